This design comes from an exercise in tuning for small area and a short achievable clock period on the open sky130 flow, not from production work.
Only simulation tests tie the RTL to the original design; equivalence was not proved.
Runs are listed by start time; runs that overlapped did not see each other's results, and the first one shown may already differ from the original design.
The series may have gaps, and a smaller design here may also do less where the tests do not look.
Power is estimated from default activity; no workload was simulated.

File: flow/config.mk
export PLATFORM = sky130hd
export DESIGN_NAME = arm_core
export DESIGN_NICKNAME = arm_core
export VERILOG_FILES = /design/flow/design.v
export SDC_FILE = /design/flow/constraint.sdc
export NUM_CORES = 4
export LEC_CHECK = 0
export CAP_MARGIN = 20
export CORE_MARGIN = 2
export CORE_UTILIZATION = 40
export SLEW_MARGIN = 20
File: flow/constraint.sdc
create_clock -name core_clock -period 10.0 [get_ports {CLOCK_50}]
set_input_delay 2.0000 -clock core_clock [delete_from_list [all_inputs] [get_ports {CLOCK_50}]]
set_output_delay 2.0000 -clock core_clock [all_outputs]
set_load 0.01 [all_outputs]
File: flow/design.v
module flopr #(parameter N=64)
				  (input logic clk, reset,
				   input logic [N-1:0] d,
					output logic [N-1:0] q);
	always_ff @(posedge clk, posedge reset)
		if (reset) q <= 'b0;
		else q <= d;
endmodule
module mux2 #(parameter N = 64)
				(input logic [N-1:0] d0, d1,
				input logic s,
				output logic [N-1:0] y);
	assign y = s ? d1 : d0;
endmodule
module adder #(parameter N = 64)
					(input logic [N-1:0] a, b,
					output logic [N-1:0] y);
	assign y = a + b;
endmodule
module sl2 #(parameter N = 64)
				(input logic [N-1:0] a,					
				output logic [N-1:0] y);
	assign y[0] = 1'b0;
	assign y[1] = 1'b0;
	assign y[63:2] = a[61:0];
endmodule
module alu(input logic [63:0] a,b,
           input logic [3:0] ALUControl,
			  output logic [63:0] result,
			  output logic zero);
	always_comb
		casez(ALUControl)
			4'b0000: result = a & b;
			4'b0001: result = a | b;
			4'b0010: result = a + b;
			4'b0110: result = a-b;
			4'b0111: result = b;
			default: result = 64'b1;
		endcase
	always_comb
		casez(result)
			64'b0: zero = 'b1;
			default: zero = 'b0;
		endcase
endmodule
module aludec (input  logic [10:0] funct,  
					input  logic [1:0]  aluop,  
					output logic [3:0] alucontrol);  				
	always_comb
		if (aluop == 2'b00) alucontrol = 4'b0010;			 
		else if (aluop == 2'b01) alucontrol = 4'b0111; 	 
		else if((aluop == 2'b10)  & (funct == 11'b10001011000)) alucontrol = 4'b0010;	 
		else if((aluop == 2'b10)  & (funct == 11'b11001011000)) alucontrol = 4'b0110;	 
		else if((aluop == 2'b10)  & (funct == 11'b10001010000)) alucontrol = 4'b0000;	 
		else if((aluop == 2'b10)  & (funct == 11'b10101010000)) alucontrol = 4'b0001;	 
		else alucontrol = 4'b0000;
endmodule
module maindec(input logic [10:0] Op,
               output logic Reg2Loc, ALUSrc, MemtoReg, RegWrite, MemRead, MemWrite, Branch,
					output logic [1:0] ALUOp);
	always_comb
		casez(Op)
			11'b111_1100_0010: {Reg2Loc, ALUSrc, MemtoReg, RegWrite, MemRead, MemWrite, Branch, ALUOp} = 9'b011110000;
			11'b111_1100_0000: {Reg2Loc, ALUSrc, MemtoReg, RegWrite, MemRead, MemWrite, Branch, ALUOp} = 9'b110001000;
		   11'b101_1010_0???: {Reg2Loc, ALUSrc, MemtoReg, RegWrite, MemRead, MemWrite, Branch, ALUOp} = 9'b100000101;
		   11'b100_0101_1000: {Reg2Loc, ALUSrc, MemtoReg, RegWrite, MemRead, MemWrite, Branch, ALUOp} = 9'b000100010;
		   11'b110_0101_1000: {Reg2Loc, ALUSrc, MemtoReg, RegWrite, MemRead, MemWrite, Branch, ALUOp} = 9'b000100010;
		   11'b100_0101_0000: {Reg2Loc, ALUSrc, MemtoReg, RegWrite, MemRead, MemWrite, Branch, ALUOp} = 9'b000100010;
			11'b101_0101_0000: {Reg2Loc, ALUSrc, MemtoReg, RegWrite, MemRead, MemWrite, Branch, ALUOp} = 9'b000100010;
			default: {Reg2Loc, ALUSrc, MemtoReg, RegWrite, MemRead, MemWrite, Branch, ALUOp} = 9'b0;
		endcase
endmodule
module controller(input logic [10:0] instr,
						output logic [3:0] AluControl,						
						output logic reg2loc, regWrite, AluSrc, Branch,
											memtoReg, memRead, memWrite);
	logic [1:0] AluOp_s;
	maindec 	decPpal 	(.Op(instr), 
							.Reg2Loc(reg2loc), 
							.ALUSrc(AluSrc), 
							.MemtoReg(memtoReg), 
							.RegWrite(regWrite), 
							.MemRead(memRead), 
							.MemWrite(memWrite), 
							.Branch(Branch), 
							.ALUOp(AluOp_s));	
	aludec 	decAlu 	(.funct(instr), 
							.aluop(AluOp_s), 
							.alucontrol(AluControl));
endmodule
module signext(input logic [31:0] a,
               output logic [63:0] y);
	always_comb
		casez(a[31:21])
			11'b111_1100_0010: y = {{55{a[20]}}, a[20:12]};
			11'b111_1100_0000: y = {{55{a[20]}}, a[20:12]};
			11'b101_1010_0???: y = {{45{a[23]}}, a[23:5]};
			default: y = 64'b0;
		endcase
endmodule
module regfile(input logic clk, reset, we3,
               input logic [4:0] ra1, ra2, wa3,
					input logic [63:0] wd3,
					output logic [63:0] rd1, rd2);
	logic [31:0][63:0] regs;
	assign regs[31] = 64'd0;
	genvar g;
	generate
		for (g = 0; g < 31; g = g + 1) begin : r
			always_ff @(posedge clk, posedge reset)
				if (reset) regs[g] <= 64'(g);
				else if ((we3) & (wa3 == 5'(g))) regs[g] <= wd3;
		end
	endgenerate
	always_comb
		begin
			if ((we3) & (wa3 != 5'b11111) & (wa3 == ra1)) rd1 = wd3;
			else rd1 = regs[ra1];
			if ((we3) & (wa3 != 5'b11111) & (wa3 == ra2)) rd2 = wd3;
			else rd2 = regs[ra2];
		end
endmodule
module fetch(input logic PCSrc_F, clk, reset,
             input logic [63:0] PCBranch_F,
				 output logic [63:0] imem_addr_F);
	logic [63:0] adder_result, mux_result;
	mux2 #(64) mux(adder_result, PCBranch_F, PCSrc_F, mux_result);
	flopr #(64) PC(clk, reset, mux_result, imem_addr_F);
	adder #(64) add(imem_addr_F, 64'd4, adder_result);
endmodule
module decode #(parameter N = 64)
					(input logic regWrite_D, reg2loc_D, clk, reset,
					input logic [N-1:0] writeData3_D,
					input logic [31:0] instr_D,
					output logic [N-1:0] signImm_D, readData1_D, readData2_D, 
					input logic [4:0] wa3_D);  
	logic [4:0] ra2;			
	mux2 	#(5) 	ra2mux	(.d0(instr_D[20:16]), .d1(instr_D[4:0]), .s(reg2loc_D), .y(ra2));
	regfile 		registers(.clk(clk), .reset(reset), .we3(regWrite_D), .ra1(instr_D[9:5]), .ra2(ra2), .wa3(wa3_D), 
								 .wd3(writeData3_D), .rd1(readData1_D), .rd2(readData2_D));
	signext 		ext		(.a(instr_D), .y(signImm_D));	
endmodule
module execute #(parameter N = 64)
					(input logic AluSrc,
                input logic [3:0] AluControl,
					 input logic [N-1:0] PC_E,signImm_E, readData1_E, readData2_E,
					 output logic zero_E,
					 output logic [N-1:0] PCBranch_E, aluResult_E, writeData_E);
	logic [N-1:0] shift_result, mux_result;
	sl2 shift(signImm_E, shift_result);
	mux2 mux(readData2_E, signImm_E, AluSrc, mux_result);
	adder add(PC_E, shift_result, PCBranch_E);
	alu ALU(readData1_E, mux_result, AluControl, aluResult_E, zero_E);
	assign writeData_E = readData2_E;
endmodule
module memory 	(input logic Branch_M, zero_M,					
					output logic PCSrc_M);
	assign PCSrc_M = Branch_M & zero_M;
endmodule
module writeback #(parameter N = 64)
					(input logic [N-1:0] aluResult_W, DM_readData_W,
					input logic memtoReg,
					output logic [N-1:0] writeData3_W);					
	mux2 #(64) MtoRmux (.d0(aluResult_W), .d1(DM_readData_W), .s(memtoReg), .y(writeData3_W));
endmodule
module datapath #(parameter N = 64)
					(input logic reset, clk,
					input logic reg2loc,									
					input logic AluSrc,
					input logic [3:0] AluControl,
					input logic	Branch,
					input logic memRead,
					input logic memWrite,
					input logic regWrite,	
					input logic memtoReg,									
					input logic [31:0] IM_readData,
					input logic [N-1:0] DM_readData,
					output logic [N-1:0] IM_addr, DM_addr, DM_writeData,
					output logic DM_writeEnable, DM_readEnable );					
	logic PCSrc;
	logic [N-1:0] PCBranch_E, aluResult_E, writeData_E, writeData3; 
	logic [N-1:0] signImm_D, readData1_D, readData2_D;
	logic zero_E;
	logic [95:0] qIF_ID;
	logic [270:0] qID_EX;
	logic [202:0] qEX_MEM;
	logic [134:0] qMEM_WB;
	fetch					FETCH 	(.PCSrc_F(PCSrc),
										.clk(clk),
										.reset(reset),
										.PCBranch_F(qEX_MEM[197:134]),
										.imem_addr_F(IM_addr));								
	flopr 	#(96)		IF_ID 	(.clk(clk),
										.reset(reset), 
										.d({IM_addr, IM_readData}),
										.q(qIF_ID));
	decode 	#(64) 	DECODE 	(.regWrite_D(qMEM_WB[134]),
										.reg2loc_D(reg2loc), 
										.clk(clk),
										.reset(reset),
										.writeData3_D(writeData3),
										.instr_D(qIF_ID[31:0]), 
										.signImm_D(signImm_D), 
										.readData1_D(readData1_D),
										.readData2_D(readData2_D),
										.wa3_D(qMEM_WB[4:0]));				
	flopr 	#(271)	ID_EX 	(.clk(clk),
										.reset(reset), 
										.d({AluSrc, AluControl, Branch, memRead, memWrite, regWrite, memtoReg,	
											qIF_ID[95:32], signImm_D, readData1_D, readData2_D, qIF_ID[4:0]}),
										.q(qID_EX));	
	execute 	#(64) 	EXECUTE 	(.AluSrc(qID_EX[270]),
										.AluControl(qID_EX[269:266]),
										.PC_E(qID_EX[260:197]), 
										.signImm_E(qID_EX[196:133]), 
										.readData1_E(qID_EX[132:69]), 
										.readData2_E(qID_EX[68:5]), 
										.PCBranch_E(PCBranch_E), 
										.aluResult_E(aluResult_E), 
										.writeData_E(writeData_E), 
										.zero_E(zero_E));											
	flopr 	#(203)	EX_MEM 	(.clk(clk),
										.reset(reset), 
										.d({qID_EX[265:261], PCBranch_E, zero_E, aluResult_E, writeData_E, qID_EX[4:0]}),
										.q(qEX_MEM));	
	memory				MEMORY	(.Branch_M(qEX_MEM[202]), 
										.zero_M(qEX_MEM[133]), 
										.PCSrc_M(PCSrc));
	assign DM_writeData = qEX_MEM[68:5];
	assign DM_addr = qEX_MEM[132:69];
	assign DM_writeEnable = qEX_MEM[200];
	assign DM_readEnable = qEX_MEM[201];
	flopr 	#(135)	MEM_WB 	(.clk(clk),
										.reset(reset), 
										.d({qEX_MEM[199:198], qEX_MEM[132:69],	DM_readData, qEX_MEM[4:0]}),
										.q(qMEM_WB));
	writeback #(64) 	WRITEBACK (.aluResult_W(qMEM_WB[132:69]), 
										.DM_readData_W(qMEM_WB[68:5]), 
										.memtoReg(qMEM_WB[133]), 
										.writeData3_W(writeData3));		
endmodule
module arm_core #(parameter N = 64)
							(input logic CLOCK_50, reset,
							output logic [N-1:0] IM_addr,
							input logic [31:0] IM_readData,
							output logic [N-1:0] DM_writeData, DM_addr,
							output logic DM_writeEnable, DM_readEnable,
							input logic [N-1:0] DM_readData);
	logic [3:0] AluControl;
	logic reg2loc, regWrite, AluSrc, Branch, memtoReg, memRead, memWrite;
	logic [10:0] instr;
	controller 		c 			(.instr(instr),
									.AluControl(AluControl),
									.reg2loc(reg2loc),
									.regWrite(regWrite),
									.AluSrc(AluSrc),
									.Branch(Branch),
									.memtoReg(memtoReg),
									.memRead(memRead),
									.memWrite(memWrite));
	datapath #(64) dp 		(.reset(reset),
									.clk(CLOCK_50),
									.reg2loc(reg2loc),
									.AluSrc(AluSrc),
									.AluControl(AluControl),
									.Branch(Branch),
									.memRead(memRead),
									.memWrite(memWrite),
									.regWrite(regWrite),
									.memtoReg(memtoReg),
									.IM_readData(IM_readData),
									.DM_readData(DM_readData),
									.IM_addr(IM_addr),
									.DM_addr(DM_addr),
									.DM_writeData(DM_writeData),
									.DM_writeEnable(DM_writeEnable),
									.DM_readEnable(DM_readEnable));
	flopr #(11)		IF_ID_TOP(.clk(CLOCK_50),
									.reset(reset),
									.d(IM_readData[31:21]),
									.q(instr));
endmodule
File: flow/run.sh
#!/bin/bash
# synth_recipe.tcl (not shown) runs the flow's synth.tcl, then flattens the netlist and writes it again
# the make line also repeats each setting of config.mk as NAME=value (left out here)
make -C /OpenROAD-flow-scripts/flow DESIGN_CONFIG=/design/flow/config.mk WORK_HOME=/design/flow/orfs CLKGATE_MAP_FILE= SYNTH_SCRIPT=/design/flow/synth_recipe.tcl finish
==> results of run 1 <==
metrics by stage:
stage	setup WS (ns)	power (mW)	hold WS, ns	util, %	instance area (um^2)
3_5_place_dp	2.25	14.0	0.335	42.0	144000
3_3_place_gp	2.16	14.0	0.333	42.0	144000
2_1_floorplan	-29.56	13.0	0.331	-	138000
4_1_cts	2.23	25.4	0.341	44.9	154000
6_report	2.11	25.3	0.338	45.0	155000
5_1_grt	1.81	26.0	0.347	45.0	154000
cell usage after synthesis (16+ instances only):
library cell,number
dfstp_2,75
xnor2_1,151
mux2_2,17
o21ai_1,16
nand2b_1,25
buf_1,140
mux2i_1,144
o21ai_0,1419
nor2b_1,91
nand4_1,50
a21o_1,83
ha_1,128
o211ai_1,84
o31ai_1,24
o221ai_1,16
a22oi_1,34
buf_4,128
and3_1,285
xor2_1,90
inv_1,72
nor3_1,55
o21a_1,29
maj3_1,56
or3_1,18
nor2_1,1204
a211o_1,69
dfrtp_1,2630
o21bai_1,22
a31oi_1,80
nand3_1,445
a311oi_1,387
mux4_2,576
buf_2,81
a21oi_1,1397
nand2_1,3223
a211oi_1,79
nor4_1,22
clkbuf_1,1158
layer usage:
layer / global-route usage (%) / wire (um)
met2: 43.9 / 226000
met3: 5.89 / 50300
met4: 12.4 / 24100
met5: 0 / 209
met1: 40.2 / 213000
layout make-up:
| class | instances | area, um^2 | area share (%) |
|---|---|---|---|
| diodes | 17 | 42.5 | 0.0275 |
| clock buffers | 432 | 8950 | 5.79 |
| clock inverters | 82 | 971 | 0.628 |
| inverters | 73 | 278 | 0.180 |
| multi-input cells | 10476 | 64900 | 42.0 |
| flip-flops and latches | 2705 | 67800 | 43.9 |
| well taps | 4557 | 5700 | 3.69 |
| repair buffers | 594 | 5840 | 3.78 |
cell families after synthesis:
group | Yosys count
buffers and inverters | 1582
AOI/OAI and AO/OA | 3837
xor gates and xnor gates | 241
muxes | 737
DFF | 2705
and+or+nand+nor | 5475
adders and majority gates | 186
worst paths after layout:
kind / from / to / slack [ns] / cells past startpoint
min: dp.IF_ID.q[45] / dp.ID_EX.q[210] / 0.34 / 0
max: dp.ID_EX.q[270] / dp.EX_MEM.q[133] / 2.11 / 24
max in group asynchronous: reset / dp.FETCH.PC.q[26] / 6.18 / 4
max reg2reg: dp.ID_EX.q[270] / dp.EX_MEM.q[133] / 2.11 / 24
min in group asynchronous: reset / dp.ID_EX.q[61] / 1.61 / 2
min reg2reg: dp.IF_ID.q[45] / dp.ID_EX.q[210] / 0.34 / 0
power groups by stage:
stage / combinational (mW) / clock, mW / sequential (mW)
2_1_floorplan: 1.50 / 0 / 11.5
3_3_place_gp: 2.37 / 0 / 11.6
3_5_place_dp: 2.37 / 0 / 11.6
4_1_cts: 2.37 / 11.5 / 11.4
5_1_grt: 2.56 / 12.0 / 11.4
6_report: 2.41 / 11.4 / 11.5
flip-flops by register name, summed over array words and instances (netlist names):
register and flops:
IF_ID_TOP.q 10, dp.DECODE.registers.regs 1984, dp.EX_MEM.q 202, dp.FETCH.PC.q 64, dp.ID_EX.q 224, dp.IF_ID.q 86
dp.MEM_WB.q 135
==> impl_metrics.py, run 1 <==
metrics = {
    "outcome": {
        "status": "no timing/DRC/antenna violations",
    },
    "power_and_ir_drop": {
        "seqPwrFrac_pct": 45.4,
        "power_density_nw_per_um2": 163,
        "p_int_mw": 18.5,
        "p_leak_nw": 64.9,
        "power.switching_mw": 6.75,
        "ir_drop_uv": 132,
        "p_comb_share_pct": 9.5,
        "p_sw_share_pct": 26.7,
        "clkPwrFrac_pct": 45.1,
    },
    "clocking": {
        "cts_buffers": 298,
        "cts.clk_slew.worst_paths_ns": 0.07,
        "clock_sinks": 2705,
        "postCtsHoldBufs": 0,
        "cts_resized": 0,
        "post-cts-setup-buffers": 0,
        "htreeDepth": 5,
        "cts_tree": "built",
        "insertion_delay_ns": 0.94,
        "clockBufferDepth": 4,
        "root_buffer": "clkbuf_16",
    },
    "floorplanning": {
        "core_area_um2": 344000,
        "dieHeight_um": 592,
        "ios": 292,
        "fp.dieArea_um2": 351000,
        "die_width_um": 592,
        "rows": 215,
        "start_util_pct": 40.3,
    },
    "worst_hold_path": {
        "min_path_type": "reg2reg",
    },
    "yosys": {
        "synth-warning-count": 11,
        "synth-xor-area-share_pct": 1.53,
        "ys_types": 98,
        "synth_top_area_share_pct": 47.6,
        "yosys.area.top_type": "dfrtp_1",
        "synthFlopType": "dfrtp_1",
        "synthAdderAreaFrac_pct": 1.59,
        "synth-compound-area-share_pct": 16.2,
        "syn_inst": 14763,
        "synth_top_family_by_area": "simple AND/OR/NAND/NOR gates",
        "mappedNetlistArea_um2": 138000,
        "synth-edff-count": 0,
        "synthTopCellsByArea": "dfrtp_1, mux4_2, nand2_1",
        "seq_area_frac_synth_pct": 49.0,
        "avgSynthCellArea_um2": 9.37,
        "synthArstFlopShare_pct": 100,
        "ys_ff_latch": 2705,
        "synth-simple-area-share_pct": 16.4,
        "synth.area.mux_share_pct": 10.6,
    },
    "final_layout": {
        "finalNetCount": 14376,
        "drive_gt1_share_pct": 11.1,
        "fill_cells": 32632,
        "syn_to_final_growth_pct": 11.7,
        "final_cell_mix": "nand2_1, dfrtp_1, o21ai_0",
        "finalNonFillerCells": 18936,
        "final_common_cell": "nand2_1",
    },
    "routing": {
        "routed_wl_mm": 514,
        "wire_per_inst_um": 27.1,
        "ant_nets": 0,
        "via_count": 113784,
        "drt_iter0_drc": 13100,
        "drcViolationCount": 0,
        "firstDrtPassIters": 6,
        "avgViaCountPerCell": 6.01,
    },
    "sta": {
        "hold_viol": 0,
        "slew_headroom_pct": 17.0,
        "rsz0062_at_grt": "no",
        "final_max_slew_viol_count": 0,
        "fin_crit_ns": 7.89,
        "tightest_slew_ns": 1.23,
        "max_freq_mhz": 127,
        "fin_tns_setup_ns": 0,
        "setup_viol": 0,
        "skew_ns": 0.0709,
        "fin_crit_sh_pct": 78.9,
    },
    "worst_setup_path": {
        "crit_path_top_delay_cell": "dfrtp_4",
        "path_common_cell": "nor4_1",
        "path_max_fanout": 52,
        "crit_path_cell_trace": "buf_4 > mux2_2 > nor3_1 > nand2_1 > nor2_4 > o2111ai_1 > and4bb_2 > o2111ai_4 > nand2_1 > o211ai_1 > o21ai_0 > ha_1 > nand4_1 > nor4_1 > inv_1 > a211oi_1 > nor3_1 > o31ai_1 > xnor2_1 > o221ai_1 > nor4_1 > nand3_1 > nor4_1 > and4b_1",
        "start_kind": "flip-flop",
        "crit_family": "simple AND/OR/NAND/NOR gates",
        "cp-end-kind": "flip-flop",
        "cp.buffers_inverters": 2,
        "cpPeakStageDelay_ns": 0.70,
        "path_class": "reg2reg",
        "cp.required_ns": 10.86,
        "critPathArrivalTime_ns": 8.75,
    },
    "placement": {
        "gp_congestion": 0.944,
        "place_inst": 18400,
        "portBuffers": 291,
        "hpwl_mm": 311,
    },
    "global_routing": {
        "first_global_vias": 108747,
        "grt_overflow": 0,
        "antenna_found_initial": 41,
        "grt_pass1_wl_mm": 756,
        "grt_max_degree": 190,
        "grt_util_all_layers_pct": 28.9,
    },
    "run": {
        "max_cap_violations": 0,
    },
}
==> run 2: changes to the inputs <==
==> flow/design.v (replaced) <==
module arm_core #(parameter N = 64)
	(input  logic CLOCK_50, reset,
	 output logic [N-1:0] IM_addr,
	 input  logic [31:0] IM_readData,
	 output logic [N-1:0] DM_writeData, DM_addr,
	 output logic DM_writeEnable, DM_readEnable,
	 input  logic [N-1:0] DM_readData);
	function automatic logic [63:0] ks_add64(input logic [63:0] a, b, input logic ci);
		logic [63:0] p, g, pp, gg, c;
		p = a ^ b;
		g = a & b;
		pp = p; gg = g;
		for (int d = 1; d < 64; d = d * 2) begin
			for (int i = 63; i >= d; i--) begin
				gg[i] = gg[i] | (pp[i] & gg[i-d]);
				pp[i] = pp[i] & pp[i-d];
			end
		end
		c = {gg[62:0] | (pp[62:0] & {63{ci}}), ci};
		ks_add64 = p ^ c;
	endfunction
	function automatic logic [19:0] ks_add19(input logic [18:0] a, b);
		logic [18:0] p, g, pp, gg;
		p = a ^ b;
		g = a & b;
		pp = p; gg = g;
		for (int d = 1; d < 19; d = d * 2) begin
			for (int i = 18; i >= d; i--) begin
				gg[i] = gg[i] | (pp[i] & gg[i-d]);
				pp[i] = pp[i] & pp[i-d];
			end
		end
		ks_add19 = {gg[18], p ^ {gg[17:0], 1'b0}};
	endfunction
	logic [63:0] pc_q;
	logic        m_taken;
	logic [63:0] m_res;
	assign IM_addr = pc_q;
	always_ff @(posedge CLOCK_50, posedge reset)
		if (reset) pc_q[63:2] <= 62'd0;
		else       pc_q[63:2] <= m_taken ? m_res[63:2] : pc_q[63:2] + 62'd1;
	assign pc_q[1:0] = 2'b00;
	logic [31:0] ins;
	assign ins = IM_readData;
	logic f_add, f_sub, f_and, f_orr, f_ld, f_st, f_cbz;
	assign f_add = ins[31:21] == 11'b10001011000;
	assign f_sub = ins[31:21] == 11'b11001011000;
	assign f_and = ins[31:21] == 11'b10001010000;
	assign f_orr = ins[31:21] == 11'b10101010000;
	assign f_ld  = ins[31:21] == 11'b11111000010;
	assign f_st  = ins[31:21] == 11'b11111000000;
	assign f_cbz = ins[31:24] == 8'b10110100;
	logic [63:0] regs [0:30];
	logic [30:0] written;
	logic        m_we;
	logic [4:0]  m_rd;
	logic        m_ld;
	logic [63:0] wdata;
	assign wdata = m_ld ? DM_readData : m_res;
	genvar g;
	generate
		for (g = 0; g < 31; g = g + 1) begin : r
			always_ff @(posedge CLOCK_50)
				if (m_we && m_rd == 5'(g)) regs[g] <= wdata;
			always_ff @(posedge CLOCK_50, posedge reset)
				if (reset) written[g] <= 1'b0;
				else written[g] <= written_n[g];
			assign written_n[g] = written[g] | (m_we && m_rd == 5'(g));
		end
	endgenerate
	logic d_add, d_sub, d_and, d_orr, d_ld, d_st, d_cbz;
	logic [23:0] d_ins;
	logic [63:0] d_pc;
	logic [18:0] d_tlo;
	logic        d_tinc, d_tdec;
	logic [18:0] f_tlo;
	logic        f_tco;
	assign {f_tco, f_tlo} = ks_add19(pc_q[20:2], ins[23:5]);
	logic [30:0] d_s1, d_s2;
	logic [4:0]  d_ra2;
	logic [30:0] written_n;
	logic [4:0]  f_ra1, f_ra2;
	assign f_ra1 = ins[9:5];
	assign f_ra2 = (f_st | f_cbz) ? ins[4:0] : ins[20:16];
	always_ff @(posedge CLOCK_50, posedge reset)
		if (reset) {d_add, d_sub, d_and, d_orr, d_ld, d_st, d_cbz} <= 7'd0;
		else       {d_add, d_sub, d_and, d_orr, d_ld, d_st, d_cbz} <=
		           {f_add, f_sub, f_and, f_orr, f_ld, f_st, f_cbz};
	always_ff @(posedge CLOCK_50) begin
		d_ins <= ins[23:0];
		d_pc  <= pc_q;
		d_tlo <= f_tlo;
		d_tinc <= f_tco & ~ins[23];    
		d_tdec <= ~f_tco & ins[23];    
		for (int i = 0; i < 31; i++) begin
			d_s1[i] <= !f_cbz && f_ra1 == 5'(i) && written_n[i];
			d_s2[i] <= f_ra2 == 5'(i) && written_n[i];
		end
		d_ra2 <= f_ra2;
	end
	logic [63:0] target;
	logic [18:0] tlo;
	assign tlo = d_tlo;
	logic [42:0] all1, all0;
	always_comb begin
		all1[0] = 1'b1;
		all0[0] = 1'b1;
		for (int i = 1; i < 43; i++) begin
			all1[i] = all1[i-1] & d_pc[20+i];
			all0[i] = all0[i-1] & ~d_pc[20+i];
		end
	end
	assign target[1:0]   = d_pc[1:0];
	assign target[20:2]  = tlo;
	assign target[63:21] = d_pc[63:21] ^ (({43{d_tinc}} & all1) | ({43{d_tdec}} & all0));
	logic [4:0] d_i1, d_i2;
	logic [31:0] wr32;
	assign wr32 = {1'b1, written};
	assign d_i1 = (!d_cbz && !wr32[d_ins[9:5]]) ? d_ins[9:5] : 5'd0;
	assign d_i2 = !wr32[d_ra2] ? d_ra2 : 5'd0;
	logic [63:0] rd1, rd2;
	always_comb begin
		rd1 = (d_cbz ? target : 64'd0) | {59'd0, d_i1};
		rd2 = {59'd0, d_i2};
		for (int i = 0; i < 31; i++) begin
			rd1 = rd1 | (d_s1[i] ? regs[i] : 64'd0);
			rd2 = rd2 | (d_s2[i] ? regs[i] : 64'd0);
		end
	end
	logic [63:0] e_a, e_b;
	logic [8:0]  e_imm;
	logic [4:0]  e_rd;
	logic e_sub, e_and, e_orr, e_ldst, e_ld, e_st, e_cbz, e_we;
	always_ff @(posedge CLOCK_50, posedge reset)
		if (reset) {e_sub, e_and, e_orr, e_ldst, e_ld, e_st, e_cbz, e_we} <= 8'd0;
		else       {e_sub, e_and, e_orr, e_ldst, e_ld, e_st, e_cbz, e_we} <=
		           {d_sub, d_and, d_orr, d_ld | d_st, d_ld, d_st, d_cbz,
		            d_add | d_sub | d_and | d_orr | d_ld};
	always_ff @(posedge CLOCK_50) begin
		e_a   <= rd1;
		e_b   <= d_sub ? ~rd2 : rd2;
		e_imm <= d_ins[20:12];
		e_rd  <= d_ins[4:0];
	end
	logic [63:0] bop, sum, res;
	assign bop = e_ldst ? {{55{e_imm[8]}}, e_imm} : e_b;
	assign sum = ks_add64(e_a, bop, e_sub);
	always_comb
		if (e_and)      res = e_a & e_b;
		else if (e_orr) res = e_a | e_b;
		else if (e_cbz) res = e_a;
		else            res = sum;
	logic [63:0] m_wd;
	logic m_st;
	always_ff @(posedge CLOCK_50, posedge reset)
		if (reset) {m_we, m_ld, m_st, m_taken} <= 4'd0;
		else       {m_we, m_ld, m_st, m_taken} <=
		           {e_we, e_ld, e_st, e_cbz && e_b == 64'd0};
	always_ff @(posedge CLOCK_50) begin
		m_res <= res;
		m_wd  <= e_b;
		m_rd  <= e_rd;
	end
	assign DM_addr        = m_res;
	assign DM_writeData   = m_wd;
	assign DM_writeEnable = m_st;
	assign DM_readEnable  = m_ld;
endmodule
--- a/flow/config.mk
+++ b/flow/config.mk
@@ -8,4 +8,7 @@
 export CAP_MARGIN = 20
 export CORE_MARGIN = 2
 export CORE_UTILIZATION = 40
+export PLACE_DENSITY = 0.55
+export SETUP_SLACK_MARGIN = 5
 export SLEW_MARGIN = 20
+export TNS_END_PERCENT = 20
==> run 2 against run 1 <==
Cell count shrank 41%. Sequential power is essentially flat. Clock skew down 0.018 ns. Via count fell by 24%. Fmax increased by 64%. Sequential share of layout area grew 15 points. Worst hold slack lost 0.029 ns. Critical path type unchanged. Highest routed layer unchanged.
==> impl_metrics.py, run 2 <==
metrics = {
    "outcome": {
        "status": "no timing/DRC/antenna violations",
    },
    "floorplanning": {
        "rows": 187,
        "fp.dieArea_um2": 264000,
        "core_area_um2": 259000,
        "start_util_pct": 40.2,
        "ios": 292,
        "dieHeight_um": 514,
        "die_width_um": 514,
    },
    "clocking": {
        "insertion_delay_ns": 0.98,
        "cts_buffers": 278,
        "root_buffer": "clkbuf_16",
        "postCtsHoldBufs": 0,
        "cts_tree": "built",
        "clock_sinks": 2521,
        "htreeDepth": 5,
        "clockBufferDepth": 4,
        "cts.clk_slew.worst_paths_ns": 0.06,
    },
    "global_routing": {
        "grt_pass1_wl_mm": 711,
        "grt_util_all_layers_pct": 39.8,
        "grt_max_degree": 84,
        "first_global_vias": 79212,
        "grt_overflow": 0,
        "antenna_found_initial": 51,
    },
    "routing": {
        "via_count": 86513,
        "drt_iter0_drc": 20869,
        "ant_nets": 0,
        "drcViolationCount": 0,
        "wire_per_inst_um": 48.7,
        "firstDrtPassIters": 10,
        "routed_wl_mm": 546,
        "avgViaCountPerCell": 7.72,
    },
    "yosys": {
        "avgSynthCellArea_um2": 14.2,
        "seq_area_frac_synth_pct": 68.2,
        "yosys.area.top_type": "edfxtp_1",
        "yosys-top-cells-count": "edfxtp_1, a22oi_1, a221oi_1",
        "ys_types": 80,
        "ys_ff_latch": 2521,
        "synthTopCellsByArea": "edfxtp_1, dfxtp_1, a221oi_1",
        "synth_top_area_share_pct": 57.3,
        "mappedNetlistArea_um2": 104000,
        "synthFlopType": "edfxtp_1",
        "synth-edff-count": 1984,
        "synth-warning-count": 3,
        "syn_inst": 7311,
        "synthArstFlopShare_pct": 4.44,
        "yosysMostFrequentCell": "edfxtp_1",
    },
    "sta": {
        "fin_tns_setup_ns": 0,
        "max_freq_mhz": 208,
        "rsz0062_at_grt": "yes",
        "hold_viol": 0,
        "tightest_slew_ns": 1.31,
        "slew_headroom_pct": 12.6,
        "skew_ns": 0.0531,
        "fin_crit_sh_pct": 48.1,
        "setup_viol": 0,
        "fin_crit_ns": 4.81,
        "final_max_slew_viol_count": 0,
    },
    "power_and_ir_drop": {
        "p_comb_share_pct": 2.2,
        "p_int_mw": 17.3,
        "power_density_nw_per_um2": 183,
        "clkPwrFrac_pct": 46.1,
        "power.switching_mw": 4.79,
        "power.total_mw": 22.1,
        "p_sw_share_pct": 21.6,
        "p_leak_nw": 40.6,
        "seqPwrFrac_pct": 51.7,
        "ir_drop_uv": 125,
    },
    "final_layout": {
        "fill_cells": 22380,
        "final_cell_mix": "edfxtp_1, a22oi_1, a221oi_1",
        "drive_gt1_share_pct": 11.0,
        "multiInputGateArea_um2": 31100,
        "top_register": "regs",
        "final_common_cell": "edfxtp_1",
        "syn_to_final_growth_pct": 16.0,
        "largest_register_ffs": 1984,
        "seq_area_um2": 71100,
        "finalNetCount": 7744,
        "design_area_um2": 121000,
    },
    "placement": {
        "portBuffers": 289,
        "gp_congestion": 0.959,
        "placement.cell_area_um2": 112000,
        "hpwl_mm": 303,
    },
    "worst_setup_path": {
        "cp-end-kind": "flip-flop",
        "path_max_fanout": 66,
        "start_kind": "flip-flop",
        "path_class": "reg2reg",
        "critPathArrivalTime_ns": 5.61,
        "cp.required_ns": 10.79,
    },
    "run": {
        "max_cap_violations": 0,
    },
    "worst_hold_path": {
        "min_path_type": "reg2reg",
    },
}
## run 2: kinds of logic (layout without fill, tap and decap cells)
kind of cell / count (synthesis) / in the layout / share of synthesized area [%]
adder cells (fa/ha/maj): 85 / 85 / 1.04
buffers and inverters: 676 / 1121 / 2.45
XOR/XNOR: 231 / 231 / 1.95
other: 1 / 51 / 0.00361
flip-flops: 2521 / 2521 / 68.2
AO/OA/AOI/OAI: 2546 / 2546 / 19.3
multiplexers: 106 / 106 / 1.31
AND/OR/NAND/NOR: 1145 / 1145 / 5.78
## run 2: worst paths after layout
path	start	endpoint	slack, ns	cells after the start
max	e_ldst	m_res[63]	5.19	16
min	d_ins[4]	e_rd[4]	0.31	0
max reg2reg	e_ldst	m_res[63]	5.19	16
min reg2reg	d_ins[4]	e_rd[4]	0.31	0
max in group asynchronous	reset	m_taken	7.16	3
min in group asynchronous	reset	pc_q[5]	1.47	2
## run 2: metrics by stage
step / hold WS, ns / utilization, % / std cells / worst slack (ns)
finish: 0.309 / 46.6 / 11208 / 5.19
detailed placement: 0.312 / 43.1 / 10681 / 3.90
floorplan: 0.310 / - / 7312 / 5.04
CTS: 0.300 / 46.5 / 11158 / 4.89
global placement: 0.310 / 43.1 / 10680 / 3.81
global route: 0.299 / 46.5 / 11164 / 4.93
## run 2: repair_timing
item	CTS	global route
setup endpoints to repair	31	19
gates resized for setup	6	10
setup buffers	1	0
pin swaps	1	1
## run 2: power groups by stage
stage	Combinational (mW)	Clock [mW]	Sequential (mW)
floorplan	0.228	0	11.6
global placement	0.467	0	11.6
detailed placement	0.464	0	11.6
CTS	0.467	10.1	11.4
global route	0.512	10.5	11.4
finish	0.486	10.2	11.4
## run 2: cell type report
class | count | area share, %
antenna | 49 | 0.102
clock buffer | 349 | 6.24
clock inverter | 127 | 0.965
inverter | 136 | 0.431
multi-input combinational | 4115 | 25.7
sequential | 2521 | 59.0
tap | 3402 | 3.53
timing repair buffer | 509 | 4.01
## run 2: per-layer routing
layer | GRT usage [%] | vias up | routed length [um]
met4 | 24.1 | 46 | 42600
met1 | 49.1 | 42559 | 183000
met3 | 19.9 | 2752 | 101000
met5 | 0.0731 | - | 512
met2 | 55.4 | 10114 | 219000
li1 | - | 31042 | -
## run 2: worst max-delay path, stage by stage (launching register included)
cell	delay, ns
dfrtp_2	0.38
buf_12	0.28
mux2_2	0.38
ha_1	0.33
a2111oi_1	0.38
o21ai_1	0.20
a211oi_2	0.33
nand3b_1	0.32
a311oi_4	0.23
o31ai_2	0.35
o21a_1	0.21
o211ai_1	0.11
buf_4	0.19
and3_1	0.18
a2111oi_1	0.42
mux2i_1	0.23
a21oi_1	0.09
==> run 3: changes to the inputs <==
==> flow/flow/run.sh (new file) <==
#!/bin/bash
# Own layout flow: the standard ORFS flow (standard.sh, standard synthesis
# unchanged), with plain buffers (not delay cells) on the ports and a tighter
# setup repair target. Each tool's output goes to a log file in this folder.
set -euo pipefail
export BUFFER_PORTS_ARGS="-buffer_cell sky130_fd_sc_hd__buf_2"
bash standard.sh SETUP_SLACK_MARGIN=6.5 finish > run_make.log 2>&1
==> flow/standard.sh (new file) <==
#!/bin/bash
# synth_recipe.tcl (not shown) runs the flow's synth.tcl, then flattens the netlist and writes it again
# the make line also repeats each setting of config.mk as NAME=value (left out here)
make -C /OpenROAD-flow-scripts/flow DESIGN_CONFIG=/design/flow/config.mk WORK_HOME=/design/flow/orfs CLKGATE_MAP_FILE= SYNTH_SCRIPT=/design/flow/synth_recipe.tcl "${@:-finish}"
--- a/flow/config.mk
+++ b/flow/config.mk
@@ -8,7 +8,8 @@
 export CAP_MARGIN = 20
 export CORE_MARGIN = 2
 export CORE_UTILIZATION = 40
+export CTS_CLUSTER_DIAMETER = 80
+export CTS_CLUSTER_SIZE = 24
 export PLACE_DENSITY = 0.55
-export SETUP_SLACK_MARGIN = 5
 export SLEW_MARGIN = 20
 export TNS_END_PERCENT = 20
removed: flow/run.sh
==> run 3 against run 2 <==
Still clean. Fmax rose by 15%. Sequential share of layout area rose by 2.1 points. Combinational power rose by 1%. Utilization fell by 1.6 points. Critical path depth rose by 3. Register-to-register slack improved by 0.61 ns. Worst hold slack improved by 0.020 ns. Sequential cell count did not move. Clock skew fell by 0.011 ns.
==> impl_metrics.py, run 3 <==
metrics = {
    "floorplanning": {
        "die_width_um": 514,
        "dieHeight_um": 514,
        "fp.dieArea_um2": 264000,
        "ios": 292,
        "core_area_um2": 259000,
        "start_util_pct": 40.2,
        "rows": 187,
    },
    "clocking": {
        "cts_tree": "built",
        "clock_sinks": 2521,
        "cts.clk_slew.worst_paths_ns": 0.10,
        "cts_buffers": 133,
        "insertion_delay_ns": 0.88,
        "root_buffer": "clkbuf_16",
        "htreeDepth": 4,
        "clockBufferDepth": 3,
    },
    "outcome": {
        "status": "no timing/DRC/antenna violations",
    },
    "yosys": {
        "seq_area_frac_synth_pct": 68.2,
        "synthFlopType": "edfxtp_1",
        "syn_inst": 7311,
        "avgSynthCellArea_um2": 14.2,
        "synth-warning-count": 3,
        "synthArstFlopShare_pct": 4.44,
        "mappedNetlistArea_um2": 104000,
        "synth-edff-count": 1984,
        "yosys-top-cells-count": "edfxtp_1, a22oi_1, a221oi_1",
        "yosys.area.top_type": "edfxtp_1",
        "ys_ff_latch": 2521,
        "yosysMostFrequentCell": "edfxtp_1",
        "synth_top_area_share_pct": 57.3,
        "synthTopCellsByArea": "edfxtp_1, dfxtp_1, a221oi_1",
        "ys_types": 80,
    },
    "power_and_ir_drop": {
        "seqPwrFrac_pct": 62.6,
        "clkPwrFrac_pct": 34.7,
        "power.switching_mw": 4.09,
        "p_sw_share_pct": 22.4,
        "p_leak_nw": 39.6,
        "power_density_nw_per_um2": 156,
        "p_int_mw": 14.1,
        "ir_drop_uv": 149,
        "p_comb_share_pct": 2.7,
        "power.total_mw": 18.2,
    },
    "final_layout": {
        "drive_gt1_share_pct": 15.6,
        "finalNonFillerCells": 11042,
        "largest_register_ffs": 1984,
        "utilization_pct": 45.0,
        "fill_cells": 22681,
        "syn_to_final_growth_pct": 12.0,
        "design_area_um2": 117000,
        "final_common_cell": "edfxtp_1",
        "top_register": "regs",
        "finalNetCount": 7695,
        "final_cell_mix": "edfxtp_1, a22oi_1, a221oi_1",
    },
    "routing": {
        "wire_per_inst_um": 49.7,
        "routed_wl_mm": 549,
        "firstDrtPassIters": 13,
        "drt_iter0_drc": 21427,
        "ant_nets": 0,
        "via_count": 86462,
        "drcViolationCount": 0,
        "avgViaCountPerCell": 7.83,
    },
    "global_routing": {
        "grt_overflow": 0,
        "grt_pass1_wl_mm": 713,
        "antenna_found_initial": 58,
        "grt_util_all_layers_pct": 39.9,
        "first_global_vias": 78361,
        "grt_max_degree": 90,
    },
    "run": {
        "max_cap_violations": 0,
    },
    "worst_setup_path": {
        "cp.required_ns": 10.75,
        "critPathArrivalTime_ns": 4.95,
        "ff2ff_path_depth": 19,
        "cp-end-kind": "flip-flop",
        "start_kind": "flip-flop",
        "path_class": "reg2reg",
        "path_max_fanout": 5,
    },
    "placement": {
        "portBuffers": 289,
        "placement.cell_area_um2": 111000,
        "gp_congestion": 0.950,
        "post-place-ws_ns": 4.37,
        "place_inst": 10677,
        "hpwl_mm": 302,
    },
    "sta": {
        "fin_tns_setup_ns": 0,
        "max_freq_mhz": 238,
        "setup_viol": 0,
        "whs_ns": 0.330,
        "hold_viol": 0,
        "tightest_slew_ns": 1.32,
        "fin_crit_sh_pct": 42.0,
        "slew_headroom_pct": 11.3,
        "fin_crit_ns": 4.20,
        "skew_ns": 0.0420,
        "rsz0062_at_grt": "yes",
        "final_max_slew_viol_count": 0,
        "fin_ws_ns": 5.80,
    },
    "worst_hold_path": {
        "min_path_type": "reg2reg",
        "hold_depth": 0,
    },
}
==> run 3: power by group through the flow <==
stage	Clock, mW	Sequential [mW]	Combinational (mW)
final	6.32	11.4	0.492
after global routing	6.61	11.4	0.518
after CTS	6.26	11.4	0.441
after detailed placement	0	11.6	0.433
after global placement	0	11.6	0.431
after floorplan	0	11.6	0.246
==> run 3: worst max-delay path, stage by stage (launching register included) <==
cell and delay (ns):
dfrtp_2 0.47, buf_12 0.15, buf_4 0.14, mux2_4 0.32, ha_4 0.29, nand4_1 0.12
a21oi_2 0.14, a211oi_2 0.10, nand3b_1 0.32, a311oi_4 0.37, buf_12 0.18, o31ai_4 0.07
o21a_1 0.22, o211ai_1 0.18, buf_4 0.19, buf_4 0.17, nand2_2 0.07, xnor2_1 0.15
o22ai_1 0.10, a221oi_1 0.35
==> run 3: logic make-up (layout without fill, tap and decap cells) <==
kind of cell               count (synthesis)  count (layout)  share of synthesized area [%]
buffers and inverters                    676             957                           2.45
adders and majority gates                 85              85                           1.04
xor gates and xnor gates                 231             231                           1.95
muxes                                    106             106                           1.31
AOI/OAI and AO/OA                       2546            2546                           19.3
other                                      1              49                        0.00361
and+or+nand+nor                         1145            1145                           5.78
DFF                                     2521            2521                           68.2
==> run 3: final timing paths <==
path / start / endpoint / slack, ns
max: e_ldst / m_res[57] / 5.80
min in group asynchronous: reset / pc_q[5] / 1.41
max in group asynchronous: reset / m_taken / 7.23
min reg2reg: d_ins[2] / e_rd[2] / 0.33
min: d_ins[2] / e_rd[2] / 0.33
max reg2reg: e_ldst / m_res[57] / 5.80
==> run 3: what timing repair did <==
action,CTS,global route
hold buffers,0,0
gates resized for setup,72,106
pin swaps,43,77
setup buffers,43,51
endpoints found under the setup margin,294,364
gates cloned,5,1
==> run 3: layout make-up <==
type | instances | area (um^2) | share of cell area, %
clock buffers | 168 | 3630 | 3.11
well taps | 3402 | 4260 | 3.65
diodes | 47 | 118 | 0.101
flip-flops and latches | 2521 | 71200 | 61.1
inverters | 136 | 517 | 0.443
multi-input cells | 4115 | 31900 | 27.4
clock inverters | 48 | 475 | 0.408
repair buffers | 605 | 4450 | 3.82
==> run 3: routing by layer <==
metal	wire length [um]	GRT usage, %
met5	687	0.566
met4	43700	24.1
met2	218000	55.4
met3	103000	20.7
met1	183000	48.8
==> run 4: changes to the inputs <==
==> flow/design.v (replaced) <==
module arm_core #(parameter N = 64)
	(input  logic CLOCK_50, reset,
	 output logic [N-1:0] IM_addr,
	 input  logic [31:0] IM_readData,
	 output logic [N-1:0] DM_writeData, DM_addr,
	 output logic DM_writeEnable, DM_readEnable,
	 input  logic [N-1:0] DM_readData);
	function automatic logic [63:0] ks_add64(input logic [63:0] a, b, input logic ci);
		logic [63:0] p, g, pp, gg, c;
		p = a ^ b;
		g = a & b;
		pp = p; gg = g;
		for (int d = 1; d < 64; d = d * 2) begin
			for (int i = 63; i >= d; i--) begin
				gg[i] = gg[i] | (pp[i] & gg[i-d]);
				pp[i] = pp[i] & pp[i-d];
			end
		end
		c = {gg[62:0] | (pp[62:0] & {63{ci}}), ci};
		ks_add64 = p ^ c;
	endfunction
	logic [63:0] pc_q;
	logic        m_taken;
	logic [63:0] m_res;
	assign IM_addr = pc_q;
	always_ff @(posedge CLOCK_50, posedge reset)
		if (reset) pc_q[63:2] <= 62'd0;
		else       pc_q[63:2] <= m_taken ? m_res[63:2] : pc_q[63:2] + 62'd1;
	assign pc_q[1:0] = 2'b00;
	logic [31:0] ins;
	assign ins = IM_readData;
	logic f_add, f_sub, f_and, f_orr, f_ld, f_st, f_cbz;
	assign f_add = ins[31:21] == 11'b10001011000;
	assign f_sub = ins[31:21] == 11'b11001011000;
	assign f_and = ins[31:21] == 11'b10001010000;
	assign f_orr = ins[31:21] == 11'b10101010000;
	assign f_ld  = ins[31:21] == 11'b11111000010;
	assign f_st  = ins[31:21] == 11'b11111000000;
	assign f_cbz = ins[31:24] == 8'b10110100;
	logic [63:0] regs [0:30];
	logic [30:0] written;
	logic [30:0] m_wen;    
	logic        m_ld;
	logic [63:0] wdata;
	assign wdata = m_ld ? DM_readData : m_res;
	genvar g;
	generate
		for (g = 0; g < 31; g = g + 1) begin : r
			always_ff @(posedge CLOCK_50)
				if (m_wen[g]) regs[g] <= wdata;
			always_ff @(posedge CLOCK_50, posedge reset)
				if (reset) written[g] <= 1'b0;
				else if (m_wen[g]) written[g] <= 1'b1;
		end
	endgenerate
	logic d_add, d_sub, d_and, d_orr, d_ld, d_st, d_cbz;
	logic [23:0] d_ins;
	logic [63:0] d_pc;
	logic [30:0] d_s1, d_s2;
	logic [4:0]  d_ra2;
	logic [4:0]  f_ra1, f_ra2;
	assign f_ra1 = ins[9:5];
	assign f_ra2 = (f_st | f_cbz) ? ins[4:0] : ins[20:16];
	always_ff @(posedge CLOCK_50, posedge reset)
		if (reset) {d_add, d_sub, d_and, d_orr, d_ld, d_st, d_cbz} <= 7'd0;
		else       {d_add, d_sub, d_and, d_orr, d_ld, d_st, d_cbz} <=
		           {f_add, f_sub, f_and, f_orr, f_ld, f_st, f_cbz};
	always_ff @(posedge CLOCK_50) begin
		d_ins <= ins[23:0];
		d_pc  <= pc_q;
		for (int i = 0; i < 31; i++) begin
			d_s1[i] <= !f_cbz && f_ra1 == 5'(i);
			d_s2[i] <= f_ra2 == 5'(i);
		end
		d_ra2 <= f_ra2;
	end
	logic [4:0] d_i1, d_i2;
	logic [31:0] wr32;
	assign wr32 = {1'b1, written};
	assign d_i1 = (!d_cbz && !wr32[d_ins[9:5]]) ? d_ins[9:5] : 5'd0;
	assign d_i2 = !wr32[d_ra2] ? d_ra2 : 5'd0;
	logic [63:0] rd1, rd2;
	always_comb begin
		rd1 = (d_cbz ? d_pc : 64'd0) | {59'd0, d_i1};
		rd2 = {59'd0, d_i2};
		for (int i = 0; i < 31; i++) begin
			rd1 = rd1 | ((d_s1[i] & written[i]) ? regs[i] : 64'd0);
			rd2 = rd2 | ((d_s2[i] & written[i]) ? regs[i] : 64'd0);
		end
	end
	logic [63:0] e_a, e_b;
	logic [63:0] e_sd;
	logic [4:0]  e_rd;
	logic e_sub, e_and, e_orr, e_ld, e_st, e_cbz, e_we;
	always_ff @(posedge CLOCK_50, posedge reset)
		if (reset) {e_sub, e_and, e_orr, e_ld, e_st, e_cbz, e_we} <= 7'd0;
		else       {e_sub, e_and, e_orr, e_ld, e_st, e_cbz, e_we} <=
		           {d_sub, d_and, d_orr, d_ld, d_st, d_cbz,
		            d_add | d_sub | d_and | d_orr | d_ld};
	always_ff @(posedge CLOCK_50) begin
		e_a   <= rd1;
		e_b   <= (d_ld | d_st) ? {{55{d_ins[20]}}, d_ins[20:12]} :
		         d_cbz         ? {{43{d_ins[23]}}, d_ins[23:5], 2'b00} :
		                         (d_sub ? ~rd2 : rd2);
		e_sd  <= rd2;    
		e_rd  <= d_ins[4:0];
	end
	logic [63:0] bop, sum, res;
	assign bop = e_b;
	assign sum = ks_add64(e_a, bop, e_sub);
	always_comb
		if (e_and)      res = e_a & e_b;
		else if (e_orr) res = e_a | e_b;
		else            res = sum;
	logic [63:0] m_wd;
	logic m_st;
	always_ff @(posedge CLOCK_50, posedge reset)
		if (reset) {m_wen, m_ld, m_st, m_taken} <= 34'd0;
		else begin
			for (int i = 0; i < 31; i++) m_wen[i] <= e_we && e_rd == 5'(i);
			{m_ld, m_st, m_taken} <= {e_ld, e_st, e_cbz && e_sd == 64'd0};
		end
	always_ff @(posedge CLOCK_50) begin
		m_res <= res;
		m_wd  <= e_sd;
	end
	assign DM_addr        = m_res;
	assign DM_writeData   = m_wd;
	assign DM_writeEnable = m_st;
	assign DM_readEnable  = m_ld;
endmodule
==> run 4 against run 3 <==
Still clean. Power rose by 2.5%. Combinational power is 34% lower. Sequential power about the same. Utilization fell by 0.64 points. Sequential share of layout area increased by 1.4 points. Global-route usage is 1.1 points lower. First-iteration DRC count fell by 4.4%. Cell area hardly changed. Clock power is 5.2% higher. Clock skew up 0.016 ns. Non-clock buffer count is 101 lower. Largest power group unchanged.
==> impl_metrics.py, run 4 <==
metrics = {
    "final_layout": {
        "syn_to_final_growth_pct": 10.1,
        "utilization_pct": 44.3,
        "fill_cells": 23435,
        "top_register": "regs",
        "largest_register_ffs": 1984,
        "drive_gt1_share_pct": 13.0,
        "final_cell_mix": "edfxtp_1, a22oi_1, a221oi_1",
        "finalNetCount": 7816,
        "final_common_cell": "edfxtp_1",
    },
    "global_routing": {
        "antenna_found_initial": 64,
        "grt_overflow": 0,
        "grt_pass1_wl_mm": 709,
        "grt_max_degree": 75,
        "first_global_vias": 78674,
        "grt_util_all_layers_pct": 38.8,
    },
    "yosys": {
        "synth-edff-count": 1984,
        "synth-warning-count": 3,
        "synthFlopType": "edfxtp_1",
        "syn_inst": 7493,
        "ys_types": 90,
        "yosysMostFrequentCell": "edfxtp_1",
        "mappedNetlistArea_um2": 106000,
        "synthTopCellsByArea": "edfxtp_1, dfxtp_1, a22oi_1",
        "avgSynthCellArea_um2": 14.1,
        "yosys.area.top_type": "edfxtp_1",
        "yosys-top-cells-count": "edfxtp_1, a22oi_1, a221oi_1",
        "ys_ff_latch": 2603,
        "seq_area_frac_synth_pct": 68.6,
        "synthArstFlopShare_pct": 5.42,
        "synth_top_area_share_pct": 56.2,
    },
    "routing": {
        "highest_layer": "met5",
        "avgViaCountPerCell": 7.62,
        "drt_iter0_drc": 20490,
        "wl_met1_mm": 185,
        "firstDrtPassIters": 16,
        "ant_nets": 0,
        "wire_per_inst_um": 48.4,
        "wl_met3_mm": 100,
        "via_count": 85778,
        "route.met2.wl_mm": 218,
        "routed_wl_mm": 545,
        "drcViolationCount": 0,
    },
    "floorplanning": {
        "start_util_pct": 40.3,
        "fp.dieArea_um2": 269000,
        "rows": 188,
        "dieHeight_um": 519,
        "ios": 292,
        "die_width_um": 519,
        "core_area_um2": 263000,
    },
    "sta": {
        "fin_crit_sh_pct": 40.1,
        "tightest_slew_ns": 1.43,
        "hold_viol": 0,
        "setup_viol": 0,
        "slew_headroom_pct": 4.71,
        "rsz0062_at_grt": "yes",
        "max_freq_mhz": 249,
        "skew_ns": 0.0576,
        "fin_crit_ns": 4.01,
        "final_max_slew_viol_count": 0,
        "fin_tns_setup_ns": 0,
    },
    "worst_hold_path": {
        "min_path_type": "reg2reg",
    },
    "run": {
        "max_cap_violations": 0,
    },
    "worst_setup_path": {
        "cp.required_ns": 10.68,
        "path_class": "reg2reg",
        "path_max_fanout": 22,
        "cp-end-kind": "flip-flop",
        "critPathArrivalTime_ns": 4.69,
        "start_kind": "flip-flop",
    },
    "clocking": {
        "cts.clk_slew.worst_paths_ns": 0.10,
        "htreeDepth": 4,
        "postCtsHoldBufs": 0,
        "root_buffer": "clkbuf_16",
        "cts_buffers": 135,
        "clock_sinks": 2603,
        "cts_tree": "built",
        "insertion_delay_ns": 0.90,
        "clockBufferDepth": 3,
    },
    "power_and_ir_drop": {
        "p_leak_nw": 37.7,
        "ir_drop_uv": 137,
        "power_density_nw_per_um2": 160,
    },
    "placement": {
        "portBuffers": 289,
        "hpwl_mm": 313,
        "gp_congestion": 0.985,
    },
    "outcome": {
        "status": "no timing/DRC/antenna violations",
    },
}
## run 4: changes by cell type in the layout (fill, tap and decap cells not counted), sizes merged, moves of 53 or more
cell / previous run / this run
nand4: 275 / 152
and2: 10 / 73
or4: 17 / 84
nand3: 177 / 390
a22oi: 660 / 955
dfxtp: 425 / 478
a22o: 592 / 482
nor3: 174 / 26
a221oi: 610 / 483
buf: 600 / 504
## run 4: worst paths after layout
path	startpoint	endpoint	slack, ns	cells past startpoint
min in group asynchronous	reset	d_orr	1.21	2
min	d_ins[4]	e_rd[4]	0.33	0
max in group asynchronous	reset	m_wen[17]	7.39	3
min reg2reg	d_ins[4]	e_rd[4]	0.33	0
max reg2reg	written[1]	e_a[46]	5.99	7
max	written[1]	e_a[46]	5.99	7
## run 4: worst max-delay path: stages, from the launching register on
cell and delay [ns]:
dfrtp_1 0.61, and2_4 0.75, buf_4 0.71, buf_4 0.65, a22o_1 0.26, a221oi_1 0.06, nand3_1 0.11, or4_1 0.50
## run 4: cells by family (layout without fill, tap and decap cells)
logic type               count (synthesis)  count (layout)  synth area share, %
other                                    1              63              0.00354
multiplexers                            98              98                 1.22
flip-flops                            2603            2603                 68.6
buffers and inverters                  715             903                 2.63
AND/OR/NAND/NOR                       1307            1309                 6.49
XOR/XNOR                               178             178                 1.47
adder cells (fa/ha/maj)                130             130                 1.54
AO/OA/AOI/OAI                         2461            2461                 18.0
## run 4: timing repair
item | 4_1_cts | 5_1_grt
resized for setup | 65 | 37
setup buffers | 13 | 11
setup endpoints to repair | 158 | 186
gates cloned | 1 | 1
pin swaps | 2 | 11
## run 4: area by class of cell
type	count	area, um^2	share of cell area [%]
flip-flops and latches	2603	72900	62.5
multi-input cells	4178	30900	26.5
well taps	3515	4400	3.77
clock buffers	188	3810	3.27
repair buffers	504	3320	2.84
inverters	166	628	0.539
clock inverters	45	584	0.501
diodes	61	153	0.131
## run 4: power by group
group          total, mW  internal (mW)  switching [mW]  leakage, nW
clock network       6.65           2.95            3.71         2.12
logic              0.324         0.0841           0.240         14.0
registers           11.7           11.6           0.109         21.5
## run 4: per-stage QoR
step,cell area [um^2],instances,total power [mW],worst slack (ns),hold slack [ns]
after global placement,111000,10939,12.3,5.58,0.310
after floorplan,106000,7494,12.0,6.24,0.310
after global routing,116000,11203,19.0,6.28,0.340
final,117000,11260,18.7,5.99,0.329
after CTS,116000,11187,18.6,6.33,0.334
after detailed placement,111000,10940,12.3,5.49,0.312
## run 4: layer usage
layer / up-vias / GRT usage (%)
met1: 42361 / 47.9
li1: 30688 / -
met4: 51 / 21.6
met2: 10054 / 54.3
met3: 2624 / 20.3
met5: - / 0.213
==> run 5: changes to the inputs <==
--- a/flow/design.v
+++ b/flow/design.v
@@ -70,7 +70,7 @@
 		d_pc  <= pc_q;
 		for (int i = 0; i < 31; i++) begin
 			d_s1[i] <= !f_cbz && f_ra1 == 5'(i);
-			d_s2[i] <= f_ra2 == 5'(i);
+			d_s2[i] <= (f_st | f_cbz) ? (ins[4:0] == 5'(i)) : (ins[20:16] == 5'(i));
 		end
 		d_ra2 <= f_ra2;
 	end
--- a/flow/config.mk
+++ b/flow/config.mk
@@ -7,9 +7,9 @@
 export LEC_CHECK = 0
 export CAP_MARGIN = 20
 export CORE_MARGIN = 2
-export CORE_UTILIZATION = 40
+export CORE_UTILIZATION = 50
 export CTS_CLUSTER_DIAMETER = 80
 export CTS_CLUSTER_SIZE = 24
-export PLACE_DENSITY = 0.55
+export PLACE_DENSITY = 0.6
 export SLEW_MARGIN = 20
 export TNS_END_PERCENT = 20
==> run 5 against run 4 <==
Critical path type unchanged. Clock power down 2%. Non-clock buffer count unchanged. Sequential share of layout area up 0.54 points. Via count up 0.51%. Clock skew up 0.0029 ns. Global-route usage up 8.5 points. Largest power group unchanged.
==> impl_metrics.py, run 5 <==
metrics = {
    "outcome": {
        "status": "no timing/DRC/antenna violations",
    },
    "worst_setup_path": {
        "cp-end-kind": "flip-flop",
        "r2r-end": "e_a[42]",
        "path_max_fanout": 26,
        "reg2reg_from": "written[18]",
        "ff2ff_setup_slack_ns": 6.06,
        "cp.required_ns": 10.66,
        "start_kind": "flip-flop",
        "crit_family": "simple AND/OR/NAND/NOR gates",
        "crit_path_cell_trace": "and2_4 > buf_4 > buf_4 > a22o_1 > a221oi_1 > nand3_1 > or4_1",
        "crit_path_top_delay_cell": "and2_4",
        "path_common_cell": "buf_4",
        "cp.buffers_inverters": 2,
        "cpPeakStageDelay_ns": 0.88,
        "critPathArrivalTime_ns": 4.61,
        "ff2ff_path_depth": 7,
        "path_class": "reg2reg",
    },
    "sta": {
        "fin_crit_ns": 3.94,
        "setup_viol": 0,
        "final_max_slew_viol_count": 0,
        "hold_viol": 0,
        "slew_headroom_pct": 11.1,
        "tightest_slew_ns": 1.33,
        "rsz0062_at_grt": "yes",
        "skew_ns": 0.0605,
        "fin_tns_setup_ns": 0,
        "fin_crit_sh_pct": 39.4,
        "fin_ws_ns": 6.06,
        "max_freq_mhz": 254,
        "whs_ns": 0.327,
    },
    "routing": {
        "avgViaCountPerCell": 8.11,
        "via_count": 86212,
        "drt_iter0_drc": 22448,
        "firstDrtPassIters": 13,
        "wl_met1_mm": 175,
        "wire_per_inst_um": 49.7,
        "routed_wl_mm": 528,
        "wl_met3_mm": 109,
        "highest_layer": "met5",
        "route.met2.wl_mm": 204,
        "ant_nets": 0,
        "drcViolationCount": 0,
    },
    "yosys": {
        "yosys-top-cells-count": "edfxtp_1, a22oi_1, a221oi_1, a22o_1, dfxtp_1",
        "avgSynthCellArea_um2": 14.1,
        "syn_inst": 7524,
        "synthArstFlopShare_pct": 5.42,
        "ys_ff_latch": 2603,
        "ys_types": 85,
        "seq_area_frac_synth_pct": 68.5,
        "yosys.area.top_type": "edfxtp_1",
        "yosysMostFrequentCell": "edfxtp_1",
        "synth-warning-count": 3,
        "synth_top_area_share_pct": 56.2,
        "synthFlopType": "edfxtp_1",
        "mappedNetlistArea_um2": 106000,
        "synth-edff-count": 1984,
        "synthTopCellsByArea": "edfxtp_1, dfxtp_1, a22oi_1",
    },
    "floorplanning": {
        "rows": 169,
        "die_width_um": 464,
        "dieHeight_um": 464,
        "fp.dieArea_um2": 216000,
        "core_area_um2": 211000,
        "start_util_pct": 50.1,
        "ios": 292,
    },
    "power_and_ir_drop": {
        "seqPwrFrac_pct": 63.3,
        "p_comb_share_pct": 1.6,
        "p_leak_nw": 37.4,
        "power.total_mw": 18.5,
        "ir_drop_uv": 176,
        "power.switching_mw": 3.97,
        "power_density_nw_per_um2": 160,
        "clkPwrFrac_pct": 35.1,
        "p_sw_share_pct": 21.5,
        "p_int_mw": 14.5,
    },
    "final_layout": {
        "final_common_cell": "edfxtp_1",
        "largest_register_ffs": 1984,
        "finalNonFillerCells": 10628,
        "top_register": "regs",
        "finalNetCount": 7851,
        "syn_to_final_growth_pct": 9.09,
        "final_cell_mix": "edfxtp_1, a22oi_1, a22o_1, a221oi_1, dfxtp_1",
        "drive_gt1_share_pct": 12.9,
    },
    "global_routing": {
        "antenna_found_initial": 59,
        "grt_pass1_wl_mm": 691,
        "grt_overflow": 0,
        "first_global_vias": 77933,
        "grt_max_degree": 80,
        "grt_util_all_layers_pct": 47.3,
    },
    "placement": {
        "gp_congestion": 0.990,
        "place_inst": 10276,
        "post-place-ws_ns": 5.62,
        "portBuffers": 289,
        "hpwl_mm": 301,
    },
    "clocking": {
        "cts.clk_slew.worst_paths_ns": 0.10,
        "postCtsHoldBufs": 0,
        "root_buffer": "clkbuf_16",
        "cts_tree": "built",
        "insertion_delay_ns": 0.88,
        "clockBufferDepth": 3,
        "clock_sinks": 2603,
        "cts_buffers": 136,
        "htreeDepth": 4,
    },
    "worst_hold_path": {
        "hold_start": "d_ins[4]",
        "min_path_type": "reg2reg",
        "hold_end": "e_rd[4]",
        "hold_depth": 0,
    },
    "run": {
        "max_cap_violations": 0,
    },
}
[run 5: cell types whose count changed in the layout (fill, tap and decap cells not counted), moves of 9 or more]
cell / change
xnor2_1: -9
nand3_1: +18
a22oi_1: -15
buf_4: +22
buf_6: -17
o21ai_0: +20
diode_2: +38
nand4_1: -20
[run 5: power groups by stage]
| stage | Sequential, mW | Clock (mW) | Combinational [mW] |
|---|---|---|---|
| 2_1_floorplan | 11.9 | 0 | 0.137 |
| 3_3_place_gp | 11.9 | 0 | 0.275 |
| 3_5_place_dp | 11.9 | 0 | 0.279 |
| 5_1_grt | 11.7 | 6.80 | 0.313 |
| 6_report | 11.7 | 6.50 | 0.301 |
| 4_1_cts | 11.7 | 6.43 | 0.284 |
[run 5: what timing repair did]
item / CTS / global route
setup endpoints to repair: 127 / 172
gates resized for setup: 43 / 49
setup buffers: 18 / 12
pin swaps: 1 / 11
[run 5: final cells by class]
type                       count  area (um^2)
tap                         2821         3530
clock inverter                45          548
timing repair buffer         504         3220
antenna                       99          248
fill                       17172        95800
inverter                     161          609
clock buffer                 178         3660
sequential                  2603        72900
multi-input combinational   4217        31000
[run 5: how the worst max path moves through the flow]
stage,slack [ns],from,endpoint,cells after the start
floorplan,6.24,reset,d_add,1
detailed placement,5.62,IM_readData[24],d_s2[15],7
global route,6.32,e_b[9],m_res[35],12
CTS,6.21,pc_q[50],IM_addr[50],1
finish,6.06,written[18],e_a[42],7
global placement,5.61,IM_readData[24],d_s2[15],7
[run 5: kinds of logic (layout without fill, tap and decap cells)]
family          count (synthesis)  count (layout)  share of synthesized area [%]
flops                        2603            2603                           68.5
compound gates               2475            2475                           18.0
simple gates                 1331            1331                           6.58
buf+inv                       705             888                           2.56
xor+xnor                      176             176                           1.45
fa+ha+maj                     130             130                           1.54
mux                           103             103                           1.27
other cells                     1             101                        0.00354
[run 5: per-layer routing]
metal / up-vias / global-route usage (%)
li1: 30846 / -
met1: 42087 / 58.3
met2: 10488 / 63.3
met3: 2726 / 28.7
met4: 65 / 25.8
met5: - / 4.92
[run 5: per-stage QoR]
stage,area (um^2),utilization [%]
after floorplan,106000,-
after global placement,111000,52.3
after detailed placement,111000,52.3
after CTS,115000,54.4
after global routing,115000,54.6
final,116000,54.7
==> run 6: changes to the inputs <==
--- a/flow/design.v
+++ b/flow/design.v
@@ -53,6 +53,8 @@
 				else if (m_wen[g]) written[g] <= 1'b1;
 		end
 	endgenerate
+	logic [30:0] written_n;
+	assign written_n = written | m_wen;
 	logic d_add, d_sub, d_and, d_orr, d_ld, d_st, d_cbz;
 	logic [23:0] d_ins;
 	logic [63:0] d_pc;
@@ -69,8 +71,8 @@
 		d_ins <= ins[23:0];
 		d_pc  <= pc_q;
 		for (int i = 0; i < 31; i++) begin
-			d_s1[i] <= !f_cbz && f_ra1 == 5'(i);
-			d_s2[i] <= (f_st | f_cbz) ? (ins[4:0] == 5'(i)) : (ins[20:16] == 5'(i));
+			d_s1[i] <= !f_cbz && f_ra1 == 5'(i) && written_n[i];
+			d_s2[i] <= ((f_st | f_cbz) ? (ins[4:0] == 5'(i)) : (ins[20:16] == 5'(i))) && written_n[i];
 		end
 		d_ra2 <= f_ra2;
 	end
@@ -84,8 +86,8 @@
 		rd1 = (d_cbz ? d_pc : 64'd0) | {59'd0, d_i1};
 		rd2 = {59'd0, d_i2};
 		for (int i = 0; i < 31; i++) begin
-			rd1 = rd1 | ((d_s1[i] & written[i]) ? regs[i] : 64'd0);
-			rd2 = rd2 | ((d_s2[i] & written[i]) ? regs[i] : 64'd0);
+			rd1 = rd1 | (d_s1[i] ? regs[i] : 64'd0);
+			rd2 = rd2 | (d_s2[i] ? regs[i] : 64'd0);
 		end
 	end
 	logic [63:0] e_a, e_b;
--- a/flow/config.mk
+++ b/flow/config.mk
@@ -7,9 +7,9 @@
 export LEC_CHECK = 0
 export CAP_MARGIN = 20
 export CORE_MARGIN = 2
-export CORE_UTILIZATION = 50
+export CORE_UTILIZATION = 40
 export CTS_CLUSTER_DIAMETER = 80
 export CTS_CLUSTER_SIZE = 24
-export PLACE_DENSITY = 0.6
+export PLACE_DENSITY = 0.55
 export SLEW_MARGIN = 20
-export TNS_END_PERCENT = 20
+export TNS_END_PERCENT = 100
==> run 6 against run 5 <==
Still clean. Clock power rose by 0.6%. Worst hold slack improved by 0.013 ns. Sequential cell count did not move. Cell area rose by 0.70%. Worst setup slack improved by 0.20 ns. Power rose by 0.40%. Sequential share of layout area fell by 0.17 points. Synthesized cell count fell by 1.1%. Synthesized area fell by 0.90%. Count of clock-buffer cells in the layout fell by 4.
==> impl_metrics.py, run 6 <==
metrics = {
    "yosys": {
        "mappedNetlistArea_um2": 105000,
        "seq_area_frac_synth_pct": 69.2,
        "yosys.area.top_type": "edfxtp_1",
        "synthArstFlopShare_pct": 5.42,
        "ys_ff_latch": 2603,
        "synth-warning-count": 3,
        "avgSynthCellArea_um2": 14.1,
        "synthTopCellsByArea": "edfxtp_1, a22oi_1, dfxtp_1",
        "ys_types": 84,
        "synthFlopType": "edfxtp_1",
        "yosys-top-cells-count": "edfxtp_1, a22oi_1, dfxtp_1",
        "syn_inst": 7442,
        "yosysMostFrequentCell": "edfxtp_1",
        "synth_top_area_share_pct": 56.7,
        "synth-edff-count": 1984,
    },
    "sta": {
        "skew_ns": 0.0377,
        "slew_headroom_pct": 12.7,
        "final_max_slew_viol_count": 0,
        "fin_crit_sh_pct": 37.4,
        "setup_viol": 0,
        "fin_crit_ns": 3.74,
        "rsz0062_at_grt": "yes",
        "fin_tns_setup_ns": 0,
        "fin_ws_ns": 6.26,
        "hold_viol": 0,
        "max_freq_mhz": 267,
        "tightest_slew_ns": 1.31,
    },
    "final_layout": {
        "fill_cells": 23298,
        "seq_area_um2": 73200,
        "final_cell_mix": "edfxtp_1, a22oi_1, dfxtp_1",
        "syn_to_final_growth_pct": 10.8,
        "top_register": "regs",
        "largest_register_ffs": 1984,
        "multiInputGateArea_um2": 29900,
        "finalNetCount": 7827,
        "utilization_pct": 44.5,
        "final_common_cell": "edfxtp_1",
        "drive_gt1_share_pct": 14.1,
    },
    "worst_setup_path": {
        "start_kind": "flip-flop",
        "crit_path_top_delay_cell": "dfxtp_4",
        "path_common_cell": "buf_4",
        "cpPeakStageDelay_ns": 0.92,
        "critPathArrivalTime_ns": 4.46,
        "cp.required_ns": 10.71,
        "path_class": "reg2reg",
        "path_max_fanout": 25,
        "crit_path_cell_trace": "buf_4 > buf_4 > a222oi_1 > nand3_1 > or4_1 > xnor2_1 > o21ai_0",
        "cp-end-kind": "flip-flop",
    },
    "clocking": {
        "postCtsHoldBufs": 0,
        "cts.clk_slew.worst_paths_ns": 0.10,
        "cts_tree": "built",
        "clock_sinks": 2603,
        "root_buffer": "clkbuf_16",
        "clockBufferDepth": 3,
        "insertion_delay_ns": 0.87,
        "cts_buffers": 134,
        "htreeDepth": 4,
    },
    "routing": {
        "routed_wl_mm": 547,
        "via_count": 85183,
        "avgViaCountPerCell": 7.55,
        "drt_iter0_drc": 20808,
        "drcViolationCount": 0,
        "firstDrtPassIters": 17,
        "wire_per_inst_um": 48.5,
        "ant_nets": 0,
    },
    "placement": {
        "post-place-ws_ns": 5.91,
        "portBuffers": 289,
        "gp_congestion": 0.983,
        "hpwl_mm": 306,
    },
    "worst_hold_path": {
        "min_path_type": "reg2reg",
    },
    "floorplanning": {
        "fp.dieArea_um2": 267000,
        "core_area_um2": 262000,
        "dieHeight_um": 517,
        "die_width_um": 517,
        "rows": 188,
        "start_util_pct": 40.1,
        "ios": 292,
    },
    "global_routing": {
        "grt_overflow": 0,
        "antenna_found_initial": 60,
        "grt_util_all_layers_pct": 39.6,
        "grt_pass1_wl_mm": 710,
        "grt_max_degree": 72,
        "first_global_vias": 77742,
    },
    "power_and_ir_drop": {
        "power.total_mw": 18.6,
        "power_density_nw_per_um2": 160,
        "p_leak_nw": 39.5,
        "ir_drop_uv": 154,
    },
    "outcome": {
        "status": "no timing/DRC/antenna violations",
    },
    "run": {
        "max_cap_violations": 0,
    },
}
run 6: cell count changes after synthesis, moves of 37 or more:
| cell | delta |
|---|---|
| a22oi_1 | +437 |
| a221oi_1 | -220 |
| a22o_1 | -220 |
| nand4_1 | +96 |
| nand3_1 | -63 |
| nor3_1 | +61 |
| and2_1 | -57 |
| or3_1 | -38 |
| or2_2 | -37 |
run 6: cell families (layout without fill, tap and decap cells):
logic type / Yosys count / after routing / share of synthesized area [%]
flops: 2603 / 2603 / 69.2
simple gates: 1267 / 1267 / 6.34
buf+inv: 716 / 952 / 2.58
other cells: 1 / 85 / 0.00357
xor+xnor: 174 / 174 / 1.45
compound gates: 2448 / 2448 / 17.6
fa+ha+maj: 130 / 130 / 1.56
mux: 103 / 103 / 1.28
run 6: path summary, 6_finish.rpt:
path	startpoint	endpoint	slack [ns]	cells past startpoint
min	d_ins[2]	e_rd[2]	0.34	0
max	d_s2[24]	e_b[49]	6.26	7
min in group asynchronous	reset	e_st	1.22	2
max in group asynchronous	reset	m_wen[0]	7.36	3
max reg2reg	d_s2[24]	e_b[49]	6.26	7
min reg2reg	d_ins[2]	e_rd[2]	0.34	0
run 6: stage by stage:
step | instance area, um^2 | hold slack, ns | cells
2_1_floorplan | 105000 | 0.310 | 7443
3_3_place_gp | 111000 | 0.311 | 10900
3_5_place_dp | 111000 | 0.315 | 10902
4_1_cts | 116000 | 0.340 | 11180
5_1_grt | 116000 | 0.352 | 11212
6_report | 116000 | 0.340 | 11277
run 6: power by group:
group / switching, mW / total (mW) / internal [mW] / leakage [nW]
Sequential: 0.0950 / 11.7 / 11.6 / 24.1
Clock: 3.63 / 6.54 / 2.92 / 2.06
Combinational: 0.251 / 0.363 / 0.112 / 13.4
run 6: area by class of cell:
cell class	instances	share of cell area [%]
repair buffers	550	3.29
clock inverters	42	0.445
well taps	3515	3.78
diodes	83	0.178
multi-input cells	4124	25.7
clock buffers	174	3.18
inverters	186	0.604
flip-flops and latches	2603	62.8
run 6: layer usage:
metal	GRT usage (%)	up-vias	wire (um)
met1	48.6	42275	185000
met5	0.523	-	672
met4	21.5	58	38600
li1	-	30627	-
met2	54.9	9823	218000
met3	22.1	2400	104000
run 6: what timing repair did:
action / in CTS / in global routing
setup buffers: 62 / 12
gates resized for setup: 120 / 29
setup endpoints to repair: 107 / 43
pin swaps: 0 / 5
run 6: worst max-delay path: cells and delay by family, from the launching register on:
| family | cells | cell delay [ns] |
|---|---|---|
| AO/OA/AOI/OAI | 2 | 0.29 |
| XOR/XNOR | 1 | 0.18 |
| buffers and inverters | 2 | 1.37 |
| flip-flops | 1 | 0.92 |
| AND/OR/NAND/NOR | 2 | 0.73 |
==> run 7: changes to the inputs <==
--- a/flow/config.mk
+++ b/flow/config.mk
@@ -7,9 +7,9 @@
 export LEC_CHECK = 0
 export CAP_MARGIN = 20
 export CORE_MARGIN = 2
-export CORE_UTILIZATION = 40
+export CORE_UTILIZATION = 50
 export CTS_CLUSTER_DIAMETER = 80
 export CTS_CLUSTER_SIZE = 24
-export PLACE_DENSITY = 0.55
+export PLACE_DENSITY = 0.6
 export SLEW_MARGIN = 20
 export TNS_END_PERCENT = 100
==> run 7 against run 6 <==
Largest cell class unchanged. Synthesized cell count unchanged. Via count grew 1.3%. Sequential share of layout area grew 0.67 points. Combinational power decreased by 5.8%. Critical path type unchanged. Worst hold slack worse by 0.0036 ns. Cell area is 1.1% lower.
==> impl_metrics.py, run 7 <==
metrics = {
    "routing": {
        "firstDrtPassIters": 14,
        "ant_nets": 0,
        "drt_iter0_drc": 22420,
        "drcViolationCount": 0,
        "routed_wl_mm": 528,
        "via_count": 86297,
        "wire_per_inst_um": 50.0,
        "avgViaCountPerCell": 8.18,
    },
    "global_routing": {
        "first_global_vias": 78044,
        "grt_max_degree": 70,
        "grt_overflow": 0,
        "antenna_found_initial": 58,
        "grt_pass1_wl_mm": 689,
        "grt_util_all_layers_pct": 47.5,
    },
    "yosys": {
        "avgSynthCellArea_um2": 14.1,
        "synth-edff-count": 1984,
        "synth_top_area_share_pct": 56.7,
        "syn_inst": 7442,
        "yosys-top-cells-count": "edfxtp_1, a22oi_1, dfxtp_1",
        "mappedNetlistArea_um2": 105000,
        "synthTopCellsByArea": "edfxtp_1, a22oi_1, dfxtp_1",
        "seq_area_frac_synth_pct": 69.2,
        "ys_types": 84,
        "ys_ff_latch": 2603,
        "yosys.area.top_type": "edfxtp_1",
        "synthFlopType": "edfxtp_1",
        "synth-warning-count": 3,
        "synthArstFlopShare_pct": 5.42,
        "yosysMostFrequentCell": "edfxtp_1",
    },
    "sta": {
        "fin_tns_setup_ns": 0,
        "fin_ws_ns": 6.28,
        "tightest_slew_ns": 1.34,
        "skew_ns": 0.0413,
        "slew_headroom_pct": 10.8,
        "final_max_slew_viol_count": 0,
        "fin_crit_ns": 3.72,
        "whs_ns": 0.336,
        "setup_viol": 0,
        "hold_viol": 0,
        "fin_crit_sh_pct": 37.2,
        "rsz0062_at_grt": "yes",
        "max_freq_mhz": 269,
    },
    "worst_setup_path": {
        "cp.required_ns": 10.73,
        "start_kind": "flip-flop",
        "cp-end-kind": "flip-flop",
        "critPathArrivalTime_ns": 4.45,
        "path_max_fanout": 25,
        "ff2ff_setup_slack_ns": 6.28,
        "path_class": "reg2reg",
    },
    "clocking": {
        "cts_buffers": 135,
        "root_buffer": "clkbuf_16",
        "clockBufferDepth": 3,
        "cts.clk_slew.worst_paths_ns": 0.10,
        "postCtsHoldBufs": 0,
        "htreeDepth": 4,
        "cts_tree": "built",
        "clock_sinks": 2603,
        "insertion_delay_ns": 0.87,
    },
    "final_layout": {
        "syn_to_final_growth_pct": 9.68,
        "final_cell_mix": "edfxtp_1, a22oi_1, dfxtp_1",
        "final_common_cell": "edfxtp_1",
        "finalNonFillerCells": 10550,
        "largest_register_ffs": 1984,
        "fill_cells": 16912,
        "top_register": "regs",
        "design_area_um2": 115000,
        "finalNetCount": 7815,
        "drive_gt1_share_pct": 13.8,
        "utilization_pct": 55.1,
    },
    "power_and_ir_drop": {
        "power.total_mw": 18.5,
        "p_leak_nw": 39.4,
        "ir_drop_uv": 208,
        "power_density_nw_per_um2": 161,
    },
    "placement": {
        "placement.cell_area_um2": 110000,
        "gp_congestion": 1.02,
        "portBuffers": 289,
        "post-place-ws_ns": 5.84,
        "place_inst": 10192,
        "hpwl_mm": 297,
    },
    "run": {
        "max_cap_violations": 0,
    },
    "floorplanning": {
        "fp.dieArea_um2": 214000,
        "ios": 292,
        "dieHeight_um": 462,
        "start_util_pct": 50.2,
        "core_area_um2": 209000,
        "die_width_um": 462,
        "rows": 168,
    },
    "worst_hold_path": {
        "min_path_type": "reg2reg",
    },
    "outcome": {
        "status": "no timing/DRC/antenna violations",
    },
}
-- run 7: what timing repair did --
item	in CTS	in global routing
pin swaps	1	1
gates resized for setup	109	23
setup buffers	58	5
endpoints found under the setup margin	92	30
-- run 7: kinds of logic after synthesis --
group                    after synthesis  synth area share [%]
flip-flops                          2603                  69.2
AO/OA/AOI/OAI                       2448                  17.6
AND/OR/NAND/NOR                     1267                  6.34
buffers and inverters                716                  2.58
XOR/XNOR                             174                  1.45
adder cells (fa/ha/maj)              130                  1.56
multiplexers                         103                  1.28
other                                  1               0.00357
-- run 7: per-layer routing --
metal / vias up / track usage [%] / wire length [um]
li1: 30576 / - / -
met1: 42133 / 59.0 / 173000
met2: 10678 / 62.8 / 202000
met3: 2841 / 29.1 / 110000
met4: 69 / 26.2 / 40200
met5: - / 4.57 / 1780
-- run 7: worst paths after layout --
kind                           from       end  depth (start not counted)
max                        d_s2[20]   e_b[51]                          8
max reg2reg                d_s2[20]   e_b[51]                          8
max in group asynchronous     reset  pc_q[45]                          3
min                        d_ins[3]   e_rd[3]                          0
min reg2reg                d_ins[3]   e_rd[3]                          0
min in group asynchronous     reset     d_add                          2
-- run 7: power by group --
group	switching, mW	internal [mW]	total [mW]	leakage [nW]
registers	0.0863	11.6	11.7	24.1
logic	0.240	0.102	0.342	13.2
clock network	3.64	2.90	6.53	2.07
-- run 7: worst max-delay path: stages (launching register included) --
cell,delay [ns]
dfxtp_4,0.81
buf_4,0.59
buf_4,0.66
a22o_1,0.25
a221oi_1,0.05
nand3_1,0.10
or4_1,0.66
xnor2_1,0.18
o21ai_0,0.09
-- run 7: layout make-up --
class | instances | area (um^2) | share of cell area (%)
inverter | 186 | 703 | 0.610
clock buffer | 189 | 3840 | 3.33
tap | 2805 | 3510 | 3.05
sequential | 2603 | 73200 | 63.5
antenna | 67 | 168 | 0.145
multi-input combinational | 4124 | 29900 | 25.9
clock inverter | 39 | 442 | 0.383
timing repair buffer | 537 | 3480 | 3.02
==> run 8: changes to the inputs <==
--- a/flow/flow/run.sh
+++ b/flow/flow/run.sh
@@ -4,4 +4,4 @@
 # setup repair target. Each tool's output goes to a log file in this folder.
 set -euo pipefail
 export BUFFER_PORTS_ARGS="-buffer_cell sky130_fd_sc_hd__buf_2"
-bash standard.sh SETUP_SLACK_MARGIN=6.5 finish > run_make.log 2>&1
+bash standard.sh SETUP_SLACK_MARGIN=7 finish > run_make.log 2>&1
--- a/flow/config.mk
+++ b/flow/config.mk
@@ -7,9 +7,9 @@
 export LEC_CHECK = 0
 export CAP_MARGIN = 20
 export CORE_MARGIN = 2
-export CORE_UTILIZATION = 50
+export CORE_UTILIZATION = 40
 export CTS_CLUSTER_DIAMETER = 80
 export CTS_CLUSTER_SIZE = 24
-export PLACE_DENSITY = 0.6
+export PLACE_DENSITY = 0.55
 export SLEW_MARGIN = 20
 export TNS_END_PERCENT = 100
==> run 8 against run 7 <==
Wire length increased by 3.8%. Worst setup slack improved by 0.19 ns. Sequential share of layout area decreased by 2.3 points. Global-route usage decreased by 8.1 points. Non-clock buffer count increased by 160. First-iteration DRC count decreased by 8.1%. Synthesized cell count unchanged. Largest cell class unchanged. Largest power group unchanged.
==> impl_metrics.py, run 8 <==
metrics = {
    "outcome": {
        "status": "no timing/DRC/antenna violations",
    },
    "power_and_ir_drop": {
        "clkPwrFrac_pct": 34.6,
        "p_comb_share_pct": 2.2,
        "seqPwrFrac_pct": 63.2,
        "p_leak_nw": 40.6,
        "p_int_mw": 14.5,
        "ir_drop_uv": 143,
        "power_density_nw_per_um2": 154,
        "p_sw_share_pct": 21.6,
        "power.switching_mw": 4.00,
    },
    "final_layout": {
        "largest_register_ffs": 1984,
        "final_cell_mix": "edfxtp_1, a22oi_1, buf_4",
        "design_area_um2": 120000,
        "drive_gt1_share_pct": 19.2,
        "syn_to_final_growth_pct": 14.0,
        "top_register": "regs",
        "fill_cells": 22921,
        "finalNetCount": 7973,
        "final_common_cell": "edfxtp_1",
    },
    "routing": {
        "drt_iter0_drc": 20614,
        "via_count": 86374,
        "routed_wl_mm": 548,
        "highest_layer": "met5",
        "avgViaCountPerCell": 7.57,
        "route.met2.wl_mm": 216,
        "wl_met1_mm": 186,
        "drcViolationCount": 0,
        "firstDrtPassIters": 17,
        "wire_per_inst_um": 48.0,
        "wl_met3_mm": 104,
        "ant_nets": 0,
    },
    "yosys": {
        "synthFlopType": "edfxtp_1",
        "seq_area_frac_synth_pct": 69.2,
        "avgSynthCellArea_um2": 14.1,
        "synth-warning-count": 3,
        "synthArstFlopShare_pct": 5.42,
        "yosys-top-cells-count": "edfxtp_1, a22oi_1, dfxtp_1",
        "ys_types": 84,
        "syn_inst": 7442,
        "yosys.area.top_type": "edfxtp_1",
        "synthTopCellsByArea": "edfxtp_1, a22oi_1, dfxtp_1",
        "synth-edff-count": 1984,
        "mappedNetlistArea_um2": 105000,
        "yosysMostFrequentCell": "edfxtp_1",
        "synth_top_area_share_pct": 56.7,
        "ys_ff_latch": 2603,
    },
    "worst_setup_path": {
        "path_max_fanout": 2,
        "cp.required_ns": 8.00,
        "crit_family": "flip-flops",
        "crit_path_cell_trace": "buf_6",
        "path_class": "reg2out",
        "start_kind": "flip-flop",
        "critPathArrivalTime_ns": 1.53,
        "cp-end-kind": "primary output",
        "cp.buffers_inverters": 1,
        "cpPeakStageDelay_ns": 0.54,
        "crit_path_top_delay_cell": "dfrtp_4",
    },
    "sta": {
        "fin_crit_sh_pct": 35.3,
        "tightest_slew_ns": 1.26,
        "hold_viol": 0,
        "final_max_slew_viol_count": 0,
        "setup_viol": 0,
        "slew_headroom_pct": 16.0,
        "fin_tns_setup_ns": 0,
        "rsz0062_at_grt": "yes",
        "skew_ns": 0.0412,
        "fin_crit_ns": 3.53,
        "max_freq_mhz": 284,
    },
    "floorplanning": {
        "rows": 188,
        "start_util_pct": 40.1,
        "fp.dieArea_um2": 267000,
        "die_width_um": 517,
        "dieHeight_um": 517,
        "core_area_um2": 262000,
        "ios": 292,
    },
    "clocking": {
        "root_buffer": "clkbuf_16",
        "insertion_delay_ns": 0.88,
        "cts_tree": "built",
        "cts_buffers": 132,
        "clock_sinks": 2603,
        "htreeDepth": 4,
        "cts.clk_slew.worst_paths_ns": 0.09,
        "postCtsHoldBufs": 0,
        "clockBufferDepth": 3,
    },
    "run": {
        "max_cap_violations": 0,
    },
    "global_routing": {
        "first_global_vias": 78564,
        "grt_util_all_layers_pct": 39.4,
        "antenna_found_initial": 55,
        "grt_overflow": 0,
        "grt_pass1_wl_mm": 709,
        "grt_max_degree": 66,
    },
    "placement": {
        "placement.cell_area_um2": 111000,
        "portBuffers": 289,
        "hpwl_mm": 307,
        "gp_congestion": 1.01,
    },
    "worst_hold_path": {
        "min_path_type": "reg2reg",
    },
}
[run 8: cell counts after synthesis]
Identical to the previous run, type by type.
[run 8: power groups by stage]
stage	Combinational [mW]	Sequential, mW	Clock (mW)
after global placement	0.302	11.9	0
after global routing	0.429	11.7	6.67
after floorplan	0.142	11.9	0
after detailed placement	0.303	11.9	0
final	0.415	11.7	6.39
after CTS	0.381	11.7	6.34
[run 8: stage by stage]
stage / setup WS [ns] / power [mW] / util [%] / hold slack (ns) / std cells
after detailed placement: 5.90 / 12.2 / 42.4 / 0.318 / 10920
after CTS: 6.41 / 18.4 / 45.2 / 0.335 / 11291
final: 6.47 / 18.5 / 45.8 / 0.335 / 11403
after global routing: 6.45 / 18.8 / 45.7 / 0.340 / 11351
after global placement: 5.91 / 12.2 / 42.4 / 0.311 / 10919
after floorplan: 6.24 / 12.0 / - / 0.310 / 7443
[run 8: cell families after synthesis]
kind of cell    count (synthesis)  synth area share [%]
flops                        2603                  69.2
compound gates               2448                  17.6
fa+ha+maj                     130                  1.56
mux                           103                  1.28
xor+xnor                      174                  1.45
buf+inv                       716                  2.58
other cells                     1               0.00357
simple gates                 1267                  6.34
[run 8: timing repair]
action                     CTS  global route
pin swaps                   50            83
buffers inserted           149            56
gates resized for setup    487           237
setup endpoints to repair  350           650
gates cloned                 0             1
hold endpoints to repair     0             0
[run 8: area by class of cell]
cell class                      count  area (um^2)  area share (%)
Inverter                          186          703           0.587
Clock inverter                     33          290           0.242
Multi-Input combinational cell   4125        31100            26.0
Sequential cell                  2603        73400            61.3
Antenna cell                       55          138           0.115
Clock buffer                      189         3790            3.16
Timing Repair Buffer              697         5950            4.97
Tap cell                         3515         4400            3.67
[run 8: layer usage]
layer | track usage, % | up-vias
met5 | 1.35 | -
met4 | 22.7 | 48
met3 | 20.7 | 2589
met2 | 54.4 | 10070
met1 | 48.8 | 42740
li1 | - | 30927
[run 8: path summary, 6_finish.rpt]
kind,from,end,slack (ns),cells past startpoint
min,d_ins[2],e_rd[2],0.33,0
max,pc_q[42],IM_addr[42],6.47,1
min in group asynchronous,reset,pc_q[7],1.24,2
max reg2reg,d_s1[1],e_a[24],6.71,5
max in group asynchronous,reset,m_wen[29],7.32,3
min reg2reg,d_ins[2],e_rd[2],0.33,0

==> re-timing with driven ports <==
The results above use ideal ports. As a check the final layouts listed here were re-extracted and re-timed, cells and wires unchanged. Step 1, drivers: a clkbuf_16 drives CLOCK_50 and a buf_2 each remaining input, both assumed. Step 2 also shifts input and output timing later by t, the mid clock arrival at the registers, as if the neighbouring blocks saw the same clock. Slacks: ideal / step 1 / step 2; pairs: ideal / step 1.
run | shift t [ns] | setup WS [ns] | latest minus earliest clock arrival (ns)
run 1 | 0.995 | 2.109 / 2.109 / 2.109 | 0.071 / 0.071
run 2 | 1.050 | 5.186 / 5.186 / 4.174 | 0.056 / 0.055
run 3 | 0.955 | 5.799 / 5.799 / 5.244 | 0.052 / 0.052
run 4 | 0.980 | 5.991 / 5.991 / 5.728 | 0.063 / 0.063
run 5 | 0.949 | 6.059 / 6.059 / 5.853 | 0.061 / 0.061
run 6 | 0.951 | 6.256 / 6.256 / 5.904 | 0.040 / 0.040
run 7 | 0.945 | 6.281 / 6.281 / 5.761 | 0.056 / 0.056
run 8 | 0.966 | 6.474 / 6.370 / 6.119 | 0.047 / 0.047
After both steps setup and hold are still met in every run listed. For run 2, which loses most, drivers alone change the setup slack by 0.000 ns; drivers and shift together by -1.012 ns.
